Background: an optimization exercise with open tools, aiming at small area. Do not read the settings as production practice. Function was checked by simulation only, so behaviour that the tests miss may differ from the original. Runs are listed by start time; runs that overlapped did not see each other's results, and the first one shown may already differ from the original design. Some runs may be left out. An edit can pass the tests and still lose a function that they never use. Power is estimated from default activity; no workload was simulated.

`design/flow/config.mk`:
```
export PLATFORM = sky130hd
export DESIGN_NAME = sha2in
export DESIGN_NICKNAME = sha2in
export VERILOG_FILES = /design/flow/design.v
export SDC_FILE = /design/flow/constraint.sdc
export NUM_CORES = 4
export LEC_CHECK = 0
export CAP_MARGIN = 20
export CORE_MARGIN = 2
export CORE_UTILIZATION = 40
export SLEW_MARGIN = 20
```
`design/flow/constraint.sdc`:
```
create_clock -name core_clock -period 4.0 [get_ports {clk}]
set_input_delay 0.8000 -clock core_clock [delete_from_list [all_inputs] [get_ports {clk}]]
set_output_delay 0.8000 -clock core_clock [all_outputs]
set_load 0.01 [all_outputs]
```
`design/flow/design.v`:
```
module dec #(parameter w=2)(
	input [w-1:0] s,
	input e,
	output reg [2**w-1:0] o
);
	always @ (*) begin
		o = 0;
		if (e)
  		  o[s] = 1;
	end
endmodule
module rgst #(
	parameter w=8
)(
	input clk, rst_b, ld, clr,
	input [w-1:0] d,
	output reg [w-1:0] q
);
	always @ (posedge clk, negedge rst_b)
		if (!rst_b)			q <= 0;
		else if (clr)			q <= 0;
		else if (ld)			q <= d;
endmodule
module cntr #(parameter w=8)(
	input clk, rst_b,c_up,clr,
	output reg [w-1:0] q
);
	always @ (posedge clk, negedge rst_b)
		if (!rst_b)			q <= 0;
		else if (c_up)			q <= q+1;
		else if (clr)			q <= 0;
endmodule
module pktmux(
  input [63:0] pkt,msg_len,
  input pad_pkt,zero_pkt,mgln_pkt,
  output reg [63:0] o
);
  always @ (*)
    if (pad_pkt == 1)         o=(1<<63);
    else if (zero_pkt == 1)   o=0;
    else if (mgln_pkt == 1)   o=msg_len;
    else                      o=pkt;
endmodule
module regfl(
  input clk,rst_b,we,
  input [2:0] s,
  input [63:0] d,
  output [511:0] q
);
  wire [7:0] dout;
  dec #(.w(3)) inst1(.s(s),.e(we),.o(dout));
  generate
    genvar i;
    for (i=0; i<8; i=i+1) begin:v
      rgst #(.w(64)) gi(.clk(clk),.rst_b(rst_b),.clr(1'b0),.d(d),.ld(dout[i]),
          .q(q[511-i*64:448-i*64]));
    end
  endgenerate
endmodule
module sha2indpath(
  input clk,rst_b,clr,st_pkt,pad_pkt,zero_pkt,mgln_pkt,
  input [63:0] pkt,
  output [2:0] idx,
  output [511:0] blk
);
  wire [63:0] mlen, mout;
  wire [21:0] mlen_r;
  assign mlen = {42'b0, mlen_r};
  pktmux inst1(.pkt(pkt),.pad_pkt(pad_pkt),.zero_pkt(zero_pkt),
      .mgln_pkt(mgln_pkt),.msg_len(mlen),.o(mout));
  regfl inst2(.clk(clk),.rst_b(rst_b),.we(st_pkt),.d(mout),
      .s(idx),.q(blk));
  cntr #(.w(3)) inst3(.clk(clk),.rst_b(rst_b),.clr(clr),.c_up(st_pkt),.q(idx));
  rgst #(.w(22)) inst4(.clk(clk),.rst_b(rst_b),.clr(clr),.q(mlen_r),
      .ld(st_pkt&(~(pad_pkt|zero_pkt|mgln_pkt))),
      .d(mlen_r+22'd64));
endmodule
module sha2inctrl(
  input clk,rst_b,lst_pkt,
  input [2:0] idx,
  output reg st_pkt,pad_pkt,
  output reg zero_pkt,mgln_pkt,
  output reg blk_val,msg_end
);
  localparam START=0,RX_PKT=1,PAD=2,ZERO=3,MGLN=4,MSG_END=5,STOP=6;
  reg [2:0] st,st_nxt;
  always @ (*)
    case(st)
      START,RX_PKT: if (lst_pkt == 0)             st_nxt=RX_PKT;
                    else                          st_nxt=PAD;
      PAD,ZERO:     if (idx == 6)                 st_nxt=MGLN;
                    else                          st_nxt=ZERO;
      MGLN:                                       st_nxt=MSG_END;
      MSG_END,STOP:                               st_nxt=STOP;
      default:                                    st_nxt=STOP;
    endcase
  always @ (*) begin
    blk_val=0;
    msg_end=0;
    st_pkt=0;
    pad_pkt=0;
    zero_pkt=0;
    mgln_pkt=0;
    case(st)
      START: begin
        st_pkt=1; end
      RX_PKT: begin
        st_pkt=1;
        if (idx == 0)
          blk_val=1; end
      PAD: begin
        st_pkt=1;
        pad_pkt=1;
        if (idx == 0)
          blk_val=1; end
      ZERO: begin
        st_pkt=1;
        zero_pkt=1;
        if (idx == 0)
          blk_val=1; end
      MGLN: begin
        st_pkt=1;
        mgln_pkt=1; end
      MSG_END: begin
        blk_val=1;
        msg_end=1; end
    endcase
  end
  always @ (posedge clk, negedge rst_b)
    if (rst_b == 0)                                 st<=START;
    else                                            st<=st_nxt;
endmodule
module sha2in(
  input clk,rst_b,lst_pkt,
  input [63:0] pkt,
  output [511:0] blk,
  output blk_val,msg_end
);
  wire [2:0] idx;
  wire st_pkt,pad_pkt,zero_pkt,mgln_pkt;
  sha2inctrl ctrl(.clk(clk),.rst_b(rst_b),.lst_pkt(lst_pkt),.idx(idx),
      .st_pkt(st_pkt),.pad_pkt(pad_pkt),.zero_pkt(zero_pkt),
      .mgln_pkt(mgln_pkt),.blk_val(blk_val),.msg_end(msg_end));
  sha2indpath dpath(.clk(clk),.rst_b(rst_b),.clr(1'b0),.st_pkt(st_pkt),
      .pad_pkt(pad_pkt),.zero_pkt(zero_pkt),.mgln_pkt(mgln_pkt),
      .pkt(pkt),.idx(idx),.blk(blk));
endmodule
```
`design/flow/run.sh`:
```
#!/bin/bash
# synth_recipe.tcl (not shown) runs the flow's synth.tcl, then flattens the netlist and writes it again
# the make line also repeats each setting of config.mk as NAME=value (left out here)
make -C /OpenROAD-flow-scripts/flow DESIGN_CONFIG=/design/flow/config.mk WORK_HOME=/design/flow/orfs CLKGATE_MAP_FILE= SYNTH_SCRIPT=/design/flow/synth_recipe.tcl finish
```
==> results.py, run 1 <==
metrics = {
    "timing": {
        "min_period_ns": 3.41,
        "min_period_over_period": 0.853,
        "fmax_mhz": 293,
        "worst-slew-pin-transition_ns": 1.05,
        "finalMaxSlewViolations": 0,
        "report.final.hold_viol_count": 0,
        "fin_skew_ns": 0.0102,
        "setup_viol": 0,
        "setup_total_negative_slack_ns": 0,
        "setup_repair_after_global_routing_missed_its_margin": "false",
        "worst_slew_margin_rel": 0.300,
    },
    "logic_synthesis": {
        "yosysMostFrequentCell": "dfrtp_1",
        "synth_instances": 1857,
        "synth-edff-count": 0,
        "synth_adder_area_share": 0.00440,
        "synth-simple-area-share": 0.136,
        "avg_cell_area_syn_um2": 10.7,
        "netlist.top_cell.by_area": "dfrtp_1",
        "synthTopCellsByCount": "dfrtp_1 (534), nand2_1 (520), o21ai_0 (419)",
        "ys_seq_area_frac": 0.672,
        "synthDominantCellAreaShare": 0.672,
        "synth_async_sr_flop_share": 1.00,
        "synthesis.nets": 1931,
        "combinational_family_with_the_most_area_after_synthesis": "compound AO/OA/AOI/OAI gates",
        "yosys_most_used_dff": "dfrtp_1",
        "synth-compound-area-share": 0.147,
        "postSynthRegisterBits": 534,
        "post_synth_xor_area_fraction": 0.00749,
        "post_synth_main_area_contributors": "dfrtp_1 (67%), o21ai_0 (11%), nand2_1 (9.8%)",
        "synthesis.yosys.warnings": 6,
        "muxShareOfSynthArea": 0.000566,
        "synth.distinct_cells": 41,
        "syn-cell-area_um2": 19900,
    },
    "placed_design": {
        "total_half_perimeter_wirelength_after_legalization_and_detailed_placement_um": 46900,
        "finalWeightedCongestion": 0.846,
        "postPlaceCellArea_um2": 26300,
        "port_buffers": 580,
    },
    "layout": {
        "num-fill-cells": 4330,
        "area_growth_syn_to_layout_pct": 41.6,
        "nets": 2469,
        "regArea_um2": 13400,
        "multi_input_comb_area_um2": 5930,
        "layout.cell_area.non_filler_um2": 28200,
        "antenna-diode-count": 0,
        "layout-drive-gt1-share": 0.0699,
    },
    "grt": {
        "globalRoute.totalOverflow": 0,
        "wire_length_of_the_first_global_routing_pass_um": 100000,
        "grt_start_max_net_pins": 89,
        "grt_use_total": 0.260,
        "grt_pass1_vias": 15500,
        "antenna_found_initial": 3,
    },
    "power": {
        "p_switching_w": 0.00643,
        "part_of_the_power_in_registers": 0.403,
        "combinational_fraction_of_design_power": 0.337,
        "power_per_cell_area_nw_per_um2": 721,
        "worst_ir_drop_vdd_uv": 408,
        "power_leakage_nw": 12.6,
        "p_int_w": 0.0139,
        "clkPwrFrac": 0.260,
        "sw_frac_of_total": 0.317,
    },
    "clock_network": {
        "clkTransAtPathRegs_ns": 0.06,
        "cts_hold_buffers": 0,
        "worst_skew_pair.late_latency_ns": 0.60,
        "clk_sink_count": 534,
        "cts_repair_resize_count": 0,
        "post_cts_buffers": 0,
        "tritoncts": "built",
        "clockBufferDepth": 3,
        "cts.htree.levels": 2,
        "cts.root.buffer_cell": "clkbuf_16",
        "cts_inserted_buffers": 56,
    },
    "die": {
        "die_height_um": 227,
        "coreArea_um2": 49100,
        "fp.dieW_um": 227,
        "initial_utilization": 0.405,
        "std_cell_rows": 81,
        "die-area_um2": 51500,
        "boundary_pin_count": 581,
    },
    "worst_setup_path": {
        "data_required_time_at_the_worst_endpoint_ns": 3.20,
        "endpoint_kind": "output pin",
        "worst-setup-path-type": "reg -> out",
        "crit_path_start_kind": "flop",
        "cp_data_arrival_time_ns": 2.61,
        "critPathMaxFanout": 17,
    },
    "drt": {
        "finalWirelength_um": 67200,
        "drt_iter0_markers": 796,
        "drt_drc_violations_left": 0,
        "avgViaCountPerCell": 5.02,
        "routedWlPerCell_um": 21.7,
        "route.antenna.remaining_nets": 0,
        "drt_pre_antenna_iters": 5,
        "vias": 15500,
    },
    "worst_hold_path": {
        "min_path_type": "in -> async",
    },
    "run": {
        "max_cap_violations": 0,
    },
    "status": {
        "outcome": "no timing/DRC/antenna violations",
    },
}
-- area by class of cell --
| class | count | share of cell area |
|---|---|---|
| clock buffer | 80 | 0.0584 |
| clock inverter | 15 | 0.00724 |
| inverter | 4 | 0.000533 |
| multi-input combinational | 1187 | 0.211 |
| sequential | 534 | 0.475 |
| tap | 664 | 0.0295 |
| timing repair buffer | 612 | 0.219 |
-- registers in the layout (all words and copies together), names as in the netlist --
signal / count
ctrl.st: 3
dpath.inst2.v.gi.q: 512
dpath.inst3.q: 3
dpath.inst4.q: 16
-- power groups by stage --
stage,Combinational (W),Sequential [W],Clock (W)
2_1_floorplan,0.00142,0.00891,0
3_3_place_gp,0.00681,0.00819,0
3_5_place_dp,0.00690,0.00825,0
4_1_cts,0.00692,0.00819,0.00538
5_1_grt,0.00741,0.00839,0.00559
6_report,0.00684,0.00818,0.00528
-- final timing paths --
kind | to | slack (ns) | cells past startpoint | startpoint
max in group asynchronous | dpath.inst2.v[1].gi.q[54] | 2.70 | 3 | rst_b
max | blk_val | 0.59 | 3 | ctrl.st[1]
min | dpath.inst2.v[6].gi.q[16] | 0.18 | 1 | rst_b
min reg2reg | dpath.inst2.v[3].gi.q[53] | 0.47 | 2 | dpath.inst2.v[3].gi.q[53]
min in group core_clock | dpath.inst2.v[3].gi.q[53] | 0.47 | 2 | dpath.inst2.v[3].gi.q[53]
max reg2reg | dpath.inst2.v[0].gi.q[46] | 1.19 | 7 | dpath.inst3.q[0]
-- critical path, cell delays in order, from the launching register on --
cell and delay, ns:
dfrtp_1 0.74, nor2_2 0.30, a211oi_1 0.37, clkdlybuf4s50_1 0.60
-- per-stage QoR --
stage,util,power [W],hold slack [ns],setup slack [ns],instances
final,0.574,0.0203,0.178,0.590,3096
after global routing,0.574,0.0214,0.224,0.438,3096
after CTS,0.574,0.0205,0.200,0.515,3096
after detailed placement,0.536,0.0151,0.469,1.16,3001
after global placement,0.536,0.0150,0.460,1.27,3001
after floorplan,-,0.0103,0.446,1.99,1857
-- cell usage in the layout, fill, tap and decap left out, types with 14 or more instances in the layout --
cell type	n
nand3_2	19
o21ai_1	95
xnor2_1	14
clkdlybuf4s50_1	579
a22o_1	16
o21ai_0	419
nand2_1	520
nand3_1	24
buf_4	23
clkbuf_16	57
dfrtp_1	534
-- kinds of logic (layout without fill, tap and decap cells) --
logic type,after synthesis,after routing
muxes,1,1
xor gates and xnor gates,17,17
buffers and inverters,136,711
and+or+nand+nor,611,611
DFF,534,534
adders and majority gates,7,7
AOI/OAI and AO/OA,551,551
-- per-layer routing --
metal / global-route usage / vias to the layer above / part of all wire
met3: 0.0832 / 157 / 0.082
met5: 0 / - / 0.00061
met4: 0.126 / 6 / 0.050
met2: 0.416 / 485 / 0.47
li1: - / 7328 / -
met1: 0.321 / 7572 / 0.40
==> run 2, diff against run 1 <==
==> design/flow/design.v (replaced) <==
module sha2in(
  input clk,rst_b,lst_pkt,
  input [63:0] pkt,
  output [511:0] blk,
  output blk_val,msg_end
);
  localparam DATA=2'd0, PAD=2'd1, ZERO=2'd2, STOP=2'd3;
  reg [1:0] st;
  reg [2:0] idx;       
  reg [15:0] n;        
  reg bv;
  reg [511:0] sr;
  wire data = (st == DATA);
  wire mgln = (st == ZERO) & (&idx);
  wire [63:0] w = data ? pkt : {st == PAD, 41'b0, mgln ? n : 16'b0, 6'b0};
  always @(posedge clk)
    sr <= {sr[447:0], w};
  assign blk = sr;
  always @(posedge clk or negedge rst_b)
    if (!rst_b) begin
      st <= DATA;
      idx <= 3'd0;
      n <= 16'd0;
      bv <= 1'b0;
    end else begin
      idx <= idx + 3'd1;
      if (data) n <= n + 16'd1;
      bv <= (&idx) & (st != STOP);
      case (st)
        DATA: if (lst_pkt) st <= PAD;
        PAD:  st <= ZERO;
        ZERO: if (&idx) st <= STOP;
        default: ;
      endcase
    end
  assign blk_val = bv;
  assign msg_end = bv & (st == STOP);
endmodule
==> run 2 against run 1 <==
  * Count of clock-buffer cells in the layout down 2
  * Clock skew up 0.014 ns
  * Non-clock buffer count down 31
  * Area after synthesis down 41%
==> results.py, run 2 <==
metrics = {
    "worst_hold_path": {
        "min_path_type": "in -> async",
    },
    "logic_synthesis": {
        "synth_async_sr_flop_share": 0.0412,
        "ys_seq_area_frac": 0.916,
        "synthTopCellsByCount": "dfxtp_1 (512), and2_1 (48), dfrtp_1 (22)",
        "synthDominantCellAreaShare": 0.869,
        "yosysMostFrequentCell": "dfxtp_1",
        "synth_instances": 669,
        "postSynthRegisterBits": 534,
        "netlist.top_cell.by_area": "dfxtp_1",
        "synth-edff-count": 0,
        "synthesis.yosys.warnings": 1,
        "yosys_most_used_dff": "dfxtp_1",
        "syn-cell-area_um2": 11800,
        "synth.distinct_cells": 22,
        "post_synth_main_area_contributors": "dfxtp_1 (87%), dfrtp_1 (4.7%), and2_1 (2.5%)",
        "avg_cell_area_syn_um2": 17.6,
        "synthesis.nets": 744,
    },
    "clock_network": {
        "cts_inserted_buffers": 51,
        "cts.htree.levels": 2,
        "cts.root.buffer_cell": "clkbuf_16",
        "cts_repair_resize_count": 0,
        "clkTransAtPathRegs_ns": 0.06,
        "cts_hold_buffers": 0,
        "worst_skew_pair.late_latency_ns": 0.56,
        "post_cts_buffers": 0,
        "clockBufferDepth": 3,
        "tritoncts": "built",
        "clk_sink_count": 534,
    },
    "worst_setup_path": {
        "endpoint_kind": "output pin",
        "worst-setup-path-type": "reg -> out",
        "critical_path.max_stage_delay_ns": 0.54,
        "crit_path_top_delay_cell": "clkdlybuf4s50_1",
        "timing.critical_path.cells": "ha_1, and2_1, clkdlybuf4s50_1",
        "critPathMaxFanout": 4,
        "cp_data_arrival_time_ns": 1.87,
        "data_required_time_at_the_worst_endpoint_ns": 3.20,
        "crit_path_start_kind": "flop",
    },
    "die": {
        "initial_utilization": 0.409,
        "std_cell_rows": 62,
        "die-area_um2": 30900,
        "die_height_um": 176,
        "fp.dieW_um": 176,
        "coreArea_um2": 28900,
        "boundary_pin_count": 581,
    },
    "timing": {
        "worst-slew-pin-transition_ns": 0.715,
        "min_period_ns": 2.67,
        "report.final.hold_viol_count": 0,
        "fmax_mhz": 375,
        "setup_viol": 0,
        "setup_repair_after_global_routing_missed_its_margin": "false",
        "min_period_over_period": 0.666,
        "worst_slew_margin_rel": 0.523,
        "fin_skew_ns": 0.0238,
        "setup_total_negative_slack_ns": 0,
        "finalMaxSlewViolations": 0,
    },
    "placed_design": {
        "total_half_perimeter_wirelength_after_legalization_and_detailed_placement_um": 32600,
        "port_buffers": 580,
        "finalWeightedCongestion": 0.896,
        "postPlaceCellArea_um2": 18000,
    },
    "drt": {
        "drt_pre_antenna_iters": 4,
        "finalWirelength_um": 39700,
        "route.antenna.remaining_nets": 0,
        "drt_iter0_markers": 279,
        "avgViaCountPerCell": 4.14,
        "drt_drc_violations_left": 0,
        "routedWlPerCell_um": 23.1,
        "vias": 7112,
    },
    "grt": {
        "grt_pass1_vias": 7060,
        "grt_use_total": 0.248,
        "globalRoute.totalOverflow": 0,
        "grt_start_max_net_pins": 38,
        "antenna_found_initial": 9,
        "wire_length_of_the_first_global_routing_pass_um": 53300,
    },
    "run": {
        "max_cap_violations": 0,
    },
    "layout": {
        "reg.largest.list": "sr (512), n (16), idx (3)",
        "register_ranked_first_by_flip_flop_count": "sr",
        "layout.cell_area.non_filler_um2": 19700,
        "layout-drive-gt1-share": 0.0678,
        "layout.cells.most_common": "clkdlybuf4s50_1",
        "area_growth_syn_to_layout_pct": 67.3,
        "largest_register_ffs": 512,
        "nets": 1369,
        "final_cell_mix": "clkdlybuf4s50_1 (579), dfxtp_1 (512), clkbuf_16 (53), and2_1 (48), dfrtp_1 (22)",
        "postLayoutCoreUtil": 0.684,
    },
    "status": {
        "outcome": "no timing/DRC/antenna violations",
    },
}
==> run 2: cell types whose count changed in the layout (fill, tap and decap cells not counted), sizes merged, moves of 5 or more <==
cell / before / now
nand2: 520 / 6
o21ai: 514 / 0
dfrtp: 534 / 22
dfxtp: 0 / 512
nand3: 56 / 4
and2: 1 / 48
buf: 33 / 2
a22oi: 16 / 0
xnor2: 14 / 4
diode: 0 / 8
xor2: 3 / 11
nor2: 10 / 5
==> run 2: layout make-up <==
class                           instances  area [µm²]
Tap cell                              384         480
Clock buffer                           78        1560
Inverter                                6        22.5
Sequential cell                       534       10800
Antenna cell                            8        20.0
Multi-Input combinational cell        120         933
Fill cell                            2119        9130
Timing Repair Buffer                  581        5810
Clock inverter                          8         105
==> run 2: worst max-delay path: cells and delay by family (launching register included) <==
kind	cells	cell delay, ns
buffers and inverters	1	0.54
AND/OR/NAND/NOR	1	0.15
adder cells (fa/ha/maj)	1	0.23
flip-flops	1	0.40
==> run 2: metal layers <==
metal | part of all wire | vias up | global-route usage
met1 | 0.35 | 3309 | 0.252
met4 | 0.034 | 4 | 0.0919
met3 | 0.12 | 76 | 0.125
li1 | - | 3400 | -
met5 | 0.00053 | - | 0
met2 | 0.50 | 323 | 0.435
==> run 2: final timing paths <==
path	start	end	slack [ns]	cells after the start
setup reg to reg	st[0]	st[1]	1.80	5
setup / recovery	st[0]	msg_end	1.33	3
hold reg to reg	sr[276]	sr[340]	0.34	0
max in group asynchronous	rst_b	n[15]	3.42	1
min in group core_clock	sr[276]	sr[340]	0.34	0
hold / removal	rst_b	idx[0]	0.22	1
==> run 2: per-stage QoR <==
step	instances	hold WS [ns]	setup slack, ns
floorplan	669	0.382	2.42
global placement	1625	0.332	1.81
detailed placement	1625	0.334	1.77
CTS	1711	0.340	1.31
global route	1712	0.238	1.22
finish	1719	0.218	1.33
==> run 2: kinds of logic after synthesis <==
logic type	after synthesis	synth area share
flip-flops	534	0.916
multiplexers	4	0.00371
AO/OA/AOI/OAI	17	0.0132
adder cells (fa/ha/maj)	8	0.00849
buffers and inverters	15	0.00509
AND/OR/NAND/NOR	76	0.0424
XOR/XNOR	15	0.0111
Power of run 2 is not shown: the default activity estimate is doubtful for this run.
==> run 3, diff against run 2 <==
--- a/design/flow/config.mk
+++ b/design/flow/config.mk
@@ -7,5 +7,8 @@
 export LEC_CHECK = 0
 export CAP_MARGIN = 20
 export CORE_MARGIN = 2
-export CORE_UTILIZATION = 40
+export CORE_UTILIZATION = 70
+export CTS_BUF_LIST = sky130_fd_sc_hd__clkbuf_4
+export CTS_CLUSTER_DIAMETER = 60
+export CTS_CLUSTER_SIZE = 20
 export SLEW_MARGIN = 20
==> run 3 against run 2 <==
  * The flow now stops in I/O pin placement
  * Area after synthesis unchanged
  * Synthesized cell count unchanged
==> results.py, run 3 <==
metrics = {
    "status": {
        "outcome": "stopped before the end",
        "failing_step": "I/O pin placement",
        "run.stop_error": "[ERROR PPL-0024] Number of IO pins (581) exceeds maximum number of available positions (478). Increase the die perimeter from 535.14um to 790.16um.",
    },
    "die": {
        "die_height_um": 134,
        "std_cell_rows": 47,
        "initial_utilization": 0.714,
        "fp.dieW_um": 134,
    },
    "logic_synthesis": {
        "yosysMostFrequentCell": "dfxtp_1",
        "synthTopCellsByCount": "dfxtp_1 (512), and2_1 (48), dfrtp_1 (22)",
        "synthesis.nets": 744,
        "post_synth_main_area_contributors": "dfxtp_1 (87%), dfrtp_1 (4.7%), and2_1 (2.5%)",
        "netlist.top_cell.by_area": "dfxtp_1",
        "synth.distinct_cells": 22,
        "synthDominantCellAreaShare": 0.869,
        "postSynthRegisterBits": 534,
        "syn-cell-area_um2": 11800,
        "synthesis.yosys.warnings": 1,
        "avg_cell_area_syn_um2": 17.6,
        "synth_async_sr_flop_share": 0.0412,
        "synth_instances": 669,
        "yosys_most_used_dff": "dfxtp_1",
        "ys_seq_area_frac": 0.916,
        "synth-edff-count": 0,
    },
}
[run 3: cell counts after synthesis]
No cell type changed its count.
[run 3: kinds of logic after synthesis]
family                   after synthesis  synth area share
AND/OR/NAND/NOR                       76            0.0424
AO/OA/AOI/OAI                         17            0.0132
multiplexers                           4           0.00371
flip-flops                           534             0.916
buffers and inverters                 15           0.00509
XOR/XNOR                              15            0.0111
adder cells (fa/ha/maj)                8           0.00849
==> run 4, diff against run 3 <==
==> design/flow/flow/run.sh (new file) <==
#!/bin/bash
# Standard layout, with the port buffers made from the smallest buffer cell
# (buf_1) instead of the one buffer_ports picks by default.
set -euo pipefail
export BUFFER_PORTS_ARGS="-buffer_cell sky130_fd_sc_hd__buf_1"
bash standard.sh > standard.log 2>&1
==> design/flow/standard.sh (new file) <==
#!/bin/bash
# synth_recipe.tcl (not shown) runs the flow's synth.tcl, then flattens the netlist and writes it again
# the make line also repeats each setting of config.mk as NAME=value (left out here)
make -C /OpenROAD-flow-scripts/flow DESIGN_CONFIG=/design/flow/config.mk WORK_HOME=/design/flow/orfs CLKGATE_MAP_FILE= SYNTH_SCRIPT=/design/flow/synth_recipe.tcl "${@:-finish}"
--- a/design/flow/config.mk
+++ b/design/flow/config.mk
@@ -7,8 +7,8 @@
 export LEC_CHECK = 0
 export CAP_MARGIN = 20
 export CORE_MARGIN = 2
-export CORE_UTILIZATION = 70
-export CTS_BUF_LIST = sky130_fd_sc_hd__clkbuf_4
-export CTS_CLUSTER_DIAMETER = 60
+export CORE_UTILIZATION = 40
+export CTS_BUF_LIST = sky130_fd_sc_hd__clkbuf_8
+export CTS_CLUSTER_DIAMETER = 50
 export CTS_CLUSTER_SIZE = 20
 export SLEW_MARGIN = 20
removed: design/flow/run.sh
==> run 4 against run 3 <==
  * Now clean on timing, DRC and antenna
  * Area after synthesis stayed put
  * Synthesized cell count did not move
==> results.py, run 4 <==
metrics = {
    "clock_network": {
        "cts.root.buffer_cell": "clkbuf_8",
        "worst_skew_pair.late_latency_ns": 0.56,
        "cts_hold_buffers": 0,
        "tritoncts": "built",
        "clockBufferDepth": 3,
        "clk_sink_count": 534,
        "cts.htree.levels": 2,
        "post_cts_buffers": 0,
        "cts_inserted_buffers": 38,
        "cts_repair_resize_count": 0,
        "clkTransAtPathRegs_ns": 0.11,
    },
    "logic_synthesis": {
        "ys_seq_area_frac": 0.916,
        "synth.distinct_cells": 22,
        "yosysMostFrequentCell": "dfxtp_1",
        "synthTopCellsByCount": "dfxtp_1 (512), and2_1 (48), dfrtp_1 (22)",
        "synth_instances": 669,
        "syn-cell-area_um2": 11800,
        "synthDominantCellAreaShare": 0.869,
        "netlist.top_cell.by_area": "dfxtp_1",
        "yosys_most_used_dff": "dfxtp_1",
        "postSynthRegisterBits": 534,
        "synth_async_sr_flop_share": 0.0412,
        "synth-edff-count": 0,
        "synthesis.yosys.warnings": 1,
        "synthesis.nets": 744,
        "post_synth_main_area_contributors": "dfxtp_1 (87%), dfrtp_1 (4.7%), and2_1 (2.5%)",
        "avg_cell_area_syn_um2": 17.6,
    },
    "timing": {
        "min_period_ns": 2.32,
        "setup_ws_ns": 1.68,
        "fin_skew_ns": 0.0256,
        "setup_repair_after_global_routing_missed_its_margin": "false",
        "setup_total_negative_slack_ns": 0,
        "fmax_mhz": 431,
        "finalMaxSlewViolations": 0,
        "report.final.hold_viol_count": 0,
        "worst-slew-pin-transition_ns": 0.677,
        "setup_viol": 0,
        "holdWs_ns": 0.196,
        "worst_slew_margin_rel": 0.548,
        "min_period_over_period": 0.580,
    },
    "drt": {
        "drt_drc_violations_left": 0,
        "finalWirelength_um": 33800,
        "route.antenna.remaining_nets": 0,
        "vias": 6923,
        "drt_pre_antenna_iters": 4,
        "drt_iter0_markers": 270,
        "routedWlPerCell_um": 20.1,
        "avgViaCountPerCell": 4.10,
    },
    "grt": {
        "grt_pass1_vias": 6796,
        "globalRoute.totalOverflow": 0,
        "grt_use_total": 0.205,
        "antenna_found_initial": 2,
        "wire_length_of_the_first_global_routing_pass_um": 45700,
        "grt_start_max_net_pins": 47,
    },
    "placed_design": {
        "placedCellCount": 1626,
        "post-place-ws_ns": 2.04,
        "finalWeightedCongestion": 0.908,
        "total_half_perimeter_wirelength_after_legalization_and_detailed_placement_um": 27800,
        "port_buffers": 580,
    },
    "die": {
        "boundary_pin_count": 581,
        "std_cell_rows": 62,
        "die-area_um2": 30900,
        "die_height_um": 176,
        "coreArea_um2": 28900,
        "fp.dieW_um": 176,
        "initial_utilization": 0.409,
    },
    "worst_setup_path": {
        "data_required_time_at_the_worst_endpoint_ns": 3.20,
        "critical_path.max_stage_delay_ns": 0.43,
        "crit_path_top_delay_cell": "dfrtp_1",
        "timing.critical_path.cells": "ha_1, and2_1, buf_1",
        "crit_path_start_kind": "flop",
        "timing.reg2reg.worst_path_depth": 5,
        "cp_data_arrival_time_ns": 1.52,
        "endpoint_kind": "output pin",
        "worst-setup-path-type": "reg -> out",
        "critPathMaxFanout": 4,
    },
    "layout": {
        "nets": 1357,
        "layout.cells.non_filler": 1687,
        "area_growth_syn_to_layout_pct": 28.7,
        "reg.largest.list": "sr (512), n (16), idx (3)",
        "register_ranked_first_by_flip_flop_count": "sr",
        "largest_register_ffs": 512,
        "num-fill-cells": 2602,
        "layout.cells.most_common": "buf_1",
        "layout-drive-gt1-share": 0.0545,
        "final_cell_mix": "buf_1 (580), dfxtp_1 (512), and2_1 (48), clkbuf_8 (42), dfrtp_1 (22)",
    },
    "status": {
        "outcome": "no timing/DRC/antenna violations",
    },
    "run": {
        "max_cap_violations": 0,
    },
    "worst_hold_path": {
        "min_path_type": "in -> async",
    },
}
run 4: cell counts after synthesis:
No cell type changed its count.
run 4: per-stage QoR:
stage / util / area, µm²
4_1_cts: 0.526 / 15200
3_5_place_dp: 0.500 / 14400
2_1_floorplan: - / 11800
3_3_place_gp: 0.500 / 14400
6_report: 0.526 / 15200
5_1_grt: 0.526 / 15200
run 4: final timing paths:
path | end | startpoint | slack, ns
setup reg to reg | n[14] | st[1] | 2.00
setup / recovery | msg_end | st[0] | 1.68
max in group asynchronous | n[14] | rst_b | 3.55
min in group core_clock | sr[300] | sr[236] | 0.34
hold / removal | n[1] | rst_b | 0.20
hold reg to reg | sr[300] | sr[236] | 0.34
run 4: layout make-up:
cell class              instances  area [µm²]  area share
clock buffers                  42         578      0.0381
multi-input cells             120         933      0.0615
flip-flops and latches        534       10800       0.712
well taps                     384         480      0.0317
diodes                          1        2.50    0.000165
inverters                       6        22.5     0.00148
repair buffers                582        2190       0.144
clock inverters                18         169      0.0111
run 4: routing by layer:
metal / GRT usage / wire [µm]
met5: 0 / 0
met4: 0.0579 / 695
met3: 0.0725 / 3060
met2: 0.350 / 16600
met1: 0.245 / 13500
run 4: logic make-up after synthesis:
| group | Yosys count | synth area share |
|---|---|---|
| mux | 4 | 0.00371 |
| flops | 534 | 0.916 |
| buf+inv | 15 | 0.00509 |
| fa+ha+maj | 8 | 0.00849 |
| xor+xnor | 15 | 0.0111 |
| simple gates | 76 | 0.0424 |
| compound gates | 17 | 0.0132 |
run 4: worst max-delay path, delay by kind of cell (launching register included):
| kind | cells | cell delay [ns] |
|---|---|---|
| buf+inv | 1 | 0.14 |
| fa+ha+maj | 1 | 0.25 |
| flops | 1 | 0.43 |
| simple gates | 1 | 0.15 |
Power of run 4 is not shown: the default activity estimate is doubtful for this run.
==> run 5, diff against run 4 <==
--- a/design/flow/config.mk
+++ b/design/flow/config.mk
@@ -8,7 +8,7 @@
 export CAP_MARGIN = 20
 export CORE_MARGIN = 2
 export CORE_UTILIZATION = 40
-export CTS_BUF_LIST = sky130_fd_sc_hd__clkbuf_8
-export CTS_CLUSTER_DIAMETER = 50
-export CTS_CLUSTER_SIZE = 20
+export CTS_BUF_LIST = sky130_fd_sc_hd__clkbuf_16
+export CTS_CLUSTER_DIAMETER = 60
+export CTS_CLUSTER_SIZE = 30
 export SLEW_MARGIN = 20
==> run 5 against run 4 <==
  * Still clean on timing, DRC and antenna
  * Count of clock-buffer cells in the layout decreased by 11
  * Synthesized cell count unchanged
  * Cell count about the same
  * Critical endpoint unchanged
==> results.py, run 5 <==
metrics = {
    "status": {
        "outcome": "no timing/DRC/antenna violations",
    },
    "layout": {
        "nets": 1350,
        "register_ranked_first_by_flip_flop_count": "sr",
        "largest_register_ffs": 512,
        "num-fill-cells": 2531,
        "layout-drive-gt1-share": 0.0562,
        "area_growth_syn_to_layout_pct": 32.7,
        "reg.largest.list": "sr (512), n (16), idx (3)",
        "final_cell_mix": "buf_1 (580), dfxtp_1 (512), and2_1 (48), clkbuf_16 (31), dfrtp_1 (22)",
        "layout.cells.most_common": "buf_1",
    },
    "clock_network": {
        "cts_repair_resize_count": 0,
        "post_cts_buffers": 0,
        "clk_sink_count": 534,
        "cts_hold_buffers": 0,
        "cts.root.buffer_cell": "clkbuf_16",
        "clockBufferDepth": 3,
        "cts.htree.levels": 1,
        "cts_inserted_buffers": 31,
        "clkTransAtPathRegs_ns": 0.10,
        "tritoncts": "built",
        "worst_skew_pair.late_latency_ns": 0.58,
    },
    "logic_synthesis": {
        "ys_seq_area_frac": 0.916,
        "avg_cell_area_syn_um2": 17.6,
        "postSynthRegisterBits": 534,
        "synthesis.nets": 744,
        "synth-edff-count": 0,
        "netlist.top_cell.by_area": "dfxtp_1",
        "post_synth_main_area_contributors": "dfxtp_1 (87%), dfrtp_1 (4.7%), and2_1 (2.5%)",
        "syn-cell-area_um2": 11800,
        "synthTopCellsByCount": "dfxtp_1 (512), and2_1 (48), dfrtp_1 (22)",
        "yosys_most_used_dff": "dfxtp_1",
        "synthDominantCellAreaShare": 0.869,
        "synth.distinct_cells": 22,
        "yosysMostFrequentCell": "dfxtp_1",
        "synthesis.yosys.warnings": 1,
        "synth_async_sr_flop_share": 0.0412,
        "synth_instances": 669,
    },
    "die": {
        "fp.dieW_um": 176,
        "die_height_um": 176,
        "die-area_um2": 30900,
        "std_cell_rows": 62,
        "initial_utilization": 0.409,
        "boundary_pin_count": 581,
        "coreArea_um2": 28900,
    },
    "drt": {
        "drt_iter0_markers": 257,
        "routedWlPerCell_um": 20.1,
        "avgViaCountPerCell": 4.13,
        "vias": 6955,
        "drt_drc_violations_left": 0,
        "finalWirelength_um": 33900,
        "route.antenna.remaining_nets": 0,
        "drt_pre_antenna_iters": 5,
    },
    "worst_setup_path": {
        "rrSetupSlack_ns": 2.01,
        "endpoint_kind": "output pin",
        "timing.reg2reg.worst_path_depth": 5,
        "reg2reg_to": "n[14]",
        "worst-setup-path-type": "reg -> out",
        "critPathMaxFanout": 4,
        "worst_setup_path_startpoint": "st[0]",
        "reg2reg_from": "st[1]",
        "data_required_time_at_the_worst_endpoint_ns": 3.20,
        "cp_data_arrival_time_ns": 1.54,
        "crit_path_start_kind": "flop",
    },
    "grt": {
        "grt_pass1_vias": 6782,
        "grt_use_total": 0.205,
        "grt_start_max_net_pins": 47,
        "globalRoute.totalOverflow": 0,
        "wire_length_of_the_first_global_routing_pass_um": 45900,
        "antenna_found_initial": 2,
    },
    "timing": {
        "worst-slew-pin-transition_ns": 0.659,
        "fmax_mhz": 427,
        "min_period_ns": 2.34,
        "fin_skew_ns": 0.0240,
        "worst_slew_margin_rel": 0.560,
        "finalMaxSlewViolations": 0,
        "setup_total_negative_slack_ns": 0,
        "report.final.hold_viol_count": 0,
        "setup_repair_after_global_routing_missed_its_margin": "false",
        "setup_viol": 0,
        "min_period_over_period": 0.585,
    },
    "run": {
        "max_cap_violations": 0,
    },
    "placed_design": {
        "port_buffers": 580,
        "total_half_perimeter_wirelength_after_legalization_and_detailed_placement_um": 27800,
        "finalWeightedCongestion": 0.908,
    },
    "worst_hold_path": {
        "min_path_type": "in -> async",
    },
}
==> run 5: cell count changes in the layout (fill, tap and decap cells not counted), sizes merged <==
cell and delta:
inv +3, clkbuf -11, bufinv +2, clkinv +4, diode +1
==> run 5: how the worst max path moves through the flow <==
stage | endpoint | slack, ns | cells after the start
floorplan | st[1] | 2.42 | 3
global placement | n[14] | 2.10 | 5
detailed placement | n[14] | 2.04 | 5
CTS | msg_end | 1.63 | 3
global route | msg_end | 1.53 | 3
finish | msg_end | 1.66 | 3
==> run 5: area by class of cell <==
class                      count  area (µm²)  area share
multi-input combinational    120         933      0.0596
clock buffer                  31         776      0.0496
antenna                        2        5.00    0.000320
timing repair buffer         582        2190       0.140
sequential                   534       10800       0.690
clock inverter                27         443      0.0283
inverter                       6        22.5     0.00144
tap                          384         480      0.0307
==> run 5: per-layer routing <==
layer  share of wire  GRT usage  vias up
li1                -          -     3351
met1            0.40      0.246     3255
met2            0.49      0.354      296
met3           0.085     0.0690       53
met4           0.023     0.0506        0
met5               0          0        -
==> run 5: logic make-up (layout without fill, tap and decap cells) <==
| family | count (synthesis) | in the layout | synth area share |
|---|---|---|---|
| XOR/XNOR | 15 | 15 | 0.0111 |
| buffers and inverters | 15 | 646 | 0.00509 |
| flip-flops | 534 | 534 | 0.916 |
| adder cells (fa/ha/maj) | 8 | 8 | 0.00849 |
| other | 0 | 2 | 0 |
| AO/OA/AOI/OAI | 17 | 17 | 0.0132 |
| AND/OR/NAND/NOR | 76 | 76 | 0.0424 |
| multiplexers | 4 | 4 | 0.00371 |
==> run 5: through the flow <==
stage / instances / hold WS (ns) / setup WS [ns] / utilization / cell area (µm²)
finish: 1686 / 0.175 / 1.66 / 0.542 / 15700
global route: 1684 / 0.172 / 1.53 / 0.542 / 15600
CTS: 1684 / 0.164 / 1.63 / 0.542 / 15600
floorplan: 669 / 0.382 / 2.42 / - / 11800
global placement: 1626 / 0.331 / 2.10 / 0.500 / 14400
detailed placement: 1626 / 0.334 / 2.04 / 0.500 / 14400
==> run 5: critical path, cell delays in order (launching register included) <==
cell     delay, ns
dfrtp_1       0.42
ha_1          0.25
and2_1        0.15
buf_1         0.14
Power of run 5 is not shown: the default activity estimate is doubtful for this run.
==> run 6, diff against run 5 <==
==> design/flow/flow/run.sh (replaced) <==
#!/bin/bash
# Standard layout, with the port buffers made from the smallest buffer cell
# (buf_1) and the clock tree built without dummy loads.
set -euo pipefail
export BUFFER_PORTS_ARGS="-buffer_cell sky130_fd_sc_hd__buf_1"
export CTS_ARGS="-sink_clustering_enable -repair_clock_nets -dont_use_dummy_load -buf_list sky130_fd_sc_hd__clkbuf_8 -sink_clustering_size 20 -sink_clustering_max_diameter 50"
bash standard.sh > standard.log 2>&1
--- a/design/flow/config.mk
+++ b/design/flow/config.mk
@@ -8,7 +8,4 @@
 export CAP_MARGIN = 20
 export CORE_MARGIN = 2
 export CORE_UTILIZATION = 40
-export CTS_BUF_LIST = sky130_fd_sc_hd__clkbuf_16
-export CTS_CLUSTER_DIAMETER = 60
-export CTS_CLUSTER_SIZE = 30
 export SLEW_MARGIN = 20
==> run 6 against run 5 <==
  * Critical path depth unchanged
  * Sequential share of layout area increased by 3.2 points
  * Synthesized cell count stayed put
  * Cell count fell by 1.2%
  * Non-clock buffer count unchanged
  * Setup slack improved by 0.057 ns
  * Clock skew is 0.037 ns higher
  * Area after synthesis unchanged
  * Global-route usage hardly changed
  * Cell area shrank 4.5%
  * Sequential cell count did not move
  * Largest cell class unchanged
  * Critical path type unchanged
==> results.py, run 6 <==
metrics = {
    "worst_setup_path": {
        "timing.critical_path.cells": "ha_1, and2_1, buf_1",
        "critPathMaxFanout": 4,
        "cp_data_arrival_time_ns": 1.48,
        "crit_path_start_kind": "flop",
        "reg2reg_to": "n[14]",
        "endpoint_kind": "output pin",
        "data_required_time_at_the_worst_endpoint_ns": 3.20,
        "worst_setup_path_startpoint": "st[0]",
        "critical_path.max_stage_delay_ns": 0.42,
        "critical_path.top_delay_family": "flip-flops",
        "worst-setup-path-type": "reg -> out",
        "crit_path_top_delay_cell": "dfrtp_1",
        "worst-path-buf-inv": 1,
        "reg2reg_from": "st[1]",
        "timing.reg2reg.worst_path_depth": 5,
        "rrSetupSlack_ns": 2.00,
    },
    "layout": {
        "largest_register_ffs": 512,
        "nets": 1357,
        "register_ranked_first_by_flip_flop_count": "sr",
        "reg.largest.list": "sr (512), n (16), idx (3)",
        "layout-drive-gt1-share": 0.0414,
        "final_cell_mix": "buf_1 (580), dfxtp_1 (512), and2_1 (48), clkbuf_8 (38), dfrtp_1 (22)",
        "num-fill-cells": 2618,
        "layout.cells.non_filler": 1665,
        "layout.cells.most_common": "buf_1",
        "layout.cell_area.non_filler_um2": 15000,
        "area_growth_syn_to_layout_pct": 26.8,
    },
    "die": {
        "initial_utilization": 0.409,
        "boundary_pin_count": 581,
        "std_cell_rows": 62,
        "coreArea_um2": 28900,
        "die-area_um2": 30900,
        "fp.dieW_um": 176,
        "die_height_um": 176,
    },
    "drt": {
        "vias": 6888,
        "avgViaCountPerCell": 4.14,
        "drt_iter0_markers": 253,
        "routedWlPerCell_um": 20.3,
        "drt_pre_antenna_iters": 4,
        "drt_drc_violations_left": 0,
        "route.antenna.remaining_nets": 0,
        "finalWirelength_um": 33700,
    },
    "timing": {
        "min_period_over_period": 0.571,
        "worst-slew-pin-transition_ns": 0.674,
        "setup_repair_after_global_routing_missed_its_margin": "false",
        "worst_slew_margin_rel": 0.550,
        "setup_total_negative_slack_ns": 0,
        "finalMaxSlewViolations": 0,
        "report.final.hold_viol_count": 0,
        "min_period_ns": 2.28,
        "fmax_mhz": 438,
        "fin_skew_ns": 0.0611,
        "setup_viol": 0,
    },
    "logic_synthesis": {
        "yosysMostFrequentCell": "dfxtp_1",
        "postSynthRegisterBits": 534,
        "synthesis.yosys.warnings": 1,
        "synth-edff-count": 0,
        "syn-cell-area_um2": 11800,
        "synthesis.nets": 744,
        "synthDominantCellAreaShare": 0.869,
        "netlist.top_cell.by_area": "dfxtp_1",
        "avg_cell_area_syn_um2": 17.6,
        "synthTopCellsByCount": "dfxtp_1 (512), and2_1 (48), dfrtp_1 (22)",
        "post_synth_main_area_contributors": "dfxtp_1 (87%), dfrtp_1 (4.7%), and2_1 (2.5%)",
        "yosys_most_used_dff": "dfxtp_1",
        "ys_seq_area_frac": 0.916,
        "synth.distinct_cells": 22,
        "synth_async_sr_flop_share": 0.0412,
        "synth_instances": 669,
    },
    "run": {
        "max_cap_violations": 0,
    },
    "placed_design": {
        "total_half_perimeter_wirelength_after_legalization_and_detailed_placement_um": 27800,
        "placedCellCount": 1626,
        "port_buffers": 580,
        "finalWeightedCongestion": 0.908,
        "postPlaceCellArea_um2": 14400,
    },
    "clock_network": {
        "cts_hold_buffers": 0,
        "cts_inserted_buffers": 38,
        "post_cts_buffers": 0,
        "clk_sink_count": 534,
        "clockBufferDepth": 3,
        "clkTransAtPathRegs_ns": 0.09,
        "cts.htree.levels": 2,
        "tritoncts": "built",
        "cts.root.buffer_cell": "clkbuf_8",
        "worst_skew_pair.late_latency_ns": 0.56,
        "cts_repair_resize_count": 0,
    },
    "worst_hold_path": {
        "min_path_type": "in -> async",
    },
    "grt": {
        "globalRoute.totalOverflow": 0,
        "grt_start_max_net_pins": 47,
        "grt_pass1_vias": 6805,
        "antenna_found_initial": 2,
        "wire_length_of_the_first_global_routing_pass_um": 45600,
        "grt_use_total": 0.205,
    },
    "status": {
        "outcome": "no timing/DRC/antenna violations",
    },
}
## run 6: cell counts after synthesis
Identical to the previous run, type by type.
## run 6: through the flow
| stage | util | hold slack (ns) | setup slack [ns] |
|---|---|---|---|
| after floorplan | - | 0.382 | 2.42 |
| after global placement | 0.500 | 0.331 | 2.10 |
| after detailed placement | 0.500 | 0.334 | 2.04 |
| after CTS | 0.518 | 0.210 | 1.68 |
| after global routing | 0.518 | 0.222 | 1.58 |
| final | 0.518 | 0.227 | 1.72 |
## run 6: cells by family (layout without fill, tap and decap cells)
| logic type | after synthesis | count (layout) | synth area share |
|---|---|---|---|
| DFF | 534 | 534 | 0.916 |
| other | 0 | 1 | 0 |
| and+or+nand+nor | 76 | 76 | 0.0424 |
| AOI/OAI and AO/OA | 17 | 17 | 0.0132 |
| xor gates and xnor gates | 15 | 15 | 0.0111 |
| muxes | 4 | 4 | 0.00371 |
| buffers and inverters | 15 | 626 | 0.00509 |
| adders and majority gates | 8 | 8 | 0.00849 |
## run 6: how the worst max path moves through the flow
stage | to | slack, ns | cells after the start
2_1_floorplan | st[1] | 2.42 | 3
3_3_place_gp | n[14] | 2.10 | 5
3_5_place_dp | n[14] | 2.04 | 5
4_1_cts | msg_end | 1.68 | 3
5_1_grt | msg_end | 1.58 | 3
6_report | msg_end | 1.72 | 3
## run 6: layout make-up
cell class                 instances  area, µm²  area share
sequential                       534      10800       0.722
timing repair buffer             582       2190       0.147
multi-input combinational        120        933      0.0624
clock buffer                      38        523      0.0350
tap                              384        480      0.0321
inverter                           6       22.5     0.00151
antenna                            1       2.50    0.000167
## run 6: layer usage
layer | vias to the layer above | part of all wire | global-route usage
met4 | 0 | 0.023 | 0.0634
met5 | - | 0 | 0
met3 | 51 | 0.091 | 0.0721
met1 | 3196 | 0.39 | 0.243
met2 | 316 | 0.49 | 0.349
li1 | 3325 | - | -
Power of run 6 is not shown: the default activity estimate is doubtful for this run.
==> run 7, diff against run 6 <==
==> design/flow/flow/run.sh (replaced) <==
#!/bin/bash
# Standard layout, with the port buffers made from the smallest buffer cell
# (buf_1) and the clock tree built without dummy loads.
set -euo pipefail
export BUFFER_PORTS_ARGS="-buffer_cell sky130_fd_sc_hd__buf_1"
export CTS_ARGS="-sink_clustering_enable -repair_clock_nets -dont_use_dummy_load -buf_list sky130_fd_sc_hd__clkbuf_4 -sink_clustering_size 12 -sink_clustering_max_diameter 40"
bash standard.sh > standard.log 2>&1
==> run 7 against run 6 <==
  * Global-route usage rose by 0.23 points
  * First-iteration DRC count fell by 8.3%
  * Cell count rose by 1.4%
  * Count of clock-buffer cells in the layout rose by 19
  * Wire length rose by 0.57%
  * Non-clock buffer count rose by 1
  * Critical path type unchanged
  * Register-to-register slack got worse by 0.03 ns
  * Via count rose by 2.2%
==> results.py, run 7 <==
metrics = {
    "worst_setup_path": {
        "crit_path_top_delay_cell": "dfrtp_1",
        "critPathMaxFanout": 4,
        "worst_setup_path_startpoint": "st[0]",
        "crit_path_start_kind": "flop",
        "reg2reg_to": "n[14]",
        "timing.critical_path.cells": "ha_1, and2_1, buf_1",
        "endpoint_kind": "output pin",
        "rrSetupSlack_ns": 1.97,
        "worst-path-buf-inv": 1,
        "reg2reg_from": "st[1]",
        "critical_path.max_stage_delay_ns": 0.43,
        "data_required_time_at_the_worst_endpoint_ns": 3.20,
        "critical_path.top_delay_family": "flip-flops",
        "cp_data_arrival_time_ns": 1.68,
        "worst-setup-path-type": "reg -> out",
        "timing.reg2reg.worst_path_depth": 5,
    },
    "clock_network": {
        "cts.htree.levels": 2,
        "worst_skew_pair.late_latency_ns": 0.70,
        "clk_sink_count": 534,
        "cts.root.buffer_cell": "clkbuf_4",
        "clockBufferDepth": 3,
        "cts_inserted_buffers": 57,
        "clkTransAtPathRegs_ns": 0.12,
        "tritoncts": "built",
    },
    "logic_synthesis": {
        "synthDominantCellAreaShare": 0.869,
        "post_synth_main_area_contributors": "dfxtp_1 (87%), dfrtp_1 (4.7%), and2_1 (2.5%)",
        "synth-edff-count": 0,
        "netlist.top_cell.by_area": "dfxtp_1",
        "synth_instances": 669,
        "synth.distinct_cells": 22,
        "synthTopCellsByCount": "dfxtp_1 (512), and2_1 (48), dfrtp_1 (22)",
        "yosysMostFrequentCell": "dfxtp_1",
        "syn-cell-area_um2": 11800,
        "synth_async_sr_flop_share": 0.0412,
        "yosys_most_used_dff": "dfxtp_1",
        "synthesis.nets": 744,
        "synthesis.yosys.warnings": 1,
        "avg_cell_area_syn_um2": 17.6,
        "postSynthRegisterBits": 534,
        "ys_seq_area_frac": 0.916,
    },
    "grt": {
        "grt_use_total": 0.207,
        "wire_length_of_the_first_global_routing_pass_um": 46100,
        "grt_start_max_net_pins": 47,
        "grt_pass1_vias": 6978,
        "globalRoute.totalOverflow": 0,
        "antenna_found_initial": 3,
    },
    "layout": {
        "largest_register_ffs": 512,
        "register_ranked_first_by_flip_flop_count": "sr",
        "reg.largest.list": "sr (512), n (16), idx (3)",
        "area_growth_syn_to_layout_pct": 26.2,
        "layout-drive-gt1-share": 0.0554,
        "postLayoutCoreUtil": 0.516,
        "nets": 1377,
        "final_cell_mix": "buf_1 (580), dfxtp_1 (512), clkbuf_4 (57), and2_1 (48), dfrtp_1 (22)",
        "layout.cells.most_common": "buf_1",
        "num-fill-cells": 2630,
    },
    "timing": {
        "holdWs_ns": 0.282,
        "report.final.hold_viol_count": 0,
        "worst_slew_margin_rel": 0.562,
        "fmax_mhz": 403,
        "fin_skew_ns": 0.0781,
        "min_period_over_period": 0.621,
        "finalMaxSlewViolations": 0,
        "min_period_ns": 2.48,
        "worst-slew-pin-transition_ns": 0.657,
        "setup_total_negative_slack_ns": 0,
        "setup_repair_after_global_routing_missed_its_margin": "false",
        "setup_viol": 0,
    },
    "placed_design": {
        "total_half_perimeter_wirelength_after_legalization_and_detailed_placement_um": 27800,
        "finalWeightedCongestion": 0.908,
        "port_buffers": 580,
    },
    "drt": {
        "drt_pre_antenna_iters": 4,
        "finalWirelength_um": 33900,
        "drt_drc_violations_left": 0,
        "drt_iter0_markers": 232,
        "route.antenna.remaining_nets": 0,
        "vias": 7040,
        "routedWlPerCell_um": 20.1,
        "avgViaCountPerCell": 4.17,
    },
    "worst_hold_path": {
        "hold-path-cell-count": 2,
        "hold_path_startpoint": "pkt[51]",
        "min_path_type": "in -> reg",
        "min_to": "sr[51]",
    },
    "die": {
        "boundary_pin_count": 581,
        "coreArea_um2": 28900,
        "fp.dieW_um": 176,
        "initial_utilization": 0.409,
        "die-area_um2": 30900,
        "std_cell_rows": 62,
        "die_height_um": 176,
    },
    "run": {
        "max_cap_violations": 0,
    },
    "status": {
        "outcome": "no timing/DRC/antenna violations",
    },
}
run 7: cell counts after synthesis:
No cell type changed its count.
run 7: area by class of cell:
| type | instances | area [µm²] | area share |
|---|---|---|---|
| Clock buffer | 57 | 428 | 0.0288 |
| Multi-Input combinational cell | 120 | 933 | 0.0627 |
| Inverter | 6 | 22.5 | 0.00151 |
| Sequential cell | 534 | 10800 | 0.726 |
| Timing Repair Buffer | 583 | 2200 | 0.148 |
| Antenna cell | 4 | 10.0 | 0.000673 |
| Tap cell | 384 | 480 | 0.0323 |
run 7: cells by family after synthesis:
| kind of cell | Yosys count | share of synthesized area |
|---|---|---|
| DFF | 534 | 0.916 |
| and+or+nand+nor | 76 | 0.0424 |
| buffers and inverters | 15 | 0.00509 |
| AOI/OAI and AO/OA | 17 | 0.0132 |
| adders and majority gates | 8 | 0.00849 |
| xor gates and xnor gates | 15 | 0.0111 |
| muxes | 4 | 0.00371 |
run 7: per-layer routing:
metal	share of wire	global-route usage	routed length, µm
met1	0.39	0.243	13300
met2	0.49	0.352	16600
met3	0.092	0.0764	3110
met4	0.024	0.0689	818
met5	0	0	0
run 7: repair_timing:
action,CTS,global route
endpoints found under the hold margin,8,0
resized for setup,0,0
hold buffers,1,0
buffers inserted,0,0
run 7: stage by stage:
step	instance area, µm²	worst slack, ns	instances
floorplan	11800	2.42	669
global placement	14400	2.10	1626
detailed placement	14400	2.04	1626
CTS	14900	1.44	1684
global route	14900	1.32	1685
finish	14900	1.52	1688
run 7: worst register-to-register path: cells and delay by family (launching register included):
kind / cells / cell delay (ns)
flops: 1 / 0.43
xor+xnor: 1 / 0.17
simple gates: 2 / 0.61
fa+ha+maj: 1 / 0.57
buf+inv: 1 / 0.12
run 7: worst max path at each step:
stage | slack [ns] | cells past startpoint | to
CTS | 1.44 | 3 | msg_end
detailed placement | 2.04 | 5 | n[14]
global placement | 2.10 | 5 | n[14]
global route | 1.32 | 3 | msg_end
finish | 1.52 | 3 | msg_end
floorplan | 2.42 | 3 | st[1]
Power of run 7 is not shown: the default activity estimate is doubtful for this run.
==> run 8, diff against run 7 <==
--- a/design/flow/config.mk
+++ b/design/flow/config.mk
@@ -5,6 +5,7 @@
 export SDC_FILE = /design/flow/constraint.sdc
 export NUM_CORES = 4
 export LEC_CHECK = 0
+export ABC_AREA = 1
 export CAP_MARGIN = 20
 export CORE_MARGIN = 2
 export CORE_UTILIZATION = 40
==> run 8 against run 7 <==
  * Global-route usage shrank 0.92 points
  * Sequential cell count is the same
  * Register-to-register slack lost 0.14 ns
  * Sequential share of layout area shrank 0.98 points
  * Die area grew 1.8%
  * Maximum frequency grew 6.0%
  * Area after synthesis grew 1.8%
==> results.py, run 8 <==
metrics = {
    "status": {
        "outcome": "no timing/DRC/antenna violations",
    },
    "clock_network": {
        "cts.htree.levels": 2,
        "worst_skew_pair.late_latency_ns": 0.71,
        "cts_inserted_buffers": 56,
        "cts_repair_resize_count": 0,
        "clkTransAtPathRegs_ns": 0.12,
        "post_cts_buffers": 0,
        "tritoncts": "built",
        "cts.root.buffer_cell": "clkbuf_4",
        "clk_sink_count": 534,
        "cts_hold_buffers": 1,
        "clockBufferDepth": 3,
    },
    "layout": {
        "layout.cell_area.non_filler_um2": 15100,
        "postLayoutCoreUtil": 0.510,
        "layout.cells.non_filler": 1814,
        "largest_register_ffs": 512,
        "layout-drive-gt1-share": 0.0458,
        "reg.largest.list": "sr (512), n (16), idx (3)",
        "area_growth_syn_to_layout_pct": 25.6,
        "register_ranked_first_by_flip_flop_count": "sr",
        "layout.cells.most_common": "buf_1",
        "final_cell_mix": "buf_1 (580), dfxtp_1 (512), nand2_1 (103), inv_1 (68), clkbuf_4 (56)",
        "nets": 1496,
        "num-fill-cells": 2715,
    },
    "logic_synthesis": {
        "netlist.top_cell.by_area": "dfxtp_1",
        "avg_cell_area_syn_um2": 15.2,
        "yosys_most_used_dff": "dfxtp_1",
        "post_synth_main_area_contributors": "dfxtp_1 (85%), dfrtp_1 (4.6%), nand2_1 (3.2%)",
        "synthTopCellsByCount": "dfxtp_1 (512), nand2_1 (103), inv_1 (68)",
        "synth-edff-count": 0,
        "yosysMostFrequentCell": "dfxtp_1",
        "synth.distinct_cells": 23,
        "synthesis.nets": 866,
        "synthesis.yosys.warnings": 1,
        "syn-cell-area_um2": 12000,
        "postSynthRegisterBits": 534,
        "synth_instances": 791,
        "synthDominantCellAreaShare": 0.854,
        "ys_seq_area_frac": 0.900,
        "synth_async_sr_flop_share": 0.0412,
    },
    "timing": {
        "finalMaxSlewViolations": 0,
        "min_period_over_period": 0.586,
        "worst-slew-pin-transition_ns": 0.637,
        "fin_skew_ns": 0.0813,
        "setup_repair_after_global_routing_missed_its_margin": "false",
        "min_period_ns": 2.34,
        "setup_total_negative_slack_ns": 0,
        "worst_slew_margin_rel": 0.575,
        "report.final.hold_viol_count": 0,
        "setup_viol": 0,
        "fmax_mhz": 427,
    },
    "worst_setup_path": {
        "data_required_time_at_the_worst_endpoint_ns": 3.20,
        "cp_data_arrival_time_ns": 1.54,
        "endpoint_kind": "output pin",
        "critPathMaxFanout": 5,
        "crit_path_start_kind": "flop",
        "worst-setup-path-type": "reg -> out",
    },
    "placed_design": {
        "postPlaceCellArea_um2": 14600,
        "placedCellCount": 1752,
        "finalWeightedCongestion": 0.847,
        "total_half_perimeter_wirelength_after_legalization_and_detailed_placement_um": 26400,
        "port_buffers": 580,
    },
    "die": {
        "initial_utilization": 0.406,
        "die-area_um2": 31400,
        "fp.dieW_um": 177,
        "coreArea_um2": 29600,
        "die_height_um": 177,
        "boundary_pin_count": 581,
        "std_cell_rows": 63,
    },
    "grt": {
        "grt_use_total": 0.198,
        "antenna_found_initial": 4,
        "grt_pass1_vias": 7257,
        "grt_start_max_net_pins": 55,
        "wire_length_of_the_first_global_routing_pass_um": 45400,
        "globalRoute.totalOverflow": 0,
    },
    "drt": {
        "avgViaCountPerCell": 4.11,
        "drt_pre_antenna_iters": 4,
        "drt_drc_violations_left": 0,
        "route.antenna.remaining_nets": 0,
        "vias": 7464,
        "drt_iter0_markers": 328,
        "routedWlPerCell_um": 18.1,
        "finalWirelength_um": 32900,
    },
    "run": {
        "max_cap_violations": 0,
    },
    "worst_hold_path": {
        "min_path_type": "in -> reg",
    },
}
[run 8: changes by cell type after synthesis, sizes merged, moves of 10 or more]
cell | before | now
and2 | 48 | 0
inv | 6 | 69
a22o | 16 | 0
nor2 | 5 | 19
o31ai | 0 | 10
o21ai | 0 | 10
nand2 | 6 | 104
[run 8: through the flow]
stage	worst slack (ns)	hold WS [ns]
after floorplan	2.46	0.382
after global placement	1.94	0.331
after detailed placement	1.85	0.333
after CTS	1.57	0.176
after global routing	1.49	0.173
final	1.66	0.257
[run 8: path summary, 6_finish.rpt]
kind | cells past startpoint | start | slack, ns | to
setup / recovery | 4 | st[0] | 1.66 | msg_end
hold / removal | 3 | pkt[23] | 0.26 | sr[23]
setup reg to reg | 7 | st[1] | 1.83 | n[13]
hold reg to reg | 0 | sr[263] | 0.29 | sr[327]
max in group asynchronous | 3 | rst_b | 3.07 | n[14]
min in group asynchronous | 3 | rst_b | 0.62 | n[0]
[run 8: area by class of cell]
type                            count  area [µm²]  share of cell area
Multi-Input combinational cell    177         898              0.0596
Antenna cell                        5        12.5            0.000830
Inverter                           69         259              0.0172
Sequential cell                   534       10800               0.716
Clock buffer                       56         420              0.0279
Tap cell                          390         488              0.0324
Timing Repair Buffer              583        2200               0.146
[run 8: cell families after synthesis]
logic type / Yosys count / synth area share
buffers and inverters: 80 / 0.0265
xor gates and xnor gates: 10 / 0.00730
AOI/OAI and AO/OA: 24 / 0.0123
and+or+nand+nor: 135 / 0.0459
adders and majority gates: 8 / 0.00834
DFF: 534 / 0.900
[run 8: worst max-delay path: stages, from the launching register on]
cell     delay (ns)
dfrtp_1        0.43
ha_1           0.23
nand2_1        0.07
inv_1          0.05
buf_1          0.14
[run 8: routing by layer]
layer,global-route usage,vias up,share of wire,wire [µm]
met5,0,-,0.00040,13
met4,0.0610,2,0.023,772
met3,0.0696,63,0.097,3200
met2,0.345,333,0.50,16500
met1,0.227,3408,0.38,12400
li1,-,3658,-,-
Power of run 8 is not shown: the default activity estimate is doubtful for this run.
==> run 9, diff against run 8 <==
==> design/flow/design.v (replaced) <==
module sha2in(
  input clk,rst_b,lst_pkt,
  input [63:0] pkt,
  output [511:0] blk,
  output blk_val,msg_end
);
  reg d, z;
  reg [2:0] idx;       
  reg [15:0] n;        
  reg bv;
  reg [511:0] sr;
  wire last = &idx;
  wire mgln = ~d & z & last;
  wire [63:0] w = d ? pkt : {~z, 41'b0, mgln ? n : 16'b0, 6'b0};
  always @(posedge clk)
    sr <= {sr[447:0], w};
  assign blk = sr;
  always @(posedge clk or negedge rst_b)
    if (!rst_b) begin
      d <= 1'b1;
      z <= 1'b0;
      idx <= 3'd0;
      n <= 16'd0;
      bv <= 1'b0;
    end else begin
      idx <= idx + 3'd1;
      n <= n + {15'd0, d};
      bv <= last & ~(d & z);
      d <= d ? (z | ~lst_pkt) : (z & last);
      z <= z | ~d;
    end
  assign blk_val = bv;
  assign msg_end = bv & d & z;
endmodule
==> design/flow/flow/run.sh (replaced) <==
#!/bin/bash
# Standard layout, with the port buffers made from the smallest buffer cell
# (buf_1) and the clock tree built without dummy loads.
set -euo pipefail
export BUFFER_PORTS_ARGS="-buffer_cell sky130_fd_sc_hd__buf_1"
export CTS_ARGS="-sink_clustering_enable -repair_clock_nets -dont_use_dummy_load -buf_list sky130_fd_sc_hd__clkbuf_4 -sink_clustering_size 10 -sink_clustering_max_diameter 30"
bash standard.sh > standard.log 2>&1
--- a/design/flow/config.mk
+++ b/design/flow/config.mk
@@ -5,7 +5,6 @@
 export SDC_FILE = /design/flow/constraint.sdc
 export NUM_CORES = 4
 export LEC_CHECK = 0
-export ABC_AREA = 1
 export CAP_MARGIN = 20
 export CORE_MARGIN = 2
 export CORE_UTILIZATION = 40
==> run 9 against run 8 <==
  * Largest cell class unchanged
  * Still clean
  * Global-route usage up 0.11 points
  * Register-to-register slack better by 0.15 ns
  * Sequential share of layout area up 0.73 points
  * Non-clock buffer count down 2
  * First-iteration DRC count down 27%
  * Via count down 4.2%
  * Maximum frequency down 14%
  * Critical path type unchanged
==> results.py, run 9 <==
metrics = {
    "status": {
        "outcome": "no timing/DRC/antenna violations",
    },
    "layout": {
        "register_ranked_first_by_flip_flop_count": "sr",
        "layout-drive-gt1-share": 0.0705,
        "area_growth_syn_to_layout_pct": 28.3,
        "postLayoutCoreUtil": 0.520,
        "num-fill-cells": 2553,
        "nets": 1393,
        "reg.largest.list": "sr (512), n (16), idx (3)",
        "largest_register_ffs": 512,
        "final_cell_mix": "buf_1 (579), dfxtp_1 (512), clkbuf_4 (88), and2_1 (47), dfrtp_1 (21)",
        "layout.cells.most_common": "buf_1",
        "layout.cell_area.non_filler_um2": 14900,
        "regArea_um2": 10800,
        "multi_input_comb_area_um2": 782,
        "layout.cells.non_filler": 1706,
    },
    "placed_design": {
        "finalWeightedCongestion": 0.883,
        "total_half_perimeter_wirelength_after_legalization_and_detailed_placement_um": 25300,
        "placedCellCount": 1615,
        "port_buffers": 580,
        "postPlaceCellArea_um2": 14300,
    },
    "die": {
        "initial_utilization": 0.405,
        "die-area_um2": 30500,
        "coreArea_um2": 28700,
        "std_cell_rows": 62,
        "boundary_pin_count": 581,
        "die_height_um": 175,
        "fp.dieW_um": 175,
    },
    "drt": {
        "drt_pre_antenna_iters": 4,
        "routedWlPerCell_um": 18.6,
        "finalWirelength_um": 31700,
        "drt_drc_violations_left": 0,
        "route.antenna.remaining_nets": 0,
        "vias": 7148,
        "avgViaCountPerCell": 4.19,
        "drt_iter0_markers": 238,
    },
    "worst_setup_path": {
        "timing.reg2reg.worst_path_depth": 5,
        "endpoint_kind": "output pin",
        "reg2reg_to": "n[10]",
        "critPathMaxFanout": 27,
        "reg2reg_from": "d",
        "timing.critical_path.cells": "and3_1, buf_1",
        "data_required_time_at_the_worst_endpoint_ns": 3.20,
        "crit_path_top_delay_cell": "dfstp_2",
        "cp_data_arrival_time_ns": 1.93,
        "critical_path.max_stage_delay_ns": 0.85,
        "worst-setup-path-type": "reg -> out",
        "rrSetupSlack_ns": 1.98,
        "crit_path_start_kind": "flop",
    },
    "logic_synthesis": {
        "synthesis.yosys.warnings": 1,
        "yosysMostFrequentCell": "dfxtp_1",
        "syn-cell-area_um2": 11600,
        "synth-compound-area-share": 0.0140,
        "combinational_family_with_the_most_area_after_synthesis": "simple AND/OR/NAND/NOR gates",
        "ys_seq_area_frac": 0.929,
        "muxShareOfSynthArea": 0,
        "postSynthRegisterBits": 534,
        "synth-edff-count": 0,
        "post_synth_xor_area_fraction": 0.0105,
        "post_synth_main_area_contributors": "dfxtp_1 (88%), dfrtp_1 (4.5%), and2_1 (2.5%)",
        "avg_cell_area_syn_um2": 17.7,
        "synthesis.nets": 731,
        "synthTopCellsByCount": "dfxtp_1 (512), and2_1 (47), dfrtp_1 (21)",
        "synthDominantCellAreaShare": 0.881,
        "netlist.top_cell.by_area": "dfxtp_1",
        "synth_instances": 659,
        "yosys_most_used_dff": "dfxtp_1",
        "synth.distinct_cells": 22,
        "synth_adder_area_share": 0.00538,
        "synth-simple-area-share": 0.0373,
        "synth_async_sr_flop_share": 0.0412,
    },
    "clock_network": {
        "tritoncts": "built",
        "cts.root.buffer_cell": "clkbuf_4",
        "cts.htree.levels": 3,
        "post_cts_buffers": 0,
        "cts_hold_buffers": 0,
        "worst_skew_pair.late_latency_ns": 0.70,
        "clkTransAtPathRegs_ns": 0.08,
        "clk_sink_count": 534,
        "clockBufferDepth": 3,
        "cts_inserted_buffers": 88,
        "cts_repair_resize_count": 0,
    },
    "grt": {
        "grt_pass1_vias": 7070,
        "globalRoute.totalOverflow": 0,
        "antenna_found_initial": 4,
        "grt_start_max_net_pins": 47,
        "wire_length_of_the_first_global_routing_pass_um": 44400,
        "grt_use_total": 0.199,
    },
    "timing": {
        "min_period_ns": 2.73,
        "setup_repair_after_global_routing_missed_its_margin": "false",
        "fmax_mhz": 366,
        "worst-slew-pin-transition_ns": 0.688,
        "report.final.hold_viol_count": 0,
        "setup_total_negative_slack_ns": 0,
        "finalMaxSlewViolations": 0,
        "worst_slew_margin_rel": 0.541,
        "min_period_over_period": 0.684,
        "fin_skew_ns": 0.102,
        "setup_viol": 0,
    },
    "run": {
        "max_cap_violations": 0,
    },
    "power": {
        "power_leakage_nw": 6.03,
        "power_per_cell_area_nw_per_um2": 596,
        "worst_ir_drop_vdd_uv": 368,
    },
    "worst_hold_path": {
        "min_path_type": "in -> async",
    },
}
run 9: cell types whose count changed in the layout (fill, tap and decap cells not counted), moves of 3 or more:
| cell | before | now |
|---|---|---|
| clkbuf_4 | 56 | 88 |
| xnor2_1 | 0 | 9 |
| a22o_1 | 0 | 16 |
| nor2_1 | 17 | 3 |
| o21ai_0 | 10 | 1 |
| inv_1 | 68 | 3 |
| and3_1 | 0 | 3 |
| and2_1 | 0 | 47 |
| o31ai_1 | 10 | 0 |
| xor2_1 | 10 | 5 |
| nand2_1 | 103 | 6 |
run 9: logic make-up after synthesis:
group,Yosys count
flops,534
simple gates,74
compound gates,20
xor+xnor,14
buf+inv,12
fa+ha+maj,5
run 9: worst max path at each step:
stage,end,slack (ns),cells after the start,start
floorplan,msg_end,2.03,3,d
global placement,msg_end,1.93,2,d
detailed placement,msg_end,1.95,2,d
CTS,msg_end,1.15,2,d
global route,msg_end,1.07,2,d
finish,msg_end,1.27,2,d
run 9: stage by stage:
step | setup WS (ns) | hold WS (ns) | total power (W)
floorplan | 2.03 | 0.382 | 0.00611
global placement | 1.93 | 0.332 | 0.00645
detailed placement | 1.95 | 0.333 | 0.00646
CTS | 1.15 | 0.00962 | 0.00902
global route | 1.07 | 0.0457 | 0.00932
finish | 1.27 | 0.0782 | 0.00890
run 9: final cells by class:
type	count	share of cell area
well taps	384	0.0322
inverters	3	0.000754
clock buffers	88	0.0443
multi-input cells	113	0.0524
repair buffers	581	0.146
flip-flops and latches	534	0.724
diodes	3	0.000503
run 9: critical path: cells and delay by family (launching register included):
kind,cells,cell delay [ns]
buffers and inverters,1,0.16
and+or+nand+nor,1,0.24
DFF,1,0.85
run 9: metal layers:
metal	GRT usage	share of wire	vias to the layer above
li1	-	-	3417
met5	0	0	-
met3	0.0748	0.085	60
met1	0.220	0.39	3322
met4	0.0774	0.025	0
met2	0.347	0.50	349
run 9: report_power, final:
| part | internal (W) | switching, W |
|---|---|---|
| sequential | 0.00563 | 0.000196 |
| clock | 0.00101 | 0.00157 |
| combinational | 0.000173 | 0.000329 |
| total | 0.00681 | 0.00209 |
==> run 10, diff against run 9 <==
==> design/flow/flow/run.sh (replaced) <==
#!/bin/bash
# Standard layout, with the port buffers made from the smallest buffer cell
# (buf_1) and the clock tree built without dummy loads.
set -euo pipefail
export BUFFER_PORTS_ARGS="-buffer_cell sky130_fd_sc_hd__buf_1"
export CTS_ARGS="-sink_clustering_enable -repair_clock_nets -dont_use_dummy_load -buf_list sky130_fd_sc_hd__clkbuf_2 -sink_clustering_size 6 -sink_clustering_max_diameter 25"
bash standard.sh > standard.log 2>&1
==> run 10 against run 9 <==
  * Still clean on timing, DRC and antenna
  * Die area unchanged
  * Sequential cell count did not move
  * Sequential share of layout area decreased by 0.86 points
  * Combinational power up 4.2%
  * Utilization is 0.63 points higher
  * Register-to-register slack worse by 0.06 ns
  * Total power fell by 1.6%
  * Wire length is 1.5% higher
  * Worst hold slack better by 0.052 ns
  * Count of clock-buffer cells in the layout increased by 28
  * Cell count is 3.2% higher
  * Largest power group unchanged
==> results.py, run 10 <==
metrics = {
    "timing": {
        "fin_skew_ns": 0.211,
        "worst_slew_margin_rel": 0.563,
        "report.final.hold_viol_count": 0,
        "min_period_over_period": 0.748,
        "setup_repair_after_global_routing_missed_its_margin": "false",
        "worst-slew-pin-transition_ns": 0.654,
        "holdWs_ns": 0.130,
        "setup_total_negative_slack_ns": 0,
        "finalMaxSlewViolations": 0,
        "setup_viol": 0,
        "min_period_ns": 2.99,
        "fmax_mhz": 334,
    },
    "drt": {
        "routedWlPerCell_um": 18.3,
        "drt_iter0_markers": 227,
        "finalWirelength_um": 32200,
        "avgViaCountPerCell": 4.20,
        "drt_pre_antenna_iters": 4,
        "route.antenna.remaining_nets": 0,
        "drt_drc_violations_left": 0,
        "vias": 7391,
    },
    "worst_setup_path": {
        "cp_data_arrival_time_ns": 2.19,
        "critPathMaxFanout": 27,
        "crit_path_start_kind": "flop",
        "worst-setup-path-type": "reg -> out",
        "endpoint_kind": "output pin",
        "data_required_time_at_the_worst_endpoint_ns": 3.20,
    },
    "logic_synthesis": {
        "syn-cell-area_um2": 11600,
        "synth-edff-count": 0,
        "yosys_most_used_dff": "dfxtp_1",
        "synthesis.yosys.warnings": 1,
        "netlist.top_cell.by_area": "dfxtp_1",
        "postSynthRegisterBits": 534,
        "synthesis.nets": 731,
        "synth_instances": 659,
        "synth_async_sr_flop_share": 0.0412,
        "synthTopCellsByCount": "dfxtp_1 (512), and2_1 (47), dfrtp_1 (21)",
        "yosysMostFrequentCell": "dfxtp_1",
        "avg_cell_area_syn_um2": 17.7,
        "ys_seq_area_frac": 0.929,
        "synthDominantCellAreaShare": 0.881,
        "synth.distinct_cells": 22,
        "post_synth_main_area_contributors": "dfxtp_1 (88%), dfrtp_1 (4.5%), and2_1 (2.5%)",
    },
    "power": {
        "power_per_cell_area_nw_per_um2": 580,
        "sw_frac_of_total": 0.250,
        "power_leakage_nw": 6.22,
        "clkPwrFrac": 0.275,
        "p_switching_w": 0.00219,
        "p_total_w": 0.00876,
        "combinational_fraction_of_design_power": 0.060,
        "worst_ir_drop_vdd_uv": 271,
        "p_int_w": 0.00657,
        "part_of_the_power_in_registers": 0.666,
    },
    "placed_design": {
        "finalWeightedCongestion": 0.883,
        "port_buffers": 580,
        "total_half_perimeter_wirelength_after_legalization_and_detailed_placement_um": 25300,
    },
    "layout": {
        "register_ranked_first_by_flip_flop_count": "sr",
        "reg.largest.list": "sr (512), n (16), idx (3)",
        "area_growth_syn_to_layout_pct": 29.9,
        "final_cell_mix": "buf_1 (579), dfxtp_1 (512), clkbuf_2 (116), and2_1 (47), dlygate4sd3_1 (26)",
        "layout.cells.most_common": "buf_1",
        "layout-drive-gt1-share": 0.0881,
        "largest_register_ffs": 512,
        "nets": 1447,
    },
    "clock_network": {
        "worst_skew_pair.late_latency_ns": 0.92,
        "clkTransAtPathRegs_ns": 0.10,
        "clk_sink_count": 534,
        "cts_hold_buffers": 26,
        "cts.htree.levels": 3,
        "cts.root.buffer_cell": "clkbuf_2",
        "post_cts_buffers": 0,
        "tritoncts": "built",
        "cts_repair_resize_count": 0,
        "clockBufferDepth": 3,
        "cts_inserted_buffers": 116,
    },
    "worst_hold_path": {
        "min_path_type": "in -> reg",
    },
    "die": {
        "fp.dieW_um": 175,
        "coreArea_um2": 28700,
        "die-area_um2": 30500,
        "std_cell_rows": 62,
        "initial_utilization": 0.405,
        "die_height_um": 175,
        "boundary_pin_count": 581,
    },
    "grt": {
        "grt_start_max_net_pins": 47,
        "wire_length_of_the_first_global_routing_pass_um": 45400,
        "globalRoute.totalOverflow": 0,
        "antenna_found_initial": 4,
        "grt_use_total": 0.202,
        "grt_pass1_vias": 7450,
    },
    "run": {
        "max_cap_violations": 0,
    },
    "status": {
        "outcome": "no timing/DRC/antenna violations",
    },
}
[run 10: cell families after synthesis]
logic type,synth area share
AO/OA/AOI/OAI,0.0140
XOR/XNOR,0.0105
adder cells (fa/ha/maj),0.00538
buffers and inverters,0.00419
flip-flops,0.929
AND/OR/NAND/NOR,0.0373
[run 10: worst paths after layout]
path	startpoint	end	slack, ns	cells after the start
setup / recovery	d	msg_end	1.01	2
hold / removal	pkt[12]	sr[12]	0.13	2
setup reg to reg	d	n[12]	1.92	5
hold reg to reg	sr[92]	sr[156]	0.16	0
max in group asynchronous	rst_b	n[4]	3.16	2
min in group asynchronous	rst_b	n[10]	0.39	2
[run 10: power by group through the flow]
stage / combinational, W / sequential [W] / clock [W]
after global routing: 0.000564 / 0.00587 / 0.00276
after CTS: 0.000534 / 0.00583 / 0.00251
final: 0.000523 / 0.00583 / 0.00240
after detailed placement: 0.000514 / 0.00595 / 0
after floorplan: 0.0000805 / 0.00603 / 0
after global placement: 0.000512 / 0.00594 / 0
[run 10: critical path: stages (launching register included)]
cell	delay (ns)
dfstp_2	0.87
and3_1	0.24
buf_1	0.16
[run 10: area by class of cell]
type	count	area (µm²)
Antenna cell	3	7.51
Inverter	3	11.3
Multi-Input combinational cell	113	782
Tap cell	384	480
Clock buffer	116	581
Fill cell	2559	13600
Timing Repair Buffer	607	2450
Sequential cell	534	10800
[run 10: stage by stage]
| step | cells | setup WS (ns) | instance area (µm²) | util |
|---|---|---|---|---|
| final | 1760 | 1.01 | 15100 | 0.526 |
| after global routing | 1758 | 0.762 | 15100 | 0.526 |
| after global placement | 1615 | 1.93 | 14300 | 0.497 |
| after CTS | 1757 | 0.868 | 15100 | 0.526 |
| after floorplan | 659 | 2.03 | 11600 | - |
| after detailed placement | 1615 | 1.95 | 14300 | 0.497 |
[run 10: layer usage]
metal	wire length, µm	GRT usage
met3	2560	0.0713
met2	16300	0.352
met5	0	0
met4	746	0.0788
met1	12600	0.226
==> run 11, diff against run 10 <==
==> design/flow/flow/run.sh (replaced) <==
#!/bin/bash
# Standard layout, with the port buffers made from the smallest buffer cell
# (buf_1) and the clock tree built without dummy loads.
set -euo pipefail
export BUFFER_PORTS_ARGS="-buffer_cell sky130_fd_sc_hd__buf_1"
export CTS_ARGS="-sink_clustering_enable -repair_clock_nets -dont_use_dummy_load -buf_list sky130_fd_sc_hd__clkbuf_4 -sink_clustering_size 12 -sink_clustering_max_diameter 40"
bash standard.sh > standard.log 2>&1
==> run 11 against run 10 <==
  * Utilization down 1.5 points
  * Clock power decreased by 12%
  * Area after synthesis did not move
  * Clock skew shrank 0.13 ns
  * Wire length shrank 2.2%
  * Sequential power about the same
  * Largest cell class unchanged
==> results.py, run 11 <==
metrics = {
    "layout": {
        "largest_register_ffs": 512,
        "area_growth_syn_to_layout_pct": 26.3,
        "final_cell_mix": "buf_1 (579), dfxtp_1 (512), clkbuf_4 (56), and2_1 (47), dfrtp_1 (21)",
        "nets": 1361,
        "layout-drive-gt1-share": 0.0474,
        "postLayoutCoreUtil": 0.512,
        "layout.cells.non_filler": 1673,
        "reg.largest.list": "sr (512), n (16), idx (3)",
        "layout.cells.most_common": "buf_1",
        "register_ranked_first_by_flip_flop_count": "sr",
    },
    "logic_synthesis": {
        "ys_seq_area_frac": 0.929,
        "muxShareOfSynthArea": 0,
        "yosys_most_used_dff": "dfxtp_1",
        "synthDominantCellAreaShare": 0.881,
        "avg_cell_area_syn_um2": 17.7,
        "post_synth_xor_area_fraction": 0.0105,
        "post_synth_main_area_contributors": "dfxtp_1 (88%), dfrtp_1 (4.5%), and2_1 (2.5%)",
        "synth_instances": 659,
        "synth_async_sr_flop_share": 0.0412,
        "synthTopCellsByCount": "dfxtp_1 (512), and2_1 (47), dfrtp_1 (21)",
        "synth-edff-count": 0,
        "syn-cell-area_um2": 11600,
        "synth-compound-area-share": 0.0140,
        "combinational_family_with_the_most_area_after_synthesis": "simple AND/OR/NAND/NOR gates",
        "netlist.top_cell.by_area": "dfxtp_1",
        "synth_adder_area_share": 0.00538,
        "synth-simple-area-share": 0.0373,
        "yosysMostFrequentCell": "dfxtp_1",
        "synthesis.nets": 731,
        "synthesis.yosys.warnings": 1,
        "postSynthRegisterBits": 534,
        "synth.distinct_cells": 22,
    },
    "status": {
        "outcome": "no timing/DRC/antenna violations",
    },
    "worst_setup_path": {
        "worst_setup_path_startpoint": "d",
        "critPathMaxFanout": 27,
        "reg2reg_from": "d",
        "worst-path-buf-inv": 1,
        "worst-setup-path-type": "reg -> out",
        "critical_path.top_delay_family": "flip-flops",
        "cp_data_arrival_time_ns": 1.91,
        "crit_path_start_kind": "flop",
        "critical_path.max_stage_delay_ns": 0.87,
        "data_required_time_at_the_worst_endpoint_ns": 3.20,
        "timing.critical_path.cells": "and3_1, buf_1",
        "crit_path_top_delay_cell": "dfstp_2",
        "endpoint_kind": "output pin",
    },
    "placed_design": {
        "post-place-ws_ns": 1.95,
        "port_buffers": 580,
        "finalWeightedCongestion": 0.883,
        "total_half_perimeter_wirelength_after_legalization_and_detailed_placement_um": 25300,
        "placedCellCount": 1615,
    },
    "power": {
        "power_per_cell_area_nw_per_um2": 576,
        "worst_ir_drop_vdd_uv": 332,
        "power_leakage_nw": 5.88,
    },
    "clock_network": {
        "cts_inserted_buffers": 56,
        "clockBufferDepth": 3,
        "cts.root.buffer_cell": "clkbuf_4",
        "tritoncts": "built",
        "cts_hold_buffers": 0,
        "worst_skew_pair.late_latency_ns": 0.70,
        "cts_repair_resize_count": 0,
        "post_cts_buffers": 0,
        "cts.htree.levels": 2,
        "clkTransAtPathRegs_ns": 0.11,
        "clk_sink_count": 534,
    },
    "timing": {
        "worst_slew_margin_rel": 0.556,
        "fmax_mhz": 369,
        "holdWs_ns": 0.0459,
        "fin_skew_ns": 0.0840,
        "min_period_ns": 2.71,
        "setup_repair_after_global_routing_missed_its_margin": "false",
        "worst-slew-pin-transition_ns": 0.665,
        "finalMaxSlewViolations": 0,
        "setup_ws_ns": 1.29,
        "min_period_over_period": 0.678,
        "setup_total_negative_slack_ns": 0,
        "setup_viol": 0,
        "report.final.hold_viol_count": 0,
    },
    "die": {
        "std_cell_rows": 62,
        "fp.dieW_um": 175,
        "die_height_um": 175,
        "coreArea_um2": 28700,
        "boundary_pin_count": 581,
        "die-area_um2": 30500,
        "initial_utilization": 0.405,
    },
    "drt": {
        "route.antenna.remaining_nets": 0,
        "drt_iter0_markers": 239,
        "vias": 6941,
        "wl_met1_um": 12300,
        "topRoutingLayerUsed": "met4",
        "dr_wl_met3_um": 2720,
        "met2WireLength_um": 15800,
        "finalWirelength_um": 31500,
        "drt_pre_antenna_iters": 4,
        "drt_drc_violations_left": 0,
        "avgViaCountPerCell": 4.15,
        "routedWlPerCell_um": 18.8,
    },
    "grt": {
        "grt_start_max_net_pins": 47,
        "grt_pass1_vias": 6815,
        "grt_use_total": 0.196,
        "globalRoute.totalOverflow": 0,
        "antenna_found_initial": 4,
        "wire_length_of_the_first_global_routing_pass_um": 43900,
    },
    "worst_hold_path": {
        "min_path_type": "in -> async",
    },
    "run": {
        "max_cap_violations": 0,
    },
}
[run 11: report_power, final]
group	total, W	switching [W]	internal [W]
logic	0.000502	0.000329	0.000173
registers	0.00583	0.000198	0.00563
clock network	0.00212	0.00148	0.000644
total	0.00845	0.00200	0.00645
[run 11: worst register-to-register path: stages, from the launching register on]
cell and delay, ns:
dfstp_2 0.87, ha_1 0.26, ha_1 0.22, and4_4 0.26
nand3_1 0.09, xnor2_1 0.13
[run 11: path summary, 6_finish.rpt]
path / to / slack [ns] / cells past startpoint
setup / recovery: msg_end / 1.29 / 2
min in group core_clock: sr[61] / 0.30 / 2
max in group asynchronous: idx[2] / 3.53 / 1
setup reg to reg: n[14] / 2.07 / 5
hold / removal: n[10] / 0.05 / 1
hold reg to reg: sr[216] / 0.30 / 0
[run 11: layout make-up]
| type | instances | area [µm²] |
|---|---|---|
| Timing Repair Buffer | 581 | 2190 |
| Multi-Input combinational cell | 113 | 782 |
| Clock buffer | 56 | 420 |
| Inverter | 3 | 11.3 |
| Fill cell | 2573 | 14000 |
| Sequential cell | 534 | 10800 |
| Tap cell | 384 | 480 |
| Antenna cell | 2 | 5.00 |
[run 11: stage by stage]
| step | power [W] | area (µm²) |
|---|---|---|
| final | 0.00845 | 14700 |
| after CTS | 0.00856 | 14700 |
| after floorplan | 0.00611 | 11600 |
| after global placement | 0.00645 | 14300 |
| after global routing | 0.00883 | 14700 |
| after detailed placement | 0.00646 | 14300 |
[run 11: cell families (layout without fill, tap and decap cells)]
kind of cell               Yosys count  count (layout)
buffers and inverters               12             640
adders and majority gates            5               5
xor gates and xnor gates            14              14
other                                0               2
DFF                                534             534
and+or+nand+nor                     74              74
AOI/OAI and AO/OA                   20              20
[run 11: layer usage]
metal  vias to the layer above  GRT usage
met5                         -          0
met3                        59     0.0702
met1                      3216      0.222
met4                         0     0.0604
met2                       329      0.345
li1                       3337          -
==> run 12, diff against run 11 <==
==> design/flow/flow/run.sh (replaced) <==
#!/bin/bash
# Standard layout, with the port buffers made from the smallest buffer cell
# (buf_1) and the clock tree built without dummy loads.
set -euo pipefail
export BUFFER_PORTS_ARGS="-buffer_cell sky130_fd_sc_hd__buf_1"
export CTS_ARGS="-sink_clustering_enable -repair_clock_nets -dont_use_dummy_load -buf_list sky130_fd_sc_hd__clkbuf_4 -sink_clustering_size 12 -sink_clustering_max_diameter 55"
bash standard.sh > standard.log 2>&1
==> run 12 against run 11 <==
  * Critical path depth is the same
  * Setup slack improved by 0.0029 ns
  * Cell count about the same
  * Via count decreased by 0.12%
  * Combinational power about the same
  * Total power fell by 0.33%
  * Die area unchanged
  * Register-to-register slack about the same
  * Utilization about the same
==> results.py, run 12 <==
metrics = {
    "timing": {
        "worst_slew_margin_rel": 0.553,
        "fmax_mhz": 369,
        "setup_viol": 0,
        "setup_repair_after_global_routing_missed_its_margin": "false",
        "fin_skew_ns": 0.0636,
        "setup_ws_ns": 1.29,
        "finalMaxSlewViolations": 0,
        "min_period_ns": 2.71,
        "worst-slew-pin-transition_ns": 0.670,
        "report.final.hold_viol_count": 0,
        "min_period_over_period": 0.677,
        "setup_total_negative_slack_ns": 0,
    },
    "clock_network": {
        "clk_sink_count": 534,
        "tritoncts": "built",
        "cts_hold_buffers": 1,
        "post_cts_buffers": 0,
        "worst_skew_pair.late_latency_ns": 0.70,
        "cts_inserted_buffers": 53,
        "cts_repair_resize_count": 0,
        "cts.root.buffer_cell": "clkbuf_4",
        "clockBufferDepth": 3,
        "clkTransAtPathRegs_ns": 0.12,
        "cts.htree.levels": 2,
    },
    "worst_hold_path": {
        "hold-path-cell-count": 0,
        "min_path_type": "reg -> reg",
        "hold_path_startpoint": "sr[422]",
        "min_to": "sr[486]",
    },
    "placed_design": {
        "finalWeightedCongestion": 0.883,
        "postPlaceCellArea_um2": 14300,
        "port_buffers": 580,
        "post-place-ws_ns": 1.95,
        "total_half_perimeter_wirelength_after_legalization_and_detailed_placement_um": 25300,
    },
    "logic_synthesis": {
        "postSynthRegisterBits": 534,
        "yosys_most_used_dff": "dfxtp_1",
        "combinational_family_with_the_most_area_after_synthesis": "simple AND/OR/NAND/NOR gates",
        "synth.distinct_cells": 22,
        "synth-compound-area-share": 0.0140,
        "syn-cell-area_um2": 11600,
        "synthesis.yosys.warnings": 1,
        "synth-edff-count": 0,
        "synth_async_sr_flop_share": 0.0412,
        "netlist.top_cell.by_area": "dfxtp_1",
        "post_synth_main_area_contributors": "dfxtp_1 (88%), dfrtp_1 (4.5%), and2_1 (2.5%)",
        "yosysMostFrequentCell": "dfxtp_1",
        "muxShareOfSynthArea": 0,
        "avg_cell_area_syn_um2": 17.7,
        "synthDominantCellAreaShare": 0.881,
        "synth_adder_area_share": 0.00538,
        "post_synth_xor_area_fraction": 0.0105,
        "synth_instances": 659,
        "synthTopCellsByCount": "dfxtp_1 (512), and2_1 (47), dfrtp_1 (21)",
        "synthesis.nets": 731,
        "synth-simple-area-share": 0.0373,
        "ys_seq_area_frac": 0.929,
    },
    "worst_setup_path": {
        "endpoint_kind": "output pin",
        "reg2reg_to": "n[10]",
        "crit_path_start_kind": "flop",
        "cp_data_arrival_time_ns": 1.91,
        "worst-setup-path-type": "reg -> out",
        "timing.reg2reg.worst_path_depth": 5,
        "critPathMaxFanout": 27,
        "data_required_time_at_the_worst_endpoint_ns": 3.20,
        "reg2reg_from": "d",
        "rrSetupSlack_ns": 2.07,
    },
    "grt": {
        "grt_use_total": 0.196,
        "wire_length_of_the_first_global_routing_pass_um": 43800,
        "grt_pass1_vias": 6772,
        "globalRoute.totalOverflow": 0,
        "antenna_found_initial": 4,
        "grt_start_max_net_pins": 47,
    },
    "status": {
        "outcome": "no timing/DRC/antenna violations",
    },
    "layout": {
        "layout-drive-gt1-share": 0.0451,
        "reg.largest.list": "sr (512), n (16), idx (3)",
        "layout.cells.most_common": "buf_1",
        "register_ranked_first_by_flip_flop_count": "sr",
        "layout.cell_area.non_filler_um2": 14700,
        "nets": 1359,
        "area_growth_syn_to_layout_pct": 26.2,
        "final_cell_mix": "buf_1 (579), dfxtp_1 (512), clkbuf_4 (53), and2_1 (47), dfrtp_1 (21)",
        "largest_register_ffs": 512,
    },
    "die": {
        "die-area_um2": 30500,
        "coreArea_um2": 28700,
        "die_height_um": 175,
        "std_cell_rows": 62,
        "initial_utilization": 0.405,
        "fp.dieW_um": 175,
        "boundary_pin_count": 581,
    },
    "drt": {
        "drt_iter0_markers": 236,
        "vias": 6933,
        "finalWirelength_um": 31500,
        "routedWlPerCell_um": 18.8,
        "drt_pre_antenna_iters": 4,
        "drt_drc_violations_left": 0,
        "route.antenna.remaining_nets": 0,
        "avgViaCountPerCell": 4.15,
    },
    "power": {
        "p_switching_w": 0.00201,
        "p_int_w": 0.00642,
        "worst_ir_drop_vdd_uv": 326,
        "power_leakage_nw": 5.87,
        "power_per_cell_area_nw_per_um2": 574,
        "combinational_fraction_of_design_power": 0.060,
        "part_of_the_power_in_registers": 0.692,
        "clkPwrFrac": 0.249,
        "sw_frac_of_total": 0.238,
    },
    "run": {
        "max_cap_violations": 0,
    },
}
[run 12: cell types whose count changed in the layout (fill, tap and decap cells not counted)]
cell           before  now
clkbuf_4           56   53
diode_2             2    3
dlygate4sd3_1       0    1
[run 12: routing by layer]
layer / vias to the layer above / global-route usage / share of wire
met5: - / 0 / 0
met4: 0 / 0.0590 / 0.024
met3: 59 / 0.0687 / 0.091
met2: 314 / 0.347 / 0.50
met1: 3222 / 0.222 / 0.38
li1: 3338 / - / -
[run 12: kinds of logic after synthesis]
kind of cell / Yosys count
XOR/XNOR: 14
AO/OA/AOI/OAI: 20
flip-flops: 534
AND/OR/NAND/NOR: 74
adder cells (fa/ha/maj): 5
buffers and inverters: 12
[run 12: how the worst max path moves through the flow]
stage / startpoint / to / cells past startpoint
global route: d / msg_end / 2
finish: d / msg_end / 2
floorplan: d / msg_end / 3
CTS: d / msg_end / 2
global placement: d / msg_end / 2
detailed placement: d / msg_end / 2
[run 12: layout make-up]
type	instances	area, µm²
clock buffers	53	398
multi-input cells	113	782
diodes	3	7.51
fillers	2565	14000
flip-flops and latches	534	10800
well taps	384	480
repair buffers	582	2200
inverters	3	11.3
[run 12: power groups by stage]
stage	clock network (W)	logic, W	registers [W]
finish	0.00210	0.000502	0.00583
global route	0.00237	0.000543	0.00587
CTS	0.00218	0.000514	0.00583
detailed placement	0	0.000514	0.00595
global placement	0	0.000512	0.00594
floorplan	0	0.0000805	0.00603
[run 12: critical path, cell delays in order, from the launching register on]
cell	delay [ns]
dfstp_2	0.86
and3_1	0.24
buf_1	0.16
[run 12: through the flow]
step / hold slack (ns) / std cells / power [W] / util
4_1_cts: 0.222 / 1669 / 0.00852 / 0.511
3_3_place_gp: 0.332 / 1615 / 0.00645 / 0.497
2_1_floorplan: 0.382 / 659 / 0.00611 / -
5_1_grt: 0.220 / 1670 / 0.00879 / 0.511
3_5_place_dp: 0.333 / 1615 / 0.00646 / 0.497
6_report: 0.294 / 1672 / 0.00843 / 0.511
==> run 13, diff against run 12 <==
==> design/flow/flow/run.sh (replaced) <==
#!/bin/bash
# Standard layout, with the port buffers made from the smallest buffer cell
# (buf_1) and the clock tree built without dummy loads.
set -euo pipefail
export BUFFER_PORTS_ARGS="-buffer_cell sky130_fd_sc_hd__buf_1"
export CTS_ARGS="-sink_clustering_enable -repair_clock_nets -dont_use_dummy_load -buf_list {sky130_fd_sc_hd__clkbuf_4 sky130_fd_sc_hd__clkbuf_8 sky130_fd_sc_hd__clkbuf_16}"
bash standard.sh > standard.log 2>&1
==> run 13 against run 12 <==
  * Area after synthesis unchanged
  * Setup slack better by 0.14 ns
  * Clock skew fell by 0.049 ns
  * Cell count is 0.30% lower
  * Worst hold slack got worse by 0.057 ns
  * Register-to-register slack got worse by 0.05 ns
  * Wire length is 1.2% higher
  * Largest power group unchanged
  * Non-clock buffer count shrank 1
  * Utilization rose by 2.9 points
  * Still clean on timing, DRC and antenna
  * Global-route usage up 0.20 points
==> results.py, run 13 <==
metrics = {
    "status": {
        "outcome": "no timing/DRC/antenna violations",
    },
    "power": {
        "sw_frac_of_total": 0.218,
        "combinational_fraction_of_design_power": 0.049,
        "power_leakage_nw": 6.23,
        "p_switching_w": 0.00222,
        "p_total_w": 0.0102,
        "clkPwrFrac": 0.377,
        "power_per_cell_area_nw_per_um2": 657,
        "worst_ir_drop_vdd_uv": 331,
        "part_of_the_power_in_registers": 0.574,
        "p_int_w": 0.00796,
    },
    "worst_setup_path": {
        "endpoint_kind": "output pin",
        "critical_path.max_stage_delay_ns": 0.85,
        "cp_data_arrival_time_ns": 1.77,
        "crit_path_top_delay_cell": "dfstp_2",
        "data_required_time_at_the_worst_endpoint_ns": 3.20,
        "critPathMaxFanout": 27,
        "worst-setup-path-type": "reg -> out",
        "crit_path_start_kind": "flop",
        "timing.critical_path.cells": "and3_1, buf_1",
    },
    "placed_design": {
        "placedCellCount": 1615,
        "port_buffers": 580,
        "total_half_perimeter_wirelength_after_legalization_and_detailed_placement_um": 25300,
        "finalWeightedCongestion": 0.883,
    },
    "layout": {
        "num-fill-cells": 2468,
        "layout-drive-gt1-share": 0.0422,
        "reg.largest.list": "sr (512), n (16), idx (3)",
        "layout.cells.most_common": "buf_1",
        "area_growth_syn_to_layout_pct": 33.2,
        "largest_register_ffs": 512,
        "postLayoutCoreUtil": 0.540,
        "nets": 1354,
        "layout.cells.non_filler": 1667,
        "final_cell_mix": "buf_1 (579), dfxtp_1 (512), clkbuf_16 (49), and2_1 (47), dfrtp_1 (21)",
        "register_ranked_first_by_flip_flop_count": "sr",
    },
    "grt": {
        "grt_pass1_vias": 6823,
        "grt_use_total": 0.198,
        "wire_length_of_the_first_global_routing_pass_um": 44200,
        "globalRoute.totalOverflow": 0,
        "grt_start_max_net_pins": 47,
        "antenna_found_initial": 5,
    },
    "timing": {
        "min_period_over_period": 0.643,
        "fmax_mhz": 389,
        "min_period_ns": 2.57,
        "fin_skew_ns": 0.0146,
        "setup_repair_after_global_routing_missed_its_margin": "false",
        "report.final.hold_viol_count": 0,
        "holdWs_ns": 0.237,
        "worst-slew-pin-transition_ns": 0.674,
        "finalMaxSlewViolations": 0,
        "setup_viol": 0,
        "worst_slew_margin_rel": 0.550,
        "setup_total_negative_slack_ns": 0,
    },
    "drt": {
        "drt_drc_violations_left": 0,
        "finalWirelength_um": 31900,
        "drt_iter0_markers": 248,
        "vias": 6930,
        "routedWlPerCell_um": 19.1,
        "drt_pre_antenna_iters": 5,
        "avgViaCountPerCell": 4.16,
        "route.antenna.remaining_nets": 0,
    },
    "logic_synthesis": {
        "synth_async_sr_flop_share": 0.0412,
        "yosys_most_used_dff": "dfxtp_1",
        "syn-cell-area_um2": 11600,
        "synthesis.nets": 731,
        "synthTopCellsByCount": "dfxtp_1 (512), and2_1 (47), dfrtp_1 (21)",
        "avg_cell_area_syn_um2": 17.7,
        "synth_instances": 659,
        "netlist.top_cell.by_area": "dfxtp_1",
        "post_synth_main_area_contributors": "dfxtp_1 (88%), dfrtp_1 (4.5%), and2_1 (2.5%)",
        "postSynthRegisterBits": 534,
        "synthesis.yosys.warnings": 1,
        "synth.distinct_cells": 22,
        "yosysMostFrequentCell": "dfxtp_1",
        "synth-edff-count": 0,
        "synthDominantCellAreaShare": 0.881,
        "ys_seq_area_frac": 0.929,
    },
    "die": {
        "coreArea_um2": 28700,
        "die-area_um2": 30500,
        "std_cell_rows": 62,
        "boundary_pin_count": 581,
        "initial_utilization": 0.405,
        "die_height_um": 175,
        "fp.dieW_um": 175,
    },
    "clock_network": {
        "clkTransAtPathRegs_ns": 0.06,
        "post_cts_buffers": 0,
        "clockBufferDepth": 3,
        "cts_inserted_buffers": 49,
        "cts_repair_resize_count": 0,
        "cts_hold_buffers": 0,
        "cts.htree.levels": 2,
        "worst_skew_pair.late_latency_ns": 0.53,
        "tritoncts": "built",
        "clk_sink_count": 534,
        "cts.root.buffer_cell": "clkbuf_16",
    },
    "run": {
        "max_cap_violations": 0,
    },
    "worst_hold_path": {
        "min_path_type": "in -> async",
    },
}
## run 13: layer usage
layer,global-route usage,part of all wire
met5,0,0
met4,0.0740,0.027
met3,0.0632,0.080
met2,0.343,0.50
met1,0.228,0.39
## run 13: through the flow
stage,worst slack (ns),area [µm²]
after global routing,1.28,15500
after floorplan,2.03,11600
after global placement,1.93,14300
final,1.43,15500
after detailed placement,1.95,14300
after CTS,1.37,15500
## run 13: worst max-delay path: cells and delay by family, from the launching register on
kind | cells | cell delay (ns)
buffers and inverters | 1 | 0.16
flip-flops | 1 | 0.85
AND/OR/NAND/NOR | 1 | 0.24
## run 13: kinds of logic (layout without fill, tap and decap cells)
group / after synthesis / after routing / share of synthesized area
xor+xnor: 14 / 14 / 0.0105
buf+inv: 12 / 633 / 0.00419
fa+ha+maj: 5 / 5 / 0.00538
compound gates: 20 / 20 / 0.0140
other cells: 0 / 3 / 0
flops: 534 / 534 / 0.929
simple gates: 74 / 74 / 0.0373
## run 13: worst paths after layout
kind                       cells after the start  endpoint  slack, ns    start
setup reg to reg                               5     n[10]       2.02        d
min in group core_clock                        0   sr[225]       0.33  sr[161]
hold / removal                                 1     n[10]       0.24    rst_b
hold reg to reg                                0   sr[225]       0.33  sr[161]
max in group asynchronous                      1         d       3.40    rst_b
setup / recovery                               2   msg_end       1.43        d
## run 13: power by group through the flow
| stage | clock, W | combinational, W | sequential [W] |
|---|---|---|---|
| detailed placement | 0 | 0.000514 | 0.00595 |
| global route | 0.00414 | 0.000542 | 0.00587 |
| floorplan | 0 | 0.0000805 | 0.00603 |
| CTS | 0.00393 | 0.000514 | 0.00584 |
| global placement | 0 | 0.000512 | 0.00594 |
| finish | 0.00384 | 0.000502 | 0.00584 |
## run 13: cell type report
cell class,instances,area (µm²),share of cell area
diodes,3,7.51,0.000484
clock buffers,49,1230,0.0791
inverters,3,11.3,0.000727
multi-input cells,113,782,0.0505
flip-flops and latches,534,10800,0.697
well taps,384,480,0.0310
repair buffers,581,2190,0.141
==> run 14, diff against run 13 <==
==> design/flow/flow/run.sh (replaced) <==
#!/bin/bash
# Standard layout, with the port buffers made from the smallest buffer cell
# (buf_1) and the clock tree built without dummy loads.
set -euo pipefail
export BUFFER_PORTS_ARGS="-buffer_cell sky130_fd_sc_hd__buf_1"
export CTS_ARGS="-sink_clustering_enable -repair_clock_nets -dont_use_dummy_load -buf_list sky130_fd_sc_hd__clkbuf_8 -sink_clustering_size 24 -sink_clustering_max_diameter 40"
bash standard.sh > standard.log 2>&1
--- a/design/flow/config.mk
+++ b/design/flow/config.mk
@@ -8,4 +8,5 @@
 export CAP_MARGIN = 20
 export CORE_MARGIN = 2
 export CORE_UTILIZATION = 40
+export PLACE_DENSITY = 0.9
 export SLEW_MARGIN = 20
==> run 14 against run 13 <==
  * Sequential share of layout area up 2.7 points
  * Worst hold slack worse by 0.045 ns
  * Synthesized cell count unchanged
  * Clock skew up 0.051 ns
  * Cell count down 0.30%
  * Wire length down 1.8%
  * Setup slack worse by 0.19 ns
  * Total power down 12%
==> results.py, run 14 <==
metrics = {
    "logic_synthesis": {
        "yosys_most_used_dff": "dfxtp_1",
        "yosysMostFrequentCell": "dfxtp_1",
        "synthDominantCellAreaShare": 0.881,
        "netlist.top_cell.by_area": "dfxtp_1",
        "combinational_family_with_the_most_area_after_synthesis": "simple AND/OR/NAND/NOR gates",
        "synth-edff-count": 0,
        "ys_seq_area_frac": 0.929,
        "muxShareOfSynthArea": 0,
        "synth_adder_area_share": 0.00538,
        "synth-compound-area-share": 0.0140,
        "synth-simple-area-share": 0.0373,
        "synth_instances": 659,
        "synth_async_sr_flop_share": 0.0412,
        "post_synth_main_area_contributors": "dfxtp_1 (88%), dfrtp_1 (4.5%), and2_1 (2.5%)",
        "synth.distinct_cells": 22,
        "postSynthRegisterBits": 534,
        "synthTopCellsByCount": "dfxtp_1 (512), and2_1 (47), dfrtp_1 (21)",
        "synthesis.yosys.warnings": 1,
        "synthesis.nets": 731,
        "avg_cell_area_syn_um2": 17.7,
        "post_synth_xor_area_fraction": 0.0105,
        "syn-cell-area_um2": 11600,
    },
    "clock_network": {
        "cts_repair_resize_count": 0,
        "cts_hold_buffers": 0,
        "clockBufferDepth": 3,
        "clk_sink_count": 534,
        "clkTransAtPathRegs_ns": 0.10,
        "post_cts_buffers": 0,
        "worst_skew_pair.late_latency_ns": 0.57,
        "cts.htree.levels": 2,
        "cts_inserted_buffers": 47,
        "tritoncts": "built",
        "cts.root.buffer_cell": "clkbuf_8",
    },
    "grt": {
        "globalRoute.totalOverflow": 0,
        "grt_use_total": 0.191,
        "grt_pass1_vias": 7225,
        "antenna_found_initial": 0,
        "grt_start_max_net_pins": 44,
        "globalRoute.busiestLayer": "met2",
        "groute.layer.met1.usage": 0.211,
        "wire_length_of_the_first_global_routing_pass_um": 43900,
        "grtUsageMet3": 0.0505,
        "grt.met2_usage": 0.347,
    },
    "layout": {
        "antenna-diode-count": 0,
        "reg.largest.list": "sr (512), n (16), idx (3)",
        "register_ranked_first_by_flip_flop_count": "sr",
        "nets": 1352,
        "layout.cell_area.non_filler_um2": 14900,
        "largest_register_ffs": 512,
        "num-fill-cells": 2374,
        "layout.cells.most_common": "buf_1",
        "layout.cells.non_filler": 1662,
        "area_growth_syn_to_layout_pct": 28.2,
        "multi_input_comb_area_um2": 782,
        "final_cell_mix": "buf_1 (579), dfxtp_1 (512), and2_1 (47), clkbuf_8 (47), dfrtp_1 (21)",
        "regArea_um2": 10800,
        "layout-drive-gt1-share": 0.0407,
    },
    "power": {
        "power_leakage_nw": 5.96,
        "power_per_cell_area_nw_per_um2": 598,
        "worst_ir_drop_vdd_uv": 394,
        "p_total_w": 0.00892,
    },
    "worst_setup_path": {
        "worst-setup-path-type": "reg -> out",
        "data_required_time_at_the_worst_endpoint_ns": 3.20,
        "critical_path.max_stage_delay_ns": 1.00,
        "timing.reg2reg.worst_path_depth": 5,
        "crit_path_top_delay_cell": "dfstp_2",
        "cp_data_arrival_time_ns": 1.96,
        "worstSetupPathDepth": 2,
        "worst-path-buf-inv": 1,
        "timing.critical_path.cells": "and3_1, buf_1",
        "endpoint_kind": "output pin",
        "crit_path_start_kind": "flop",
        "critPathMaxFanout": 43,
        "critical_path.top_delay_family": "flip-flops",
    },
    "timing": {
        "min_period_ns": 2.76,
        "finalMaxSlewViolations": 0,
        "worst-slew-pin-transition_ns": 0.728,
        "report.final.hold_viol_count": 0,
        "worst_slew_margin_rel": 0.514,
        "setup_viol": 0,
        "fmax_mhz": 362,
        "setup_repair_after_global_routing_missed_its_margin": "false",
        "setup_total_negative_slack_ns": 0,
        "min_period_over_period": 0.691,
        "fin_skew_ns": 0.0658,
    },
    "run": {
        "max_cap_violations": 0,
    },
    "drt": {
        "avgViaCountPerCell": 4.31,
        "drt_iter0_markers": 220,
        "routedWlPerCell_um": 18.8,
        "route.antenna.remaining_nets": 0,
        "drt_drc_violations_left": 0,
        "finalWirelength_um": 31300,
        "vias": 7165,
        "drt_pre_antenna_iters": 6,
    },
    "placed_design": {
        "postPlaceCellArea_um2": 14300,
        "placedCellCount": 1615,
        "total_half_perimeter_wirelength_after_legalization_and_detailed_placement_um": 24800,
        "port_buffers": 580,
        "finalWeightedCongestion": 0.902,
    },
    "die": {
        "die-area_um2": 30500,
        "initial_utilization": 0.405,
        "die_height_um": 175,
        "coreArea_um2": 28700,
        "fp.dieW_um": 175,
        "std_cell_rows": 62,
        "boundary_pin_count": 581,
    },
    "worst_hold_path": {
        "min_path_type": "in -> async",
    },
    "status": {
        "outcome": "no timing/DRC/antenna violations",
    },
}
[run 14: worst reg2reg max path: cells and delay by family (launching register included)]
| family | cells | cell delay, ns |
|---|---|---|
| DFF | 1 | 1.00 |
| adders and majority gates | 2 | 0.54 |
| and+or+nand+nor | 2 | 0.37 |
| xor gates and xnor gates | 1 | 0.14 |
[run 14: per-stage QoR]
| step | hold WS [ns] | util | setup slack (ns) |
|---|---|---|---|
| floorplan | 0.382 | - | 2.03 |
| global placement | 0.332 | 0.497 | 1.82 |
| detailed placement | 0.334 | 0.497 | 1.78 |
| CTS | 0.282 | 0.519 | 1.19 |
| global route | 0.184 | 0.519 | 1.08 |
| finish | 0.191 | 0.519 | 1.24 |
[run 14: final timing paths]
kind,start,to,slack [ns]
max,d,msg_end,1.24
min,rst_b,n[13],0.19
max reg2reg,d,n[14],1.84
min reg2reg,sr[30],sr[94],0.28
max in group asynchronous,rst_b,d,3.37
min in group core_clock,sr[30],sr[94],0.28
[run 14: kinds of logic after synthesis]
group,Yosys count
XOR/XNOR,14
flip-flops,534
adder cells (fa/ha/maj),5
AND/OR/NAND/NOR,74
AO/OA/AOI/OAI,20
buffers and inverters,12
[run 14: final cells by class]
class	count	area share
sequential	534	0.725
tap	384	0.0322
multi-input combinational	113	0.0525
timing repair buffer	581	0.147
inverter	3	0.000755
clock buffer	47	0.0434
[run 14: where the power goes]
part / switching, W / internal, W
Combinational: 0.000311 / 0.000174
Clock: 0.00152 / 0.00105
Sequential: 0.000228 / 0.00563
[run 14: metal layers]
layer / wire [µm] / vias to the layer above
li1: - / 3296
met1: 11600 / 3413
met2: 16300 / 374
met3: 2300 / 82
met4: 1170 / 0
met5: 0 / -
==> run 15, diff against run 14 <==
==> design/flow/flow/run.sh (replaced) <==
#!/bin/bash
# Standard layout, with the port buffers made from the smallest buffer cell
# (buf_1) and the clock tree built without dummy loads.
set -euo pipefail
export BUFFER_PORTS_ARGS="-buffer_cell sky130_fd_sc_hd__buf_1"
export CTS_ARGS="-sink_clustering_enable -repair_clock_nets -dont_use_dummy_load -buf_list sky130_fd_sc_hd__clkbuf_4 -sink_clustering_size 12 -sink_clustering_max_diameter 40"
bash standard.sh > standard.log 2>&1
==> run 15 against run 14 <==
  * Highest routed layer unchanged
  * Non-clock buffer count did not move
  * Count of clock-buffer cells in the layout rose by 10
  * Total power fell by 4.8%
  * Combinational power barely moved
  * Die area did not move
  * Cell area fell by 1.4%
==> results.py, run 15 <==
metrics = {
    "logic_synthesis": {
        "synth-edff-count": 0,
        "synthTopCellsByCount": "dfxtp_1 (512), and2_1 (47), dfrtp_1 (21)",
        "synthDominantCellAreaShare": 0.881,
        "netlist.top_cell.by_area": "dfxtp_1",
        "synth-simple-area-share": 0.0373,
        "syn-cell-area_um2": 11600,
        "synth_adder_area_share": 0.00538,
        "synthesis.nets": 731,
        "synth.distinct_cells": 22,
        "synth_async_sr_flop_share": 0.0412,
        "post_synth_xor_area_fraction": 0.0105,
        "synth_instances": 659,
        "yosys_most_used_dff": "dfxtp_1",
        "synthesis.yosys.warnings": 1,
        "combinational_family_with_the_most_area_after_synthesis": "simple AND/OR/NAND/NOR gates",
        "yosysMostFrequentCell": "dfxtp_1",
        "avg_cell_area_syn_um2": 17.7,
        "post_synth_main_area_contributors": "dfxtp_1 (88%), dfrtp_1 (4.5%), and2_1 (2.5%)",
        "muxShareOfSynthArea": 0,
        "postSynthRegisterBits": 534,
        "ys_seq_area_frac": 0.929,
        "synth-compound-area-share": 0.0140,
    },
    "worst_setup_path": {
        "worst-path-buf-inv": 1,
        "timing.critical_path.cells": "and3_1, buf_1",
        "worst-setup-path-type": "reg -> out",
        "critical_path.max_stage_delay_ns": 1.02,
        "data_required_time_at_the_worst_endpoint_ns": 3.20,
        "critPathMaxFanout": 43,
        "worst_setup_path_startpoint": "d",
        "reg2reg_from": "d",
        "endpoint_kind": "output pin",
        "critical_path.top_delay_family": "flip-flops",
        "crit_path_top_delay_cell": "dfstp_2",
        "cp_data_arrival_time_ns": 2.11,
        "crit_path_start_kind": "flop",
    },
    "grt": {
        "globalRoute.totalOverflow": 0,
        "grt_start_max_net_pins": 44,
        "grt_use_total": 0.192,
        "wire_length_of_the_first_global_routing_pass_um": 44200,
        "antenna_found_initial": 1,
        "grt_pass1_vias": 7361,
    },
    "placed_design": {
        "finalWeightedCongestion": 0.902,
        "port_buffers": 580,
        "total_half_perimeter_wirelength_after_legalization_and_detailed_placement_um": 24800,
    },
    "layout": {
        "layout.cells.most_common": "buf_1",
        "register_ranked_first_by_flip_flop_count": "sr",
        "nets": 1362,
        "largest_register_ffs": 512,
        "postLayoutCoreUtil": 0.512,
        "layout-drive-gt1-share": 0.0481,
        "final_cell_mix": "buf_1 (579), dfxtp_1 (512), clkbuf_4 (57), and2_1 (47), dfrtp_1 (21)",
        "reg.largest.list": "sr (512), n (16), idx (3)",
        "num-fill-cells": 2421,
        "area_growth_syn_to_layout_pct": 26.3,
    },
    "drt": {
        "drt_drc_violations_left": 0,
        "routedWlPerCell_um": 18.6,
        "drt_pre_antenna_iters": 4,
        "vias": 7221,
        "avgViaCountPerCell": 4.31,
        "finalWirelength_um": 31200,
        "route.antenna.remaining_nets": 0,
        "drt_iter0_markers": 278,
    },
    "clock_network": {
        "post_cts_buffers": 0,
        "cts_inserted_buffers": 57,
        "cts_hold_buffers": 0,
        "cts.root.buffer_cell": "clkbuf_4",
        "cts.htree.levels": 2,
        "clkTransAtPathRegs_ns": 0.12,
        "worst_skew_pair.late_latency_ns": 0.69,
        "clk_sink_count": 534,
        "tritoncts": "built",
        "clockBufferDepth": 3,
        "cts_repair_resize_count": 0,
    },
    "run": {
        "max_cap_violations": 0,
    },
    "status": {
        "outcome": "no timing/DRC/antenna violations",
    },
    "worst_hold_path": {
        "min_path_type": "in -> async",
    },
    "power": {
        "worst_ir_drop_vdd_uv": 352,
        "power_leakage_nw": 5.89,
        "p_total_w": 0.00849,
        "power_per_cell_area_nw_per_um2": 578,
    },
    "timing": {
        "setup_repair_after_global_routing_missed_its_margin": "false",
        "setup_viol": 0,
        "finalMaxSlewViolations": 0,
        "min_period_ns": 2.91,
        "worst_slew_margin_rel": 0.511,
        "fin_skew_ns": 0.0629,
        "fmax_mhz": 343,
        "worst-slew-pin-transition_ns": 0.734,
        "setup_total_negative_slack_ns": 0,
        "report.final.hold_viol_count": 0,
        "min_period_over_period": 0.728,
    },
    "die": {
        "std_cell_rows": 62,
        "die_height_um": 175,
        "boundary_pin_count": 581,
        "die-area_um2": 30500,
        "coreArea_um2": 28700,
        "fp.dieW_um": 175,
        "initial_utilization": 0.405,
    },
}
-- run 15: per-stage QoR --
step	hold WS [ns]	instance area, µm²	worst slack (ns)	instances
after floorplan	0.382	11600	2.03	659
final	0.0673	14700	1.09	1674
after global placement	0.332	14300	1.82	1615
after detailed placement	0.334	14300	1.78	1615
after CTS	0.157	14700	0.983	1672
after global routing	0.0410	14700	0.860	1673
-- run 15: final cells by class --
cell class	instances	area, µm²	share of cell area
antenna	2	5.00	0.000341
clock buffer	57	428	0.0291
inverter	3	11.3	0.000766
multi-input combinational	113	782	0.0532
sequential	534	10800	0.735
tap	384	480	0.0327
timing repair buffer	581	2190	0.149
-- run 15: path summary, 6_finish.rpt --
| kind | end | slack [ns] | cells past startpoint |
|---|---|---|---|
| min in group core_clock | d | 0.27 | 2 |
| max | msg_end | 1.09 | 2 |
| min | n[9] | 0.07 | 1 |
| min reg2reg | sr[329] | 0.28 | 0 |
| max in group asynchronous | d | 3.52 | 1 |
| max reg2reg | n[10] | 1.82 | 5 |
-- run 15: where the power goes --
part	switching (W)	total (W)	internal [W]
sequential	0.000227	0.00586	0.00563
clock	0.00149	0.00214	0.000652
combinational	0.000310	0.000485	0.000174
-- run 15: cells by family (layout without fill, tap and decap cells) --
kind of cell / Yosys count / after routing
flops: 534 / 534
fa+ha+maj: 5 / 5
buf+inv: 12 / 641
simple gates: 74 / 74
other cells: 0 / 2
compound gates: 20 / 20
xor+xnor: 14 / 14
-- run 15: layer usage --
metal / global-route usage / wire length [µm]
met4: 0.0799 / 1090
met1: 0.211 / 11600
met3: 0.0545 / 2320
met5: 0 / 0
met2: 0.346 / 16200
==> run 16, diff against run 15 <==
==> design/flow/flow/run.sh (replaced) <==
#!/bin/bash
# Standard layout, with the port buffers made from the smallest buffer cell
# (buf_1) and the clock tree built without dummy loads.
set -euo pipefail
export BUFFER_PORTS_ARGS="-buffer_cell sky130_fd_sc_hd__buf_1"
export CTS_ARGS="-sink_clustering_enable -dont_use_dummy_load -buf_list sky130_fd_sc_hd__clkbuf_4 -sink_clustering_size 12 -sink_clustering_max_diameter 40"
bash standard.sh > standard.log 2>&1
--- a/design/flow/config.mk
+++ b/design/flow/config.mk
@@ -8,5 +8,4 @@
 export CAP_MARGIN = 20
 export CORE_MARGIN = 2
 export CORE_UTILIZATION = 40
-export PLACE_DENSITY = 0.9
 export SLEW_MARGIN = 20
==> run 16 against run 15 <==
  * Still clean
  * Utilization barely moved
  * Clock power barely moved
  * Cell area is essentially flat
  * Critical path type unchanged
  * Largest power group unchanged
==> results.py, run 16 <==
metrics = {
    "logic_synthesis": {
        "yosys_most_used_dff": "dfxtp_1",
        "synth_instances": 659,
        "post_synth_main_area_contributors": "dfxtp_1 (88%), dfrtp_1 (4.5%), and2_1 (2.5%)",
        "postSynthRegisterBits": 534,
        "avg_cell_area_syn_um2": 17.7,
        "synth-edff-count": 0,
        "synth.distinct_cells": 22,
        "synthesis.nets": 731,
        "netlist.top_cell.by_area": "dfxtp_1",
        "ys_seq_area_frac": 0.929,
        "yosysMostFrequentCell": "dfxtp_1",
        "synth_async_sr_flop_share": 0.0412,
        "synthTopCellsByCount": "dfxtp_1 (512), and2_1 (47), dfrtp_1 (21)",
        "syn-cell-area_um2": 11600,
        "synthDominantCellAreaShare": 0.881,
        "synthesis.yosys.warnings": 1,
    },
    "clock_network": {
        "clkTransAtPathRegs_ns": 0.11,
        "cts.root.buffer_cell": "clkbuf_4",
        "cts_inserted_buffers": 56,
        "clk_sink_count": 534,
        "worst_skew_pair.late_latency_ns": 0.70,
        "cts.htree.levels": 2,
        "cts_repair_resize_count": 0,
        "post_cts_buffers": 0,
        "tritoncts": "built",
        "clockBufferDepth": 3,
        "cts_hold_buffers": 0,
    },
    "worst_hold_path": {
        "min_path_type": "in -> async",
    },
    "run": {
        "max_cap_violations": 0,
    },
    "worst_setup_path": {
        "timing.critical_path.cells": "and3_1, buf_1",
        "worst-setup-path-type": "reg -> out",
        "cp_data_arrival_time_ns": 1.91,
        "worst_setup_path_startpoint": "d",
        "reg2reg_to": "n[14]",
        "worst_setup_path_endpoint": "msg_end",
        "critical_path.max_stage_delay_ns": 0.87,
        "reg2reg_from": "d",
        "critPathMaxFanout": 27,
        "crit_path_top_delay_cell": "dfstp_2",
        "crit_path_start_kind": "flop",
        "endpoint_kind": "output pin",
        "rrSetupSlack_ns": 2.07,
        "data_required_time_at_the_worst_endpoint_ns": 3.20,
        "timing.reg2reg.worst_path_depth": 5,
    },
    "power": {
        "part_of_the_power_in_registers": 0.690,
        "power_per_cell_area_nw_per_um2": 576,
        "p_total_w": 0.00845,
        "sw_frac_of_total": 0.237,
        "p_int_w": 0.00645,
        "power_leakage_nw": 5.88,
        "clkPwrFrac": 0.251,
        "worst_ir_drop_vdd_uv": 332,
        "combinational_fraction_of_design_power": 0.059,
        "p_switching_w": 0.00200,
    },
    "timing": {
        "min_period_over_period": 0.678,
        "min_period_ns": 2.71,
        "fmax_mhz": 369,
        "fin_skew_ns": 0.0840,
        "setup_repair_after_global_routing_missed_its_margin": "false",
        "worst_slew_margin_rel": 0.556,
        "finalMaxSlewViolations": 0,
        "setup_total_negative_slack_ns": 0,
        "worst-slew-pin-transition_ns": 0.665,
        "setup_viol": 0,
        "report.final.hold_viol_count": 0,
    },
    "layout": {
        "layout-drive-gt1-share": 0.0474,
        "register_ranked_first_by_flip_flop_count": "sr",
        "layout.cells.non_filler": 1673,
        "num-fill-cells": 2573,
        "reg.largest.list": "sr (512), n (16), idx (3)",
        "final_cell_mix": "buf_1 (579), dfxtp_1 (512), clkbuf_4 (56), and2_1 (47), dfrtp_1 (21)",
        "layout.cell_area.non_filler_um2": 14700,
        "nets": 1361,
        "area_growth_syn_to_layout_pct": 26.3,
        "largest_register_ffs": 512,
        "layout.cells.most_common": "buf_1",
    },
    "placed_design": {
        "postPlaceCellArea_um2": 14300,
        "finalWeightedCongestion": 0.883,
        "total_half_perimeter_wirelength_after_legalization_and_detailed_placement_um": 25300,
        "port_buffers": 580,
        "placedCellCount": 1615,
    },
    "drt": {
        "drt_drc_violations_left": 0,
        "drt_pre_antenna_iters": 4,
        "avgViaCountPerCell": 4.15,
        "route.antenna.remaining_nets": 0,
        "vias": 6941,
        "drt_iter0_markers": 239,
        "finalWirelength_um": 31500,
        "routedWlPerCell_um": 18.8,
    },
    "die": {
        "fp.dieW_um": 175,
        "coreArea_um2": 28700,
        "die_height_um": 175,
        "std_cell_rows": 62,
        "boundary_pin_count": 581,
        "initial_utilization": 0.405,
        "die-area_um2": 30500,
    },
    "grt": {
        "globalRoute.totalOverflow": 0,
        "grt_pass1_vias": 6815,
        "antenna_found_initial": 4,
        "grt_use_total": 0.196,
        "wire_length_of_the_first_global_routing_pass_um": 43900,
        "grt_start_max_net_pins": 47,
    },
    "status": {
        "outcome": "no timing/DRC/antenna violations",
    },
}
-- run 16: final cells by class --
cell class	instances	area, µm²	share of cell area
flip-flops and latches	534	10800	0.735
repair buffers	581	2190	0.149
multi-input cells	113	782	0.0532
well taps	384	480	0.0327
clock buffers	56	420	0.0286
inverters	3	11.3	0.000767
diodes	2	5.00	0.000341
-- run 16: per-stage QoR --
stage          utilization  hold slack (ns)  worst slack [ns]
6_report             0.512           0.0459              1.29
5_1_grt              0.512          0.00548              1.10
4_1_cts              0.512          0.00296              1.18
3_5_place_dp         0.497            0.333              1.95
3_3_place_gp         0.497            0.332              1.93
2_1_floorplan            -            0.382              2.03
-- run 16: layer usage --
metal  part of all wire  GRT usage  up-vias
li1                   -          -     3337
met4              0.023     0.0604        0
met1               0.39      0.222     3216
met3              0.086     0.0702       59
met5                  0          0        -
met2               0.50      0.345      329
-- run 16: worst min-delay path by stage --
stage / start / end / slack (ns) / cells after the start
2_1_floorplan: sr[36] / sr[100] / 0.38 / 0
3_3_place_gp: sr[301] / sr[365] / 0.33 / 0
3_5_place_dp: sr[37] / sr[101] / 0.33 / 0
4_1_cts: rst_b / n[5] / 0.003 / 1
5_1_grt: rst_b / n[5] / 0.005 / 1
6_report: rst_b / n[10] / 0.05 / 1
-- run 16: cell families after synthesis --
| group | after synthesis | synth area share |
|---|---|---|
| flip-flops | 534 | 0.929 |
| buffers and inverters | 12 | 0.00419 |
| XOR/XNOR | 14 | 0.0105 |
| AO/OA/AOI/OAI | 20 | 0.0140 |
| AND/OR/NAND/NOR | 74 | 0.0373 |
| adder cells (fa/ha/maj) | 5 | 0.00538 |
-- run 16: power groups by stage --
stage / combinational (W) / clock, W / sequential [W]
after global placement: 0.000512 / 0 / 0.00594
after detailed placement: 0.000514 / 0 / 0.00595
after global routing: 0.000542 / 0.00242 / 0.00587
after floorplan: 0.0000805 / 0 / 0.00603
after CTS: 0.000514 / 0.00221 / 0.00583
final: 0.000502 / 0.00212 / 0.00583
-- run 16: critical path: cells and delay by family, from the launching register on --
family	cells	cell delay, ns
flip-flops	1	0.87
AND/OR/NAND/NOR	1	0.24
buffers and inverters	1	0.16
==> run 17, diff against run 16 <==
==> design/flow/run.sh (new file) <==
#!/bin/bash
# synth_recipe.tcl (not shown) runs the flow's synth.tcl, then flattens the netlist and writes it again
# the make line also repeats each setting of config.mk as NAME=value (left out here)
make -C /OpenROAD-flow-scripts/flow DESIGN_CONFIG=/design/flow/config.mk WORK_HOME=/design/flow/orfs CLKGATE_MAP_FILE= SYNTH_SCRIPT=/design/flow/synth_recipe.tcl finish
--- a/design/flow/config.mk
+++ b/design/flow/config.mk
@@ -8,4 +8,7 @@
 export CAP_MARGIN = 20
 export CORE_MARGIN = 2
 export CORE_UTILIZATION = 40
+export CTS_BUF_LIST = sky130_fd_sc_hd__clkbuf_4
+export CTS_CLUSTER_DIAMETER = 30
+export CTS_CLUSTER_SIZE = 10
 export SLEW_MARGIN = 20
removed: design/flow/flow/run.sh
removed: design/flow/standard.sh
==> run 17 against run 16 <==
  * Still clean on timing, DRC and antenna
  * Wire length rose by 16%
  * Synthesized cell count did not move
  * Cell count rose by 5.7%
  * Area after synthesis did not move
  * Largest power group unchanged
==> results.py, run 17 <==
metrics = {
    "placed_design": {
        "total_half_perimeter_wirelength_after_legalization_and_detailed_placement_um": 29300,
        "finalWeightedCongestion": 0.849,
        "port_buffers": 580,
    },
    "logic_synthesis": {
        "postSynthRegisterBits": 534,
        "synth.distinct_cells": 22,
        "avg_cell_area_syn_um2": 17.7,
        "muxShareOfSynthArea": 0,
        "synth_adder_area_share": 0.00538,
        "post_synth_main_area_contributors": "dfxtp_1 (88%), dfrtp_1 (4.5%), and2_1 (2.5%)",
        "ys_seq_area_frac": 0.929,
        "synthesis.yosys.warnings": 1,
        "yosys_most_used_dff": "dfxtp_1",
        "synth-edff-count": 0,
        "yosysMostFrequentCell": "dfxtp_1",
        "syn-cell-area_um2": 11600,
        "combinational_family_with_the_most_area_after_synthesis": "simple AND/OR/NAND/NOR gates",
        "synth-compound-area-share": 0.0140,
        "post_synth_xor_area_fraction": 0.0105,
        "synthesis.nets": 731,
        "synthDominantCellAreaShare": 0.881,
        "synth_instances": 659,
        "synth-simple-area-share": 0.0373,
        "synthTopCellsByCount": "dfxtp_1 (512), and2_1 (47), dfrtp_1 (21)",
        "synth_async_sr_flop_share": 0.0412,
        "netlist.top_cell.by_area": "dfxtp_1",
    },
    "timing": {
        "worst_slew_margin_rel": 0.546,
        "report.final.hold_viol_count": 0,
        "min_period_ns": 2.71,
        "min_period_over_period": 0.677,
        "setup_repair_after_global_routing_missed_its_margin": "false",
        "fin_skew_ns": 0.0438,
        "fmax_mhz": 369,
        "setup_viol": 0,
        "setup_total_negative_slack_ns": 0,
        "worst-slew-pin-transition_ns": 0.681,
        "finalMaxSlewViolations": 0,
    },
    "die": {
        "coreArea_um2": 28700,
        "die-area_um2": 30500,
        "die_height_um": 175,
        "initial_utilization": 0.405,
        "boundary_pin_count": 581,
        "std_cell_rows": 62,
        "fp.dieW_um": 175,
    },
    "grt": {
        "grt_use_total": 0.235,
        "wire_length_of_the_first_global_routing_pass_um": 51000,
        "globalRoute.totalOverflow": 0,
        "grt_start_max_net_pins": 72,
        "antenna_found_initial": 2,
        "grt_pass1_vias": 7246,
    },
    "clock_network": {
        "cts_hold_buffers": 0,
        "clk_sink_count": 534,
        "tritoncts": "built",
        "cts.htree.levels": 3,
        "cts_inserted_buffers": 87,
        "post_cts_buffers": 0,
        "clockBufferDepth": 3,
        "worst_skew_pair.late_latency_ns": 0.71,
        "cts.root.buffer_cell": "clkbuf_4",
        "clkTransAtPathRegs_ns": 0.10,
        "cts_repair_resize_count": 0,
    },
    "worst_setup_path": {
        "endpoint_kind": "output pin",
        "reg2reg_to": "n[10]",
        "reg2reg_from": "d",
        "critPathMaxFanout": 2,
        "rrSetupSlack_ns": 1.78,
        "worst-setup-path-type": "reg -> out",
        "timing.reg2reg.worst_path_depth": 6,
        "worst_setup_path_startpoint": "d",
        "data_required_time_at_the_worst_endpoint_ns": 3.20,
        "cp_data_arrival_time_ns": 1.91,
        "crit_path_start_kind": "flop",
    },
    "drt": {
        "avgViaCountPerCell": 4.05,
        "drt_drc_violations_left": 0,
        "drt_iter0_markers": 250,
        "drt_pre_antenna_iters": 4,
        "finalWirelength_um": 36700,
        "route.antenna.remaining_nets": 0,
        "routedWlPerCell_um": 20.7,
        "vias": 7172,
    },
    "layout": {
        "area_growth_syn_to_layout_pct": 65.0,
        "num-fill-cells": 2183,
        "postLayoutCoreUtil": 0.669,
        "final_cell_mix": "clkdlybuf4s50_1 (579), dfxtp_1 (512), clkbuf_4 (92), and2_1 (47), dfrtp_1 (21)",
        "largest_register_ffs": 512,
        "multi_input_comb_area_um2": 782,
        "layout.cells.most_common": "clkdlybuf4s50_1",
        "register_ranked_first_by_flip_flop_count": "sr",
        "regArea_um2": 10800,
        "layout-drive-gt1-share": 0.101,
        "reg.largest.list": "sr (512), n (16), idx (3)",
        "nets": 1392,
    },
    "status": {
        "outcome": "no timing/DRC/antenna violations",
    },
    "power": {
        "worst_ir_drop_vdd_uv": 312,
        "power_per_cell_area_nw_per_um2": 553,
        "power_leakage_nw": 7.90,
    },
    "worst_hold_path": {
        "min_path_type": "in -> async",
    },
    "run": {
        "max_cap_violations": 0,
    },
}
## run 17: cell count changes in the layout (fill, tap and decap cells not counted), sizes merged, moves of 11 or more
| cell | before | now |
|---|---|---|
| clkinvlp | 0 | 11 |
| buf | 581 | 2 |
| clkbuf | 56 | 92 |
| bufinv | 0 | 11 |
| clkinv | 0 | 33 |
| clkdlybuf4s50 | 0 | 579 |
## run 17: worst max path at each step
| stage | to | cells after the start |
|---|---|---|
| floorplan | msg_end | 3 |
| global placement | n[10] | 6 |
| detailed placement | n[10] | 6 |
| finish | msg_end | 2 |
| global route | msg_end | 2 |
| CTS | msg_end | 2 |
## run 17: critical path, stage by stage, from the launching register on
cell and delay (ns):
dfstp_2 0.54, and3_1 0.15, clkdlybuf4s50_1 0.55
## run 17: layer usage
metal | GRT usage | wire length [µm] | share of wire
met5 | 0 | 0 | 0
met4 | 0.0670 | 600 | 0.016
met3 | 0.100 | 3480 | 0.095
met2 | 0.424 | 19000 | 0.52
met1 | 0.249 | 13500 | 0.37
## run 17: logic make-up after synthesis
| group | Yosys count |
|---|---|
| simple gates | 74 |
| fa+ha+maj | 5 |
| buf+inv | 12 |
| compound gates | 20 |
| flops | 534 |
| xor+xnor | 14 |
## run 17: where the power goes
group	internal [W]	switching (W)
registers	0.00563	0.000196
logic	0.000548	0.000357
clock network	0.00191	0.00197
total	0.00808	0.00252
## run 17: final cells by class
| class | count | area share |
|---|---|---|
| tap | 384 | 0.0250 |
| inverter | 3 | 0.000587 |
| timing repair buffer | 581 | 0.303 |
| clock buffer | 92 | 0.0360 |
| sequential | 534 | 0.563 |
| multi-input combinational | 113 | 0.0407 |
| antenna | 1 | 0.000130 |
| clock inverter | 61 | 0.0321 |
## run 17: through the flow
step	instance area [µm²]	hold slack (ns)	std cells	worst slack, ns	total power [W]
2_1_floorplan	11600	0.382	659	2.03	0.00611
3_3_place_gp	17900	0.331	1615	1.80	0.00686
3_5_place_dp	17900	0.334	1615	1.76	0.00687
4_1_cts	19200	0.316	1768	1.24	0.0107
5_1_grt	19200	0.0479	1769	1.20	0.0111
6_report	19200	0.0927	1769	1.29	0.0106

what the ideal ports hide:
No port has a modelled driver above. Below, the same layouts with a new extraction and two added sets of constraints. Step 1, drivers: a clkbuf_16 drives clk and a buf_2 each remaining input, both assumed. Step 2 moves the port delays by t, midway between the first and last clock arrival at a register: inputs arrive t later, outputs are due t later. That takes back most of the time a late clock gives input paths. Three values: no drivers, after step 1, after step 2; two values: the first two.
run	t, ns	slack for setup (ns)	worst slew at a driven data input, ns
run 1	0.649	0.590 / 0.535 / 1.184	0.08
run 2	0.597	1.335 / 1.287 / 1.801	0.10
run 4	0.589	1.680 / 1.637 / 2.002	0.07
run 5	0.615	1.660 / 1.613 / 2.014	0.07
run 6	0.570	1.717 / 1.674 / 2.004	0.07
run 7	0.709	1.517 / 1.473 / 1.974	0.07
run 8	0.710	1.657 / 1.609 / 1.826	0.10
run 9	0.699	1.266 / 1.216 / 1.914	0.13
run 10	0.861	1.008 / 0.962 / 1.823	0.11
run 11	0.705	1.290 / 1.240 / 1.945	0.11
run 12	0.713	1.293 / 1.243 / 1.956	0.12
run 13	0.572	1.429 / 1.375 / 1.947	0.12
run 14	0.583	1.236 / 1.195 / 1.778	0.10
run 15	0.698	1.089 / 1.050 / 1.748	0.10
run 16	0.705	1.290 / 1.240 / 1.945	0.11
run 17	0.732	1.294 / 1.249 / 1.784	0.13
After both steps every run listed still meets setup and hold.
